From an optimization exercise on the open Yosys and OpenROAD flow, aimed at small area; shortcuts taken in it are not production practice. At most, simulation tests tie the RTL to the original design; equivalence was not proved. Runs are listed by start time; runs that overlapped did not see each other's results, and the first one shown may already differ from the original design. The series may have gaps, and a smaller design here may also do less where the tests do not look. Only the layout flow was run in run 3; the RTL was not checked for function there. In runs 7 to 10 the design's own scripts or RTL, not TritonCTS, make the clock network. The clock port is modelled as an ideal driver, which makes a skipped or thinned clock tree look cheaper than it is; a real chip needs a root buffer or a tree.

$ cat design.v
module LedScan (
	input clk12MHz, 
	input rst,
	input [7:0] leds1,		
	input [7:0] leds2,
	input [7:0] leds3,
	input [7:0] leds4,
	output reg [7:0] leds, 
	output reg [3:0] lcol
	);
    reg [11:0] timer;
    always @ (posedge clk12MHz) begin
		if (rst) begin
			leds[7:0] <= 8'b0;
			lcol[3:0] <= 4'b0;
		end else
		case (timer[11:10])
			2'b00: begin
    			leds[7:0] <= leds1[7:0];
				lcol[3:0] <= 4'b1110;
			end	    
			2'b01: begin
    			leds[7:0] <= leds2[7:0];
				lcol[3:0] <= 4'b1101;
			end	    
			2'b10: begin
    			leds[7:0] <= leds3[7:0];
				lcol[3:0] <= 4'b1011;
			end	    
			2'b11: begin
    			leds[7:0] <= leds4[7:0];
				lcol[3:0] <= 4'b0111;
			end	    
    	endcase
    end
    always @ (posedge clk12MHz) begin
        if (rst) timer <= 12'b0;
        else timer <= timer + 1;
    end
endmodule
module ClkDiv (
	input clk12MHz, 
	input rst,
	output reg clk1MHz,
	output clk1MHz_rise,
	output clk1MHz_fall
	);
	reg clk;
	parameter frequency = 1000000;
	parameter DIVISOR = 12000000 / frequency;
    reg [31:0] counter;
	assign clk1MHz_rise = clk & ~clk1MHz;
	assign clk1MHz_fall = ~clk & clk1MHz;
	always @(posedge clk12MHz) begin
		if (rst) begin
			counter <= 32'b0;
			clk1MHz <= 1'b0;
			clk <= 1'b0;
		end else begin
			counter <= counter + 1;
			clk1MHz <= clk;
			if (((counter*2) % (DIVISOR)) == 0) clk <= ~clk;
		end
	end
endmodule
module ShiftReg (
	input clk12MHz, 
	input rst,
	input clk1MHz, 
	input clk1MHz_rise,
	input clk1MHz_fall,
	input shift_en, 
	input SPI_MISO_IN,
	output reg SPI_MOSI_OUT,
	output SPI_CLK,
	output reg [3:0] shift_count,
	output reg [7:0] shift_out_reg,
	output reg [7:0] shift_in_reg
	);
	reg [7:0] shift_out;
	reg [7:0] shift_in;
	assign SPI_CLK = ~clk1MHz & ~shift_en;
	always @(posedge clk12MHz) begin
		if (rst) begin
			shift_out_reg <= 8'b0;
			shift_in_reg <= 8'b0;
			SPI_MOSI_OUT <= 1'b0;
		end else if (clk1MHz_fall) begin
		shift_out_reg <= shift_out;
		shift_in_reg <= shift_in;
		SPI_MOSI_OUT <= shift_out[7];
		end
	end
	always @(posedge clk12MHz) begin
		if (rst) begin
			shift_count <= 4'b0;
			shift_out <= 8'b0;
			shift_in <= 8'b0;
		end else if (!clk1MHz_rise) begin
			shift_count <= shift_count;
			shift_out <= shift_out;
			shift_in <= shift_in;
		end else if (~shift_en) begin
			shift_count <= shift_count + 1;
			shift_out <= {shift_out[6:0], 1'b1};
			shift_in <= {shift_in[6:0], SPI_MISO_IN};
		end else begin
			shift_count <= shift_count;
			shift_out <= 8'b11011001;
			shift_in <= shift_in;
		end
	end
endmodule
module top (
	input clk12MHz, 
	input rst,
	input SPI_MISO_IN,
	output SPI_CLK_OUT,
	output SPI_MOSI_OUT,
	output SPI_CS_OUT,
	output led1, 
	output led2, 
	output led3, 
	output led4, 
	output led5, 
	output led6, 
	output led7, 
	output led8, 
	output lcol1, 
	output lcol2, 
	output lcol3, 
	output lcol4
	);
	wire SPI_CLK;
	wire clk1MHz;
	wire clk1MHz_rise;
	wire clk1MHz_fall;
	reg [7:0] leds1;
	reg [7:0] leds2;
	reg [7:0] leds3;
	reg [7:0] leds4;
	wire [7:0] leds;
	wire [3:0] lcol;
	assign { led8, led7, led6, led5, led4, led3, led2, led1 } = leds[7:0];
	assign { lcol4, lcol3, lcol2, lcol1 } = lcol[3:0];
	reg count_en;
	reg delay_en;
	reg [31:0] time_count;
	wire [7:0] shift_out_reg;
	wire [7:0] shift_in_reg;
	wire [3:0] shift_count;
	reg state;
	reg next;
	parameter IDLE=2'b00, SENDING=2'b01, DELAY=2'b10;
 	LedScan scan (
		.clk12MHz(clk12MHz), 
		.rst(rst),
		.leds1(leds1),		
		.leds2(leds2),
		.leds3(leds3),
		.leds4(leds4),
		.leds(leds), 
		.lcol(lcol)
	);
	ClkDiv clkDiv (
		.clk12MHz(clk12MHz),
		.rst(rst),
		.clk1MHz(clk1MHz),
		.clk1MHz_rise(clk1MHz_rise),
		.clk1MHz_fall(clk1MHz_fall)
	);
	ShiftReg shiftReg (
		.clk12MHz(clk12MHz),
		.rst(rst),
		.clk1MHz(clk1MHz),
		.clk1MHz_rise(clk1MHz_rise),
		.clk1MHz_fall(clk1MHz_fall),
		.SPI_CLK(SPI_CLK),
		.shift_en(count_en),
		.SPI_MISO_IN(SPI_MISO_IN),
		.SPI_MOSI_OUT(SPI_MOSI_OUT),
		.shift_count(shift_count),
		.shift_out_reg(shift_out_reg),
		.shift_in_reg(shift_in_reg)
	);
	assign SPI_CLK_OUT = SPI_CLK;
	assign SPI_CS_OUT = count_en;
    always @ (*) begin
		leds1[7:0] = {~count_en, ~delay_en, 2'b11, ~shift_count};
		leds2[7:0] = shift_out_reg;
		leds3[7:0] = shift_in_reg;
		leds4[7:0] = {~time_count[7:0]};
    end
    always@(*) begin
		case (state)
			IDLE: next = (!rst) ? SENDING : IDLE;
			SENDING: next = (shift_count == 4'b0111) ? DELAY : SENDING;
			DELAY: next = DELAY;
			default: next = DELAY;
		endcase
	end
	always @(posedge clk12MHz) begin
		if (rst) begin
			state <= IDLE;
			time_count <= 32'h0;
		end else if (clk1MHz_rise) begin
			state <= next;
			time_count <= (delay_en) ? (time_count + 1) : 32'h0;
		end
	end
	always @(*) begin
		case (state)
			IDLE: begin		
				count_en = 1'b1;
				delay_en = 1'b0;
			end
			SENDING: begin
				count_en = 1'b0;
				delay_en = 1'b0;
			end
			DELAY: begin
				count_en = 1'b1;
				delay_en = 1'b1;
			end
			default: begin
				count_en = 1'b0;
				delay_en = 1'b1;
			end
		endcase
	end
endmodule
$ cat run.sh
#!/bin/bash
# synth_recipe.tcl (not shown) runs the flow's synth.tcl, then flattens the netlist and writes it again
# the make line also repeats each setting of config.mk as NAME=value (left out here)
make -C /OpenROAD-flow-scripts/flow DESIGN_CONFIG=/design/flow/config.mk WORK_HOME=/design/flow/orfs CLKGATE_MAP_FILE= SYNTH_SCRIPT=/design/flow/synth_recipe.tcl finish
$ cat config.mk
export PLATFORM = sky130hd
export DESIGN_NAME = top
export DESIGN_NICKNAME = top
export VERILOG_FILES = /design/flow/design.v
export SDC_FILE = /design/flow/constraint.sdc
export NUM_CORES = 4
export LEC_CHECK = 0
export CAP_MARGIN = 20
export CORE_MARGIN = 2
export CORE_UTILIZATION = 40
export SLEW_MARGIN = 20
$ cat constraint.sdc
create_clock -name core_clock -period 10.0 [get_ports {clk12MHz}]
set_input_delay 2.0000 -clock core_clock [delete_from_list [all_inputs] [get_ports {clk12MHz}]]
set_output_delay 2.0000 -clock core_clock [all_outputs]
set_load 0.01 [all_outputs]
==> impl_results.md, run 1 <==
* Final WL at 12500 um
* Num CTS Buffers at 9
* Diode count at 0
* WP data arrival at 6.78 ns
* # DRC at 0
* WP data required at about 10 ns
* Run status: complete, no violations
* Final Skew at just over 0.01 ns
* Grt total ovfl at 0
* DR iter-0 viols at 298
* Main flop type after synthesis: dfxtp_1
* Nets at 739
* Core ar. at 0.0140 mm2
* Hold_sp: scan.timer[0]
* Synth async-reset ratio at 0
* Die Footprint at 0.0154 mm2
* Fraction of layout instances using a drive strength above 1 at 0.0761
* Met2 wire len at 5850 um
* Clk latency of the worst-skew pair at 0.34 ns
* Mapped cell area at 0.00576 mm2
* Fin crit share at 0.655
* Vias in the first global route at about 4700
* Overall Global Routing Usage at 0.170
* Most common cell in the synthesized netlist: nand2_1
* Antenna violations before repair at 0
* Area delta synth->final at 8.49%
* Synthesis Warnings at 4
* Worst-Margin Slew at 0.955 ns
* Root Driver: clkbuf_16
* Synth cell types at 93
* # Max-Cap Violations at 0
* Worst setup path startpoint: clkDiv.counter[27]
* # rows at 43
* Post-CTS Hold Fix Bufs at 0
* Mapped Avg Cell Area at 7.65 um2
* RSZ-0062 raised after global routing: false
* Relative slew slack at 0.364
* Fmax at between 150 and 200 MHz
* Ranking of synthesized cells by area: dfxtp_1 33%, nand2_1 7.0%, nor2_1 6.5%, a21oi_1 5.0%, xnor2_1 4.4%
* Worst hold path type: flop to flop
* H-tree depth at 3
* Slew Limit Fails at 0
* WL/cell at 13.6 um
* Setup crit end kind: flop
* Pin count of the biggest net entering global routing at 95
* Vias per cell at between 5 and 6
* TritonCTS clock tree: built
* Initial core utilization at 0.412
* Final min period at 6.55 ns
* Die W at 124 um
* Clock buffer depth at 2
* Worst Setup Start Kind: flop
* Post-synthesis sequential area ratio at 0.327
* Number of flops mapped to enable cells by yosys at 0
* Clock slew at reported path FFs at 0.07 ns
* Post-DRT Antenna Nets at 0
* Sink Count at 94
* Synth top cells by count: 107 x nand2_1, 100 x nor2_1, 94 x dfxtp_1, 58 x a21oi_1, 43 x clkbuf_1
* Final Hold Viols at 0
* Number of flip-flops in the largest register at 31
* Pre-antenna DRT Iters at 5
* First-pass GRT wire length at about 22000 um
* Post-CTS sizing at 0
* Gpl congestion at 0.883
* Crit Path Max Fanout at 16
* Worst r2r src: clkDiv.counter[27]
* Yosys top cell area share at 0.327
* DR top layer: met4
* Yosys top cell by area: dfxtp_1
* Wl on met1 at 6110 um
* Setup_tns at 0 ns
* Final setup vio count at 0
* Postcts setup bufs at 0
* Top Ports at 18
* Die height at 124 um
* Placed wire-length estimate at 8790 um
* CP Class: flop to flop
* Syn nets at 761
* FILL cells at 1417
* IO Port Bufs at 17
* Met3 WL at around 350 um
* Vias at 5105
* Flops & latches, synth at 94
* Syn Inst Count at 753
## area by class of cell
type                       instances  area (um2)  share of cell area
multi-input combinational        596        3620               0.579
sequential                        94        1880               0.301
clock buffer                      11         253              0.0404
tap                              180         225              0.0360
timing repair buffer              18         173              0.0276
clock inverter                     5        57.6             0.00921
inverter                          12        45.0             0.00720
## final timing paths
check / slack [ns] / to / depth (start not counted)
setup / recovery: 3.45 / clkDiv.clk / 23
hold / removal: 0.45 / scan.timer[0] / 1
setup reg to reg: 3.45 / clkDiv.clk / 23
hold reg to reg: 0.45 / scan.timer[0] / 1
## placed cells by master (no fill, tap or decap), types with 11 or more instances in the layout
master,count
dfxtp_1,94
nor2b_1,14
nor3b_1,12
nand2_1,107
a21oi_1,58
xnor2_1,29
nand3_1,37
nand2b_1,12
nor3_1,19
o21ai_0,19
clkdlybuf4s50_1,16
xor2_1,20
inv_1,11
a211oi_1,11
nor2_1,100
## cells by family (layout without fill, tap and decap cells)
kind of cell,after synthesis,count (layout),synth area share
buf+inv,63,46,0.0462
flops,94,94,0.327
fa+ha+maj,5,5,0.0109
compound gates,169,169,0.216
simple gates,369,369,0.318
xor+xnor,49,49,0.0745
mux,4,4,0.00782
## worst max-delay path: stages (launching register included)
cell,delay [ns]
dfxtp_1,0.65
xnor2_1,0.21
a211oi_1,0.33
a2bb2oi_2,0.27
and2_4,0.22
o311ai_0,0.15
a2bb2oi_1,0.32
nand2_1,0.18
or3_1,0.39
a21oi_2,0.22
nor3_4,0.09
or4_1,0.48
o21ai_1,0.11
or2_1,0.37
o31ai_1,0.19
a221o_1,0.37
or2_4,0.28
o21ai_0,0.08
o2111ai_1,0.16
a2bb2oi_1,0.37
nor3_1,0.08
o31a_1,0.31
o311ai_2,0.29
mux2_4,0.32
## metrics by stage
| step | util | setup slack, ns | std cells | cell area (um2) | hold WS (ns) |
|---|---|---|---|---|---|
| 4_1_cts | 0.447 | 3.50 | 916 | 6250 | 0.455 |
| 2_1_floorplan | - | 4.32 | 753 | 5760 | 0.418 |
| 3_5_place_dp | 0.425 | 3.51 | 900 | 5940 | 0.439 |
| 6_report | 0.447 | 3.45 | 916 | 6250 | 0.451 |
| 5_1_grt | 0.447 | 2.85 | 916 | 6250 | 0.476 |
| 3_3_place_gp | 0.425 | 3.70 | 900 | 5940 | 0.429 |
## layer usage
layer  GRT usage  up-vias
li1            -     2603
met1       0.227     2412
met2       0.283       75
met3      0.0348       15
met4      0.0393        0
met5           0        -
Power of run 1 is not shown: the default activity estimate is doubtful for this run.
==> inputs of run 2 (changes only) <==
==> design.v (replaced) <==
module top (
	input clk12MHz,
	input rst,
	input SPI_MISO_IN,
	output SPI_CLK_OUT,
	output SPI_MOSI_OUT,
	output SPI_CS_OUT,
	output led1,
	output led2,
	output led3,
	output led4,
	output led5,
	output led6,
	output led7,
	output led8,
	output lcol1,
	output lcol2,
	output lcol3,
	output lcol4
	);
	reg [1:0] ph;         
	reg [11:0] tmr;       
	reg state;            
	reg [3:0] sc;         
	reg first_done;       
	reg [8:0] sin;        
	reg [3:0] p;
	always @(*) begin
		case ({ph, tmr[1:0]})
			4'b00_00: p = 4'd0;
			4'b01_01: p = 4'd1;
			4'b10_10: p = 4'd2;
			4'b00_11: p = 4'd3;
			4'b01_00: p = 4'd4;
			4'b10_01: p = 4'd5;
			4'b00_10: p = 4'd6;
			4'b01_11: p = 4'd7;
			4'b10_00: p = 4'd8;
			4'b00_01: p = 4'd9;
			4'b01_10: p = 4'd10;
			4'b10_11: p = 4'd11;
			default:  p = 4'bxxxx;
		endcase
	end
	wire rise = (p == 4'd0);                        
	wire spi_hi = (p >= 4'd1) && (p <= 4'd6);       
	wire win = (p >= 4'd1) && (p <= 4'd7);          
	wire rst_d = ~state & ~sc[3] & tmr[0];
	always @(posedge clk12MHz) begin
		if (rst) begin
			ph <= 2'd2;
			tmr <= 12'hfff;
		end else begin
			ph <= (ph == 2'd2) ? 2'd0 : ph + 2'd1;
			tmr <= tmr + 12'd1;
		end
	end
	always @(posedge clk12MHz) begin
		if (rst) begin
			state <= 1'b0;
			sc <= 4'd0;
			first_done <= 1'b0;
		end else if (rise) begin
			if (state) begin
				sc <= sc + 4'd1;
				if (sc == 4'd7) state <= 1'b0;
			end else
				state <= 1'b1;
			if (sc[3]) first_done <= 1'b1;
		end
	end
	always @(posedge clk12MHz)
		if (rise && state) sin <= {sin[7:0], SPI_MISO_IN};
	function [7:0] pat(input [2:0] k);
		pat = (16'hd9ff << k) >> 8;
	endfunction
	wire [7:0] so_cur = state ? ((first_done & ~sc[3]) ? 8'hff : pat(sc[2:0]))
	                          : (sc[3] ? 8'hff : 8'h00);
	wire was_load = state & ((sc == 4'd8) | ((sc == 4'd0) & ~first_done));
	wire [3:0] sc_m1 = sc - 4'd1;
	wire state_prev = ~was_load;
	wire [3:0] sc_prev = was_load ? sc : sc_m1;
	wire [7:0] so_prev = ~state ? 8'hff :
	                     was_load ? (sc[3] ? 8'hff : 8'h00) :
	                     ((first_done & ~sc_m1[3]) ? 8'hff : pat(sc_m1[2:0]));
	wire [7:0] col1 = (p == 4'd1) ? {state_prev, 3'b111, ~sc_prev} : {state, 3'b111, ~sc};
	wire [7:0] col2 = win ? so_prev : so_cur;
	wire [7:0] col3 = (win & ~was_load) ? sin[8:1] : sin[7:0];
	reg [7:0] leds;
	reg [3:0] lcol;
	always @(*) begin
		if (rst_d) begin
			leds = 8'h00;
			lcol = 4'b0000;
		end else case (tmr[11:10])
			2'b00: begin leds = col1;  lcol = 4'b1110; end
			2'b01: begin leds = col2;  lcol = 4'b1101; end
			2'b10: begin leds = col3;  lcol = 4'b1011; end
			default: begin leds = 8'hff; lcol = 4'b0111; end
		endcase
	end
	assign { led8, led7, led6, led5, led4, led3, led2, led1 } = leds;
	assign { lcol4, lcol3, lcol2, lcol1 } = lcol;
	assign SPI_CS_OUT = ~state;
	assign SPI_CLK_OUT = state & ~spi_hi;
	assign SPI_MOSI_OUT = spi_hi ? so_prev[7] : so_cur[7];
endmodule
==> run 2 against run 1 <==
Net effect:
- still clean on timing, DRC and antenna
- critical path depth fell by 15
- fmax rose by 21%
- sequential share of layout area fell by 2.3 points
- global-route usage rose by 2.0 points
- setup slack improved by 1.1 ns
- cell count fell by 64%
==> impl_results.md, run 2 <==
* Vias at 1908 (was 5105)
* Die Footprint at 0.00597 mm2 (was 0.0154 mm2)
* # rows at 26 (was 43)
* Core ar. at 0.00514 mm2 (was 0.0140 mm2)
* Diode count at 0 (unchanged)
* Worst r2r src: tmr[1] (was clkDiv.counter[27])
* Mapped cell area at 0.00215 mm2 (was 0.00576 mm2)
* Post-CTS sizing at 0 (unchanged)
* Met3 WL at 239 um (was 353 um)
* H-tree depth at 2 (was 3)
* Gpl congestion at 0.940 (was 0.883)
* Root Driver: clkbuf_8 (was clkbuf_16)
* TritonCTS clock tree: built (unchanged)
* Die W at 77.2 um (was 124 um)
* Initial core utilization at 0.417 (was 0.412)
* RSZ-0062 raised after global routing: false (unchanged)
* IO Port Bufs at 17 (unchanged)
* Yosys top cell area share at 0.187 (was 0.327)
* Post-DRT Antenna Nets at 0 (unchanged)
* CP Class: flop to output port (was flop to flop)
* Post-synthesis sequential area ratio at 0.313 (was 0.327)
* Worst Setup Start Kind: flop (unchanged)
* Synth top cells by count: 20 x dfxtp_1, 14 x a31oi_1, 14 x nand2_1, 14 x nor2_1, 13 x ha_1 (was 107 x nand2_1, 100 x nor2_1, 94 x dfxtp_1, 58 x a21oi_1, 43 x clkbuf_1)
* Hold_ws at 0.483 ns (was 0.451 ns)
* # Max-Cap Violations at 0 (unchanged)
* Vias per cell at 5.82 (was 5.57)
* Overall Global Routing Usage at 0.190 (was 0.170)
* Area delta synth->final at 12.4% (was 8.49%)
* Sink Count at 29 (was 94)
* Hold depth at 0 (was 1)
* Antenna violations before repair at 0 (unchanged)
* Clock buffer depth at 2 (unchanged)
* WP data arrival at 3.40 ns (was 6.78 ns)
* Postcts setup bufs at 0 (unchanged)
* WP data required at 8.00 ns (was 10.23 ns)
* Relative slew slack at 0.382 (was 0.364)
* Top flop regs: tmr (12), sin (9), sc (4)
* Met2 wire len at 2440 um (was 5850 um)
* DP Cell Count at 320 (was 900)
* Top reg by flops: tmr
* Setup crit end kind: output port (was flop)
* Nets at 273 (was 739)
* Run status: complete, no violations (unchanged)
* Final worst-path setup slack at 4.60 ns (was 3.45 ns)
* Critical R2R Capture: sin[7] (was clkDiv.clk)
* Hold_sp: sin[0] (was scan.timer[0])
* R2r worst-path depth at 6 (was 23)
* Final setup vio count at 0 (unchanged)
* Wl on met1 at 2530 um (was 6110 um)
* Placed wire-length estimate at 3850 um (was 8790 um)
* Grt total ovfl at 0 (unchanged)
* First-pass GRT wire length at 9220 um (was 21600 um)
* Crit Path Max Fanout at 8 (was 16)
* Worst-Margin Slew at 0.923 ns (was 0.955 ns)
* Fraction of layout instances using a drive strength above 1 at 0.0736 (was 0.0761)
* Dpl ws at 4.91 ns (was 3.51 ns)
* Final WL at 5280 um (was 12500 um)
* Flops & latches, synth at 29 (was 94)
* Vias in the first global route at 1850 (was 4748)
* Main flop type after synthesis: dfxtp_1 (unchanged)
* Ranking of synthesized cells by area: dfxtp_1 19%, edfxtp_1 13%, ha_1 7.6%, a31oi_1 4.1%, mux2i_1 3.7% (was dfxtp_1 33%, nand2_1 7.0%, nor2_1 6.5%, a21oi_1 5.0%, xnor2_1 4.4%)
* Pre-antenna DRT Iters at 4 (was 5)
* Synthesis Warnings at 1 (was 4)
* Layout Cells excl Fill at 328 (was 916)
* Setup_tns at 0 ns (unchanged)
* Worst hold path type: flop to flop (unchanged)
* Slew Limit Fails at 0 (unchanged)
* Num CTS Buffers at 5 (was 9)
* Synth async-reset ratio at 0 (unchanged)
* # DRC at 0 (unchanged)
* Fmax at 185 MHz (was 153 MHz)
* Hold endpoint: sin[1] (was scan.timer[0])
* Flop-to-flop setup slack at 7.54 ns (was 3.45 ns)
* Pin count of the biggest net entering global routing at 21 (was 95)
* Final Hold Viols at 0 (unchanged)
* Final Skew at 0.00417 ns (was 0.0101 ns)
* Most common cell in the synthesized netlist: dfxtp_1 (was nand2_1)
* Yosys top cell by area: dfxtp_1 (unchanged)
* Syn nets at 265 (was 761)
* DR iter-0 viols at 167 (was 298)
* Syn Inst Count at 249 (was 753)
* DR top layer: met4 (unchanged)
* Die height at 77.2 um (was 124 um)
* Fin crit share at 0.540 (was 0.655)
* Clk latency of the worst-skew pair at 0.27 ns (was 0.34 ns)
* Final min period at 5.40 ns (was 6.55 ns)
* Most frequent cells in the layout: 20 x dfxtp_1, 17 x clkdlybuf4s50_1, 14 x nand2_1, 14 x nor2_1, 14 x a31oi_1 (was 107 x nand2_1, 100 x nor2_1, 94 x dfxtp_1, 58 x a21oi_1, 37 x nand3_1)
* Top Ports at 18 (unchanged)
* Post-CTS Hold Fix Bufs at 0 (unchanged)
* Mapped Avg Cell Area at 8.62 um2 (was 7.65 um2)
* Synth cell types at 53 (was 93)
* WL/cell at 16.1 um (was 13.6 um)
* Number of flops mapped to enable cells by yosys at 9 (was 0)
* Clock slew at reported path FFs at 0.06 ns (was 0.07 ns)
* Commonest non-fill, non-tap cell in the layout: dfxtp_1 (was nand2_1)
* Number of flip-flops in the largest register at 12 (was 31)
[run 2: routing by layer]
layer	track usage	up-vias
li1	-	945
met1	0.260	893
met2	0.294	62
met3	0.0329	8
met4	0.0804	0
met5	0	-
[run 2: cell families (layout without fill, tap and decap cells)]
kind of cell / count (synthesis) / in the layout / share of synthesized area
buf+inv: 28 / 37 / 0.0571
simple gates: 85 / 85 / 0.226
xor+xnor: 10 / 10 / 0.0408
fa+ha+maj: 13 / 13 / 0.0758
compound gates: 72 / 72 / 0.229
flops: 29 / 29 / 0.313
mux: 12 / 12 / 0.0583
[run 2: critical path: stages (launching register included)]
cell and delay, ns:
dfxtp_1 0.44, inv_1 0.15, ha_1 0.28, mux2_2 0.29, o21ai_1 0.55, nand2_1 0.24
mux2_2 0.34, a221oi_1 0.24, clkdlybuf4s50_1 0.58
[run 2: worst max path at each step]
stage | startpoint | endpoint | slack [ns] | depth (start not counted)
global route | tmr[0] | led7 | 4.37 | 8
CTS | tmr[0] | led7 | 4.57 | 8
floorplan | tmr[0] | led6 | 5.70 | 8
finish | tmr[0] | led7 | 4.60 | 8
global placement | tmr[0] | led7 | 4.98 | 8
detailed placement | tmr[0] | led7 | 4.91 | 8
[run 2: cell type report]
class / count / area (um2)
inverters: 11 / 41.3
repair buffers: 18 / 178
clock inverters: 2 / 10.0
fillers: 550 / 2730
flip-flops and latches: 29 / 671
multi-input cells: 192 / 1350
well taps: 70 / 87.6
clock buffers: 6 / 72.6
[run 2: through the flow]
step | util | cell area (um2)
6_report | 0.469 | 2410
5_1_grt | 0.469 | 2410
4_1_cts | 0.469 | 2410
3_5_place_dp | 0.453 | 2330
3_3_place_gp | 0.453 | 2330
2_1_floorplan | - | 2150
Power of run 2 is not shown: the default activity estimate is doubtful for this run.
==> inputs of run 3 (changes only) <==
--- a/design.v
+++ b/design.v
@@ -72,19 +72,19 @@
 	always @(posedge clk12MHz)
 		if (rise && state) sin <= {sin[7:0], SPI_MISO_IN};
-	function [7:0] pat(input [2:0] k);
-		pat = (16'hd9ff << k) >> 8;
-	endfunction
-	wire [7:0] so_cur = state ? ((first_done & ~sc[3]) ? 8'hff : pat(sc[2:0]))
-	                          : (sc[3] ? 8'hff : 8'h00);
+	wire [2:0] k = sc[2:0];
+	wire [8:0] w = ({1'b1, 16'hd9ff} << k) >> 8;
 	wire was_load = state & ((sc == 4'd8) | ((sc == 4'd0) & ~first_done));
-	wire [3:0] sc_m1 = sc - 4'd1;
-	wire state_prev = ~was_load;
-	wire [3:0] sc_prev = was_load ? sc : sc_m1;
-	wire [7:0] so_prev = ~state ? 8'hff :
-	                     was_load ? (sc[3] ? 8'hff : 8'h00) :
-	                     ((first_done & ~sc_m1[3]) ? 8'hff : pat(sc_m1[2:0]));
-	wire [7:0] col1 = (p == 4'd1) ? {state_prev, 3'b111, ~sc_prev} : {state, 3'b111, ~sc};
-	wire [7:0] col2 = win ? so_prev : so_cur;
-	wire [7:0] col3 = (win & ~was_load) ? sin[8:1] : sin[7:0];
+	wire ff_c = ~state | (first_done & ~sc[3]);
+	wire zero_c = ~first_done & (sc == 4'd0);
+	wire ff2 = ff_c | (win & (k == 3'd0));
+	wire zz2 = zero_c & (win | ~state);
+	wire ffm = ff_c | (spi_hi & (k == 3'd0));
+	wire zzm = zero_c & (spi_hi | ~state);
+	wire [8:0] x9 = tmr[11] ? sin : w;
+	wire sh = win & ~(tmr[11] & was_load);
+	wire [7:0] y = sh ? x9[8:1] : x9[7:0];
+	wire [7:0] col23 = tmr[11] ? y : (zz2 ? 8'h00 : (ff2 ? 8'hff : y));
+	wire [3:0] sc_prev = was_load ? sc : sc - 4'd1;
+	wire [7:0] col1 = (p == 4'd1) ? {~was_load, 3'b111, ~sc_prev} : {state, 3'b111, ~sc};
 	reg [7:0] leds;
 	reg [3:0] lcol;
@@ -95,6 +95,6 @@
 		end else case (tmr[11:10])
 			2'b00: begin leds = col1;  lcol = 4'b1110; end
-			2'b01: begin leds = col2;  lcol = 4'b1101; end
-			2'b10: begin leds = col3;  lcol = 4'b1011; end
+			2'b01: begin leds = col23; lcol = 4'b1101; end
+			2'b10: begin leds = col23; lcol = 4'b1011; end
 			default: begin leds = 8'hff; lcol = 4'b0111; end
 		endcase
@@ -104,4 +104,4 @@
 	assign SPI_CS_OUT = ~state;
 	assign SPI_CLK_OUT = state & ~spi_hi;
-	assign SPI_MOSI_OUT = spi_hi ? so_prev[7] : so_cur[7];
+	assign SPI_MOSI_OUT = ~zzm & (ffm | (spi_hi ? w[8] : w[7]));
 endmodule
==> flow/run.sh (new file) <==
#!/bin/bash
# Own layout flow: the standard synthesis, then its combinational logic
# re-mapped for area (flip-flops untouched), then the standard layout steps
# with 1x port buffers.
set -euo pipefail
W=$PWD
F=$W/flow
R=$W/orfs/results/$FLOW_PLATFORM/top/base
export LIB=$FLOW_HOME/platforms/$FLOW_PLATFORM/lib/sky130_fd_sc_hd__tt_025C_1v80.lib
export WORKDIR=$W

bash standard.sh synth > $W/run_synth.log 2>&1
cp $R/1_2_yosys.v $W/1_2_yosys_standard.v

export NETLIST_IN=$W/1_2_yosys_standard.v
export NETLIST_OUT=$W/1_2_yosys_reopt.v
export ABC_SCRIPT=$F/area.abc
yosys -c $F/reopt.ys > $W/run_reopt.log 2>&1

cp $NETLIST_OUT $R/1_2_yosys.v
rm -f $R/1_synth.odb $R/1_synth.sdc
bash standard.sh BUFFER_PORTS_ARGS="-buffer_cell sky130_fd_sc_hd__buf_1" finish > $W/run_finish.log 2>&1
==> flow/area.abc (new file) <==
strash
balance; rewrite; refactor; balance; rewrite; rewrite -z; balance; refactor -z; rewrite -z; balance
balance; rewrite; refactor; balance; rewrite; rewrite -z; balance; refactor -z; rewrite -z; balance
dch -f
amap
topo
==> flow/reopt.ys (new file) <==
# Re-map the combinational logic of the standard synthesis for area. The
# flip-flops stay as they are (same instances, names and cells): their cells
# are black boxes here, so only the logic between them is re-mapped.
yosys read_liberty -ignore_miss_func $::env(LIB)
yosys read_verilog $::env(NETLIST_IN)
yosys hierarchy -top $::env(FLOW_TOP)
yosys blackbox =*__df* =*__edf* =*__sdf* =*__sedf* =*__dl*
yosys flatten
yosys rename -hide w:*.*
yosys opt_clean -purge
yosys abc -liberty $::env(LIB) -dont_use *probe* -dont_use *lpflow* -script $::env(ABC_SCRIPT)
yosys opt_clean -purge
yosys hilomap -singleton -hicell sky130_fd_sc_hd__conb_1 HI -locell sky130_fd_sc_hd__conb_1 LO
yosys tee -o $::env(WORKDIR)/reopt_stat.txt stat -liberty $::env(LIB) $::env(FLOW_TOP)
yosys select $::env(FLOW_TOP)
yosys write_verilog -noattr -noexpr -nohex -nodec -selected $::env(NETLIST_OUT)
==> standard.sh (new file) <==
#!/bin/bash
# synth_recipe.tcl (not shown) runs the flow's synth.tcl, then flattens the netlist and writes it again
# the make line also repeats each setting of config.mk as NAME=value (left out here)
make -C /OpenROAD-flow-scripts/flow DESIGN_CONFIG=/design/flow/config.mk WORK_HOME=/design/flow/orfs CLKGATE_MAP_FILE= SYNTH_SCRIPT=/design/flow/synth_recipe.tcl "${@:-finish}"
removed: run.sh
==> run 3 against run 2 <==
Net effect:
- count of clock-buffer cells in the layout grew 2
- cell count decreased by 18%
- clock skew rose by 0.0023 ns
- critical path depth increased by 2
- fmax up 9.3%
- non-clock buffer count down 1
- setup slack improved by 0.46 ns
- synthesized cell count shrank 21%
- register-to-register slack gained 0.26 ns
- routed wire length decreased by 34%
==> impl_results.md, run 3 <==
* Final min period at 4.94 ns (was 5.40 ns)
* Synthesis Warnings at 1 (unchanged)
* Fmax at 203 MHz (was 185 MHz)
* Top Ports at 18 (unchanged)
* Gpl congestion at 0.881 (was 0.940)
* Initial core utilization at 0.412 (was 0.417)
* Final Hold Viols at 0 (unchanged)
* Hold endpoint: tmr[0] (was sin[1])
* Vias per cell at 5.30 (was 5.82)
* Worst r2r src: tmr[1] (unchanged)
* Setup crit end kind: output port (unchanged)
* Placed wire-length estimate at 2680 um (was 3850 um)
* Hold depth at 1 (was 0)
* Final setup vio count at 0 (unchanged)
* # rows at 22 (was 26)
* DR top layer: met4 (unchanged)
* Fin crit share at 0.494 (was 0.540)
* Clock slew at reported path FFs at 0.06 ns (about the same)
* CP Class: flop to output port (unchanged)
* TritonCTS clock tree: built (unchanged)
* Flop-to-flop setup slack at 7.80 ns (was 7.54 ns)
* Antenna violations before repair at 0 (unchanged)
* Final Skew at 0.00651 ns (was 0.00417 ns)
* Vias at 1425 (was 1908)
* Clock buffer depth at 2 (unchanged)
* Worst hold path type: flop to flop (unchanged)
* Pin count of the biggest net entering global routing at 19 (was 21)
* WP data arrival at 2.94 ns (was 3.40 ns)
* Top flop regs: tmr (12), sin (9), sc (4) (unchanged)
* Root Driver: clkbuf_8 (unchanged)
* Postcts setup bufs at 0 (unchanged)
* Number of flip-flops in the largest register at 12 (unchanged)
* Die height at 64.9 um (was 77.2 um)
* Mapped cell area at 0.00149 mm2 (was 0.00215 mm2)
* Post-DRT Antenna Nets at 0 (unchanged)
* Diode count at 0 (unchanged)
* Clk latency of the worst-skew pair at 0.28 ns (was 0.27 ns)
* Top reg by flops: tmr (unchanged)
* Syn nets at 199 (was 265)
* Die Footprint at 0.00422 mm2 (was 0.00597 mm2)
* # DRC at 0 (unchanged)
* Mapped Avg Cell Area at 7.58 um2 (was 8.62 um2)
* Crit Path Max Fanout at 9 (was 8)
* Post-CTS Hold Fix Bufs at 0 (unchanged)
* Met3 WL at 192 um (was 239 um)
* Grt total ovfl at 0 (unchanged)
* Area delta synth->final at 13.7% (was 12.4%)
* Met2 wire len at 1500 um (was 2440 um)
* Syn Inst Count at 196 (was 249)
* Post-CTS sizing at 0 (unchanged)
* Worst-Margin Slew at 0.909 ns (was 0.923 ns)
* Nets at 223 (was 273)
* Sink Count at 29 (unchanged)
* Core ar. at 0.00361 mm2 (was 0.00514 mm2)
* DR iter-0 viols at 43 (was 167)
* FILL cells at 403 (was 550)
* Relative slew slack at 0.392 (was 0.382)
* Run status: complete, no violations (unchanged)
* Overall Global Routing Usage at 0.189 (was 0.190)
* Vias in the first global route at 1312 (was 1850)
* Wl on met1 at 1720 um (was 2530 um)
* Critical R2R Capture: sc[3] (was sin[7])
* Fraction of layout instances using a drive strength above 1 at 0.0226 (was 0.0736)
* First-pass GRT wire length at 5990 um (was 9220 um)
* Setup_tns at 0 ns (unchanged)
* Die W at 64.9 um (was 77.2 um)
* Hold_sp: tmr[0] (was sin[0])
* H-tree depth at 2 (unchanged)
* WL/cell at 13.0 um (was 16.1 um)
* Most frequent cells in the layout: 46 x nor2_1, 23 x o21ai_0, 22 x clkinv_1, 20 x dfxtp_1 (was 20 x dfxtp_1, 17 x clkdlybuf4s50_1, 14 x nand2_1, 14 x nor2_1, 14 x a31oi_1)
* RSZ-0062 raised after global routing: false (unchanged)
* Num CTS Buffers at 5 (unchanged)
* Pre-antenna DRT Iters at 4 (unchanged)
* Worst Setup Start Kind: flop (unchanged)
* Final WL at 3490 um (was 5280 um)
* IO Port Bufs at 17 (unchanged)
* # Max-Cap Violations at 0 (unchanged)
* Slew Limit Fails at 0 (unchanged)
* Commonest non-fill, non-tap cell in the layout: nor2_1 (was dfxtp_1)
* WP data required at 8.00 ns (about the same)
* R2r worst-path depth at 8 (was 6)
## run 3: metrics by stage
stage | hold slack [ns] | utilization | worst slack [ns] | cells | area (um2)
6_report | 0.448 | 0.468 | 5.06 | 269 | 1690
5_1_grt | 0.482 | 0.468 | 4.83 | 269 | 1690
4_1_cts | 0.446 | 0.468 | 5.10 | 269 | 1690
3_5_place_dp | 0.430 | 0.446 | 5.42 | 261 | 1610
3_3_place_gp | 0.425 | 0.446 | 5.41 | 261 | 1610
2_1_floorplan | 0.405 | - | 5.99 | 196 | 1490
## run 3: worst max path at each step
stage / from / to / cells past startpoint / slack (ns)
detailed placement: tmr[0] / led7 / 10 / 5.42
global placement: tmr[0] / led7 / 10 / 5.41
CTS: tmr[0] / led7 / 10 / 5.10
finish: tmr[0] / led7 / 10 / 5.06
floorplan: tmr[0] / led3 / 9 / 5.99
global route: tmr[0] / led7 / 10 / 4.83
## run 3: cell type report
class	count	area, um2	share of cell area
Inverter	22	82.6	0.0489
Clock buffer	8	80.1	0.0474
Timing Repair Buffer	17	63.8	0.0378
Sequential cell	29	671	0.397
Tap cell	48	60.1	0.0356
Multi-Input combinational cell	145	732	0.433
## run 3: worst max-delay path, cell delays in order, from the launching register on
cell and delay, ns:
dfxtp_1 0.40, clkinv_1 0.17, o22ai_1 0.18, o21ai_0 0.28, nor2_1 0.37, clkinv_1 0.31, o21ai_0 0.26, clkinv_1 0.20
o22ai_1 0.21, o21a_1 0.13, buf_1 0.15
## run 3: per-layer routing
layer  vias up  global-route usage
met5         -                   0
met2        36               0.274
met4         0              0.0904
met1       627               0.257
met3         7              0.0521
li1        755                   -
Power of run 3 is not shown: the default activity estimate is doubtful for this run.
==> inputs of run 4 (changes only) <==
==> design.v (replaced) <==
module top (
	input clk12MHz,
	input rst,
	input SPI_MISO_IN,
	output SPI_CLK_OUT,
	output SPI_MOSI_OUT,
	output SPI_CS_OUT,
	output led1,
	output led2,
	output led3,
	output led4,
	output led5,
	output led6,
	output led7,
	output led8,
	output lcol1,
	output lcol2,
	output lcol3,
	output lcol4
	);
	reg [1:0] ph;         
	reg [11:0] tmr;       
	reg state;            
	reg [3:0] sc;         
	reg first_done;       
	reg miso_bit;         
	reg [7:0] din;        
	reg [3:0] p;
	always @(*) begin
		case ({ph, tmr[1:0]})
			4'b00_00: p = 4'd0;
			4'b01_01: p = 4'd1;
			4'b10_10: p = 4'd2;
			4'b00_11: p = 4'd3;
			4'b01_00: p = 4'd4;
			4'b10_01: p = 4'd5;
			4'b00_10: p = 4'd6;
			4'b01_11: p = 4'd7;
			4'b10_00: p = 4'd8;
			4'b00_01: p = 4'd9;
			4'b01_10: p = 4'd10;
			4'b10_11: p = 4'd11;
			default:  p = 4'bxxxx;
		endcase
	end
	wire c1 = (p == 4'd0);                          
	wire c2 = (p == 4'd1);                          
	wire c8 = (p == 4'd7);                          
	wire spi_hi = (p >= 4'd1) && (p <= 4'd6);       
	wire win_m = (p >= 4'd2) && (p <= 4'd6);        
	wire win_2 = (p >= 4'd2) && (p <= 4'd7);        
	wire was_load = state & ((sc == 4'd8) | ((sc == 4'd0) & ~first_done));
	wire rst_d = ~state & ~sc[3] & tmr[1];
	always @(posedge clk12MHz) begin
		if (rst) begin
			ph <= 2'd2;
			tmr <= 12'hfff;
		end else begin
			ph <= (ph == 2'd2) ? 2'd0 : ph + 2'd1;
			tmr <= tmr + 12'd1;
		end
	end
	always @(posedge clk12MHz) begin
		if (rst) begin
			state <= 1'b0;
			sc <= 4'd0;
			first_done <= 1'b0;
		end else if (c2) begin
			if (state) begin
				sc <= sc + 4'd1;
				if (sc == 4'd7) state <= 1'b0;
			end else
				state <= 1'b1;
			if (sc[3]) first_done <= 1'b1;
		end
	end
	always @(posedge clk12MHz)
		if (c1 && state) miso_bit <= SPI_MISO_IN;
	always @(posedge clk12MHz)
		if (c8 && !was_load) din <= {din[6:0], miso_bit};
	function [7:0] pat(input [2:0] j);
		pat = (16'hd9ff << j) >> 8;
	endfunction
	wire ff_c = ~state | (first_done & ~sc[3]);
	wire zero_c = ~first_done & (sc == 4'd0);
	function [7:0] view(input prev, input zero, input ff, input st, input [2:0] k);
		if (zero & (prev | ~st)) view = 8'h00;
		else if (ff) view = 8'hff;
		else view = pat(k - {2'b00, prev});
	endfunction
	wire [7:0] col1 = {state, 3'b111, ~sc};
	wire [7:0] col2 = view(win_2, zero_c, ff_c, state, sc[2:0]);
	wire [7:0] col3 = din;
	wire [7:0] mosi_v = view(win_m, zero_c, ff_c, state, sc[2:0]);
	reg [7:0] leds;
	reg [3:0] lcol;
	always @(*) begin
		if (rst_d) begin
			leds = 8'h00;
			lcol = 4'b0000;
		end else case (tmr[11:10])
			2'b00: begin leds = col1;  lcol = 4'b1110; end
			2'b01: begin leds = col2;  lcol = 4'b1101; end
			2'b10: begin leds = col3;  lcol = 4'b1011; end
			default: begin leds = 8'hff; lcol = 4'b0111; end
		endcase
	end
	assign { led8, led7, led6, led5, led4, led3, led2, led1 } = leds;
	assign { lcol4, lcol3, lcol2, lcol1 } = lcol;
	assign SPI_CS_OUT = c2 ? (state & (sc == 4'd7)) : ~state;
	assign SPI_CLK_OUT = state & ~spi_hi;
	assign SPI_MOSI_OUT = mosi_v[7];
endmodule
--- a/flow/run.sh
+++ b/flow/run.sh
@@ -20,3 +20,5 @@
 cp $NETLIST_OUT $R/1_2_yosys.v
 rm -f $R/1_synth.odb $R/1_synth.sdc
-bash standard.sh BUFFER_PORTS_ARGS="-buffer_cell sky130_fd_sc_hd__buf_1" finish > $W/run_finish.log 2>&1
+bash standard.sh BUFFER_PORTS_ARGS="-buffer_cell sky130_fd_sc_hd__buf_1" \
+  CTS_ARGS="-sink_clustering_enable -repair_clock_nets -buf_list sky130_fd_sc_hd__clkbuf_4 -root_buf sky130_fd_sc_hd__clkbuf_4 -sink_clustering_size 30 -dont_use_dummy_load" \
+  finish > $W/run_finish.log 2>&1
==> run 4 against run 3 <==
Net effect:
- count of clock-buffer cells in the layout is 3 lower
- utilization increased by 0.25 points
- routed wire length fell by 10%
- via count fell by 5.5%
- non-clock buffer count grew 1
- register-to-register slack better by 0.24 ns
- setup slack better by 0.058 ns
- first-iteration DRC count rose to 2.6 times the previous value
- die area shrank 5.4%
- highest routed layer unchanged
- largest cell class is now registers
- hold slack about the same
- critical path type unchanged
- global-route usage decreased by 1.2 points
- synthesized area decreased by 5.7%
==> impl_results.md, run 4 <==
* Run status: complete, no violations (unchanged)
* Design area at 0.00157 mm2 (was 0.00169 mm2)
* DP Cell Count at 249 (was 261)
* Met3 Usage GRT at 0.0518 (was 0.0521)
* Most Used Layer, Global Route: met2 (unchanged)
* Final Hold Viols at 0 (unchanged)
* H-tree depth at 2 (unchanged)
* Core Util, Final at 0.471 (was 0.468)
* IO Port Bufs at 17 (unchanged)
* Clk latency of the worst-skew pair at 0.34 ns (was 0.28 ns)
* Flop-to-flop setup slack at 8.04 ns (was 7.80 ns)
* CP Class: flop to output port (unchanged)
* Worst Setup Start Kind: flop (unchanged)
* Gpl congestion at 0.940 (was 0.881)
* Worst r2r src: state (was tmr[1])
* Critical R2R Capture: state (was sc[3])
* Vias in the first global route at 1266 (was 1312)
* Root Driver: clkbuf_4 (was clkbuf_8)
* Vias per cell at 5.30 (about the same)
* # DRC at 0 (unchanged)
* WP data arrival at 2.88 ns (was 2.94 ns)
* RSZ-0062 raised after global routing: false (unchanged)
* Layout Cells excl Fill at 254 (was 269)
* Die W at 63.2 um (was 64.9 um)
* Crit Path Max Fanout at 7 (was 9)
* Commonest non-fill, non-tap cell in the layout: nor2_1 (unchanged)
* Die Footprint at 0.00399 mm2 (was 0.00422 mm2)
* Die height at 63.2 um (was 64.9 um)
* Setup crit end kind: output port (unchanged)
* Placed wire-length estimate at 2390 um (was 2680 um)
* Fraction of layout instances using a drive strength above 1 at 0.0337 (was 0.0226)
* Final Skew at 0.0214 ns (was 0.00651 ns)
* Hold_sp: miso_bit (was tmr[0])
* Clock slew at reported path FFs at 0.07 ns (was 0.06 ns)
* WP data required at 8.00 ns (about the same)
* Relative slew slack at 0.550 (was 0.392)
* Diode count at 0 (unchanged)
* Pre-antenna DRT Iters at 4 (unchanged)
* Mapped Avg Cell Area at 7.57 um2 (was 7.58 um2)
* Nets at 213 (was 223)
* # rows at 21 (was 22)
* Post-CTS Hold Fix Bufs at 0 (unchanged)
* Initial core utilization at 0.420 (was 0.412)
* Number of flip-flops in the largest register at 12 (unchanged)
* Vias at 1346 (was 1425)
* R2r worst-path depth at 7 (was 8)
* Sequential standard cell area at 671 um2 (unchanged)
* Multi-input logic area at 659 um2 (was 732 um2)
* Grt total ovfl at 0 (unchanged)
* Clock buffer depth at 2 (unchanged)
* Sink Count at 29 (unchanged)
* Post-DRT Antenna Nets at 0 (unchanged)
* Postcts setup bufs at 0 (unchanged)
* Overall Global Routing Usage at 0.176 (was 0.189)
* Syn Inst Count at 185 (was 196)
* GR Util met2 at 0.283 (was 0.274)
* Post-CTS sizing at 0 (unchanged)
* Setup_tns at 0 ns (unchanged)
* Syn nets at 188 (was 199)
* Most frequent cells in the layout: 49 x nor2_1, 20 x clkinv_1, 20 x dfxtp_1, 18 x o21ai_0, 17 x buf_1 (was 46 x nor2_1, 23 x o21ai_0, 22 x clkinv_1, 20 x dfxtp_1)
* DR iter-0 viols at 112 (was 43)
* Pin count of the biggest net entering global routing at 16 (was 19)
* Final min period at 4.88 ns (was 4.94 ns)
* Placed cell area at 0.00153 mm2 (was 0.00161 mm2)
* Top reg by flops: tmr (unchanged)
* Fmax at 205 MHz (was 203 MHz)
* TritonCTS clock tree: built (unchanged)
* Mapped cell area at 0.00140 mm2 (was 0.00149 mm2)
* Top Ports at 18 (unchanged)
* Slew Limit Fails at 0 (unchanged)
* Top flop regs: tmr (12), din (8), sc (4) (was tmr (12), sin (9), sc (4))
* Hold depth at 0 (was 1)
* Hold endpoint: din[0] (was tmr[0])
* FILL cells at 344 (was 403)
* Worst hold path type: flop to flop (unchanged)
* # Max-Cap Violations at 0 (unchanged)
* Fin crit share at 0.488 (was 0.494)
* Num CTS Buffers at 5 (unchanged)
* Worst-Margin Slew at 0.671 ns (was 0.909 ns)
* M1 GR Usage at 0.214 (was 0.257)
* Area delta synth->final at 12.2% (was 13.7%)
* WL/cell at 12.3 um (was 13.0 um)
* Final WL at 3130 um (was 3490 um)
* First-pass GRT wire length at 5460 um (was 5990 um)
* Synthesis Warnings at 1 (unchanged)
* Core ar. at 0.00334 mm2 (was 0.00361 mm2)
* Final setup vio count at 0 (unchanged)
* Antenna violations before repair at 0 (unchanged)
==> run 4: metrics by stage <==
step	setup slack (ns)	hold WS [ns]
finish	5.12	0.449
global placement	5.66	0.422
detailed placement	5.53	0.428
global route	4.81	0.459
floorplan	5.72	0.400
CTS	5.14	0.446
==> run 4: layer usage <==
layer,wire length [um],up-vias
met4,57,0
met3,147,8
met5,0,-
met1,1460,608
met2,1470,35
li1,-,695
==> run 4: final cells by class <==
cell class              count  share of cell area
multi-input cells         136               0.420
well taps                  46              0.0366
inverters                  20              0.0478
clock buffers               5              0.0239
flip-flops and latches     29               0.427
repair buffers             18              0.0454
==> run 4: worst max path at each step <==
| stage | cells after the start | end | startpoint |
|---|---|---|---|
| 5_1_grt | 11 | led7 | tmr[1] |
| 6_report | 11 | led6 | tmr[1] |
| 3_5_place_dp | 11 | led6 | tmr[1] |
| 3_3_place_gp | 11 | led6 | tmr[1] |
| 4_1_cts | 11 | led6 | tmr[1] |
| 2_1_floorplan | 10 | led6 | tmr[1] |
==> run 4: critical path: stages, from the launching register on <==
cell and delay [ns]:
dfxtp_1 0.42, clkinv_1 0.16, nor2_1 0.19, clkinv_1 0.13
o21ai_0 0.19, nor2_1 0.07, a21oi_1 0.28, nor2_1 0.09
a21oi_1 0.22, o21ai_0 0.20, a2111oi_0 0.42, buf_1 0.19
Power of run 4 is not shown: the default activity estimate is doubtful for this run.
==> inputs of run 5 (changes only) <==
--- a/flow/run.sh
+++ b/flow/run.sh
@@ -21,4 +21,4 @@
 rm -f $R/1_synth.odb $R/1_synth.sdc
 bash standard.sh BUFFER_PORTS_ARGS="-buffer_cell sky130_fd_sc_hd__buf_1" \
-  CTS_ARGS="-sink_clustering_enable -repair_clock_nets -buf_list sky130_fd_sc_hd__clkbuf_4 -root_buf sky130_fd_sc_hd__clkbuf_4 -sink_clustering_size 30 -dont_use_dummy_load" \
+  CTS_ARGS="-sink_clustering_enable -repair_clock_nets -buf_list sky130_fd_sc_hd__clkbuf_8 -root_buf sky130_fd_sc_hd__clkbuf_8 -sink_clustering_size 40 -sink_clustering_max_diameter 200 -dont_use_dummy_load" \
   finish > $W/run_finish.log 2>&1
==> run 5 against run 4 <==
Net effect:
- sequential cell count unchanged
- synthesized cell count did not move
- fmax up 1.1%
- setup slack better by 0.052 ns
- first-iteration DRC count is 21% higher
- still clean
- routed wire length grew 0.13%
- final area increased by 2.0%
- clock skew down 0.0095 ns
==> impl_results.md, run 5 <==
* Layout Cells excl Fill at 254 (unchanged)
* Crit path largest cell delay at 0.42 ns (about the same)
* IO Port Bufs at 17 (unchanged)
* Fin crit share at 0.483 (was 0.488)
* Synthesis Warnings at 1 (unchanged)
* H-tree depth at 2 (unchanged)
* Worst-Margin Slew at 0.675 ns (was 0.671 ns)
* Clock slew at reported path FFs at 0.05 ns (was 0.07 ns)
* Core Util, Final at 0.480 (was 0.471)
* Final worst-path setup slack at 5.17 ns (was 5.12 ns)
* Diode count at 0 (unchanged)
* Hold_sp: miso_bit (unchanged)
* Slew Limit Fails at 0 (unchanged)
* First-pass GRT wire length at 5440 um (was 5460 um)
* # rows at 21 (unchanged)
* Initial core utilization at 0.420 (unchanged)
* WP data required at 8.00 ns (about the same)
* FILL cells at 340 (was 344)
* Post-CTS sizing at 0 (unchanged)
* WP data arrival at 2.83 ns (was 2.88 ns)
* Antenna violations before repair at 0 (unchanged)
* Setup crit end kind: output port (unchanged)
* CP max stage cell: dfxtp_1 (unchanged)
* Pre-antenna DRT Iters at 4 (unchanged)
* Final Hold Viols at 0 (unchanged)
* Worst Setup Start Kind: flop (unchanged)
* Postcts setup bufs at 0 (unchanged)
* Placed wire-length estimate at 2390 um (unchanged)
* Vias per cell at 5.33 (was 5.30)
* Num CTS Buffers at 5 (unchanged)
* Worst Path Buf+Inv at 3 (unchanged)
* Cell mode on critical path: nor2_1 (unchanged)
* # DRC at 0 (unchanged)
* CP Class: flop to output port (unchanged)
* R2r worst-path depth at 7 (unchanged)
* Most frequent cells in the layout: 49 x nor2_1, 20 x clkinv_1, 20 x dfxtp_1, 18 x o21ai_0, 17 x buf_1 (unchanged)
* Syn Inst Count at 185 (unchanged)
* Critical R2R Capture: state (unchanged)
* Post-CTS Hold Fix Bufs at 0 (unchanged)
* Top reg by flops: tmr (unchanged)
* Die height at 63.2 um (unchanged)
* Hold depth at 0 (unchanged)
* Mapped cell area at 0.00140 mm2 (unchanged)
* Hold endpoint: din[0] (unchanged)
* Commonest non-fill, non-tap cell in the layout: nor2_1 (unchanged)
* TritonCTS clock tree: built (unchanged)
* Mapped Avg Cell Area at 7.57 um2 (unchanged)
* Run status: complete, no violations (unchanged)
* Pin count of the biggest net entering global routing at 16 (unchanged)
* Worst setup path startpoint: tmr[1] (unchanged)
* Root Driver: clkbuf_8 (was clkbuf_4)
* Final Skew at 0.0119 ns (was 0.0214 ns)
* Dpl ws at 5.53 ns (unchanged)
* Vias at 1353 (was 1346)
* Worst hold path type: flop to flop (unchanged)
* Area delta synth->final at 14.5% (was 12.2%)
* Gpl congestion at 0.940 (unchanged)
* Die W at 63.2 um (unchanged)
* Clock buffer depth at 2 (unchanged)
* Top Ports at 18 (unchanged)
* WL/cell at 12.4 um (was 12.3 um)
* Crit Path Max Fanout at 7 (unchanged)
* Fmax at 207 MHz (was 205 MHz)
* Vias in the first global route at 1262 (was 1266)
* Final WL at 3140 um (was 3130 um)
* Cell family with the largest share of critical-path delay: compound AO/OA/AOI/OAI gates (unchanged)
* Relative slew slack at 0.548 (was 0.550)
* Sink Count at 29 (unchanged)
* Syn nets at 188 (unchanged)
* RSZ-0062 raised after global routing: false (unchanged)
* Top flop regs: tmr (12), din (8), sc (4) (unchanged)
* Die Footprint at 0.00399 mm2 (unchanged)
* Flop-to-flop setup slack at 8.02 ns (was 8.04 ns)
* Cells along the critical path: clkinv_1, nor2_1, clkinv_1, o21ai_0, nor2_1, a21oi_1, nor2_1, a21oi_1, o21ai_0, a2111oi_0, buf_1 (unchanged)
* Setup_tns at 0 ns (unchanged)
* Nets at 213 (unchanged)
* Post-DRT Antenna Nets at 0 (unchanged)
* Number of flip-flops in the largest register at 12 (unchanged)
* DP Cell Count at 249 (unchanged)
* DR iter-0 viols at 135 (was 112)
* Clk latency of the worst-skew pair at 0.28 ns (was 0.34 ns)
* Grt total ovfl at 0 (unchanged)
* Overall Global Routing Usage at 0.174 (was 0.176)
* Core ar. at 0.00334 mm2 (unchanged)
* Fraction of layout instances using a drive strength above 1 at 0.0337 (unchanged)
* # Max-Cap Violations at 0 (unchanged)
* Final setup vio count at 0 (unchanged)
* Final min period at 4.83 ns (was 4.88 ns)
* Worst r2r src: state (unchanged)
[run 5: cell types whose count changed in the layout (fill, tap and decap cells not counted)]
cell,previous run,this run
clkbuf_8,0,5
clkbuf_4,5,0
[run 5: area by class of cell]
class,count,area (um2),share of cell area
Inverter,20,75.1,0.0468
Sequential cell,29,671,0.418
Tap cell,46,57.6,0.0359
Clock buffer,5,68.8,0.0429
Multi-Input combinational cell,136,659,0.411
Timing Repair Buffer,18,71.3,0.0445
[run 5: how the worst max path moves through the flow]
stage               cells past startpoint  slack (ns)    to
detailed placement                     11        5.53  led6
global route                           11        4.88  led7
floorplan                              10        5.72  led6
global placement                       11        5.66  led6
finish                                 11        5.17  led6
CTS                                    11        5.21  led6
[run 5: worst reg2reg max path, delay by kind of cell, from the launching register on]
family,cells,cell delay (ns)
DFF,1,0.51
AOI/OAI and AO/OA,1,0.22
buffers and inverters,1,0.18
and+or+nand+nor,5,0.97
[run 5: stage by stage]
step / hold WS (ns) / instance area, um2
finish: 0.443 / 1600
global route: 0.452 / 1600
CTS: 0.440 / 1600
detailed placement: 0.428 / 1530
global placement: 0.422 / 1530
floorplan: 0.400 / 1400
[run 5: routing by layer]
metal	part of all wire	GRT usage	up-vias
met5	0	0	-
met4	0.020	0.0722	0
met3	0.047	0.0518	7
met2	0.46	0.282	39
met1	0.47	0.215	611
li1	-	-	696
Power of run 5 is not shown: the default activity estimate is doubtful for this run.
==> inputs of run 6 (changes only) <==
==> flow/run.sh (replaced) <==
#!/bin/bash
# Own layout flow: the standard synthesis, then its combinational logic
# re-mapped for area (flip-flops untouched; the smallest of a few ABC
# scripts is kept), then the standard layout steps with 1x port buffers and
# a small clock tree.
set -euo pipefail
W=$PWD
F=$W/flow
R=$W/orfs/results/$FLOW_PLATFORM/top/base
export LIB=$FLOW_HOME/platforms/$FLOW_PLATFORM/lib/sky130_fd_sc_hd__tt_025C_1v80.lib

bash standard.sh synth > $W/run_synth.log 2>&1
cp $R/1_2_yosys.v $W/1_2_yosys_standard.v

export NETLIST_IN=$W/1_2_yosys_standard.v
for s in abc1 abc2 abc3; do
  ( NETLIST_OUT=$W/reopt_$s.v ABC_SCRIPT=$F/$s.abc \
    yosys -c $F/reopt.ys > $W/run_reopt_$s.log 2>&1 || true ) &
done
wait
best=""; best_area=""
for s in abc1 abc2 abc3; do
  [[ -f $W/reopt_$s.v.stat ]] || continue
  a=$(awk '/Chip area/ {print $NF}' $W/reopt_$s.v.stat)
  echo "$s $a" >> $W/reopt_areas.txt
  if [[ -z "$best" ]] || awk -v a="$a" -v b="$best_area" 'BEGIN{exit !(a<b)}'; then
    best=$s; best_area=$a
  fi
done
echo "best $best $best_area" >> $W/reopt_areas.txt

cp $W/reopt_$best.v $R/1_2_yosys.v
rm -f $R/1_synth.odb $R/1_synth.sdc
bash standard.sh BUFFER_PORTS_ARGS="-buffer_cell sky130_fd_sc_hd__buf_1" \
  CTS_ARGS="-sink_clustering_enable -repair_clock_nets -buf_list sky130_fd_sc_hd__clkbuf_4 -root_buf sky130_fd_sc_hd__clkbuf_4 -sink_clustering_size 30 -dont_use_dummy_load" \
  finish > $W/run_finish.log 2>&1
==> flow/abc1.abc (new file) <==
strash
balance; rewrite; refactor; balance; rewrite; rewrite -z; balance; refactor -z; rewrite -z; balance
balance; rewrite; refactor; balance; rewrite; rewrite -z; balance; refactor -z; rewrite -z; balance
dch -f
amap
topo
==> flow/abc2.abc (new file) <==
strash
&get -n
&deepsyn -T 60
&put
dch -f
amap
topo
==> flow/abc3.abc (new file) <==
strash
&get -n
&deepsyn -T 60 -S 7
&put
strash
dch -f
amap
strash
dch -f
amap
topo
--- a/flow/reopt.ys
+++ b/flow/reopt.ys
@@ -12,5 +12,5 @@
 yosys opt_clean -purge
 yosys hilomap -singleton -hicell sky130_fd_sc_hd__conb_1 HI -locell sky130_fd_sc_hd__conb_1 LO
-yosys tee -o $::env(WORKDIR)/reopt_stat.txt stat -liberty $::env(LIB) $::env(FLOW_TOP)
+yosys tee -o $::env(NETLIST_OUT).stat stat -liberty $::env(LIB) $::env(FLOW_TOP)
 yosys select $::env(FLOW_TOP)
 yosys write_verilog -noattr -noexpr -nohex -nodec -selected $::env(NETLIST_OUT)
removed: flow/area.abc
==> run 6 against run 5 <==
Net effect:
- synthesized area decreased by 8.4%
- hold slack got worse by 0.025 ns
- first-iteration DRC count shrank 58%
- count of clock-buffer cells in the layout unchanged
- sequential share of layout area grew 4.8 points
- register-to-register slack worse by 0.27 ns
- via count decreased by 14%
- critical endpoint is now led7
==> impl_results.md, run 6 <==
* Mapped Avg Cell Area at 8.22 um2 (was 7.57 um2)
* RSZ-0062 raised after global routing: false (unchanged)
* Root Driver: clkbuf_4 (was clkbuf_8)
* CP max stage cell: dfxtp_1 (unchanged)
* Vias at 1166 (was 1353)
* Number of flip-flops in the largest register at 12 (unchanged)
* WP data arrival at 3.00 ns (was 2.83 ns)
* Overall Global Routing Usage at 0.174 (about the same)
* Post-CTS sizing at 0 (unchanged)
* Hold_ws at 0.418 ns (was 0.443 ns)
* Fin crit share at 0.500 (was 0.483)
* Syn nets at 159 (was 188)
* Most frequent cells in the layout: 39 x nor2_1, 20 x clkinv_1, 20 x dfxtp_1, 17 x buf_1 (was 49 x nor2_1, 20 x clkinv_1, 20 x dfxtp_1, 18 x o21ai_0, 17 x buf_1)
* Mapped cell area at 0.00128 mm2 (was 0.00140 mm2)
* IO Port Bufs at 17 (unchanged)
* Clock buffer depth at 2 (unchanged)
* Final WL at 2820 um (was 3140 um)
* Setup_tns at 0 ns (unchanged)
* Vias per cell at 5.25 (was 5.33)
* Fraction of layout instances using a drive strength above 1 at 0.0281 (was 0.0337)
* Run status: complete, no violations (unchanged)
* Commonest non-fill, non-tap cell in the layout: nor2_1 (unchanged)
* Sink Count at 29 (unchanged)
* Synthesis Warnings at 1 (unchanged)
* Worst Setup Start Kind: flop (unchanged)
* Setup crit end kind: output port (unchanged)
* WL/cell at 12.7 um (was 12.4 um)
* Die W at 60.6 um (was 63.2 um)
* DR iter-0 viols at 57 (was 135)
* Worst hold path type: flop to flop (unchanged)
* Num CTS Buffers at 5 (unchanged)
* Fmax at 200 MHz (was 207 MHz)
* Die Footprint at 0.00368 mm2 (was 0.00399 mm2)
* Initial core utilization at 0.420 (about the same)
* Relative slew slack at 0.558 (was 0.548)
* Clk latency of the worst-skew pair at 0.33 ns (was 0.28 ns)
* Post-DRT Antenna Nets at 0 (unchanged)
* Top reg by flops: tmr (unchanged)
* Gpl congestion at 0.947 (was 0.940)
* Post-CTS Hold Fix Bufs at 0 (unchanged)
* Syn Inst Count at 156 (was 185)
* Pre-antenna DRT Iters at 5 (was 4)
* Pin count of the biggest net entering global routing at 16 (unchanged)
* Crit path largest cell delay at 0.44 ns (was 0.42 ns)
* Die height at 60.6 um (was 63.2 um)
* Antenna violations before repair at 0 (unchanged)
* WP data required at 8.00 ns (about the same)
* Top Ports at 18 (unchanged)
* Postcts setup bufs at 0 (unchanged)
* Worst-Margin Slew at 0.660 ns (was 0.675 ns)
* Nets at 183 (was 213)
* Placed wire-length estimate at 2120 um (was 2390 um)
* Diode count at 0 (unchanged)
* Final setup vio count at 0 (unchanged)
* Grt total ovfl at 0 (unchanged)
* Crit Path Max Fanout at 7 (unchanged)
* Vias in the first global route at 1054 (was 1262)
* First-pass GRT wire length at 4640 um (was 5440 um)
* Final min period at 5.00 ns (was 4.83 ns)
* Top flop regs: tmr (12), din (8), sc (4) (unchanged)
* Clock slew at reported path FFs at 0.09 ns (was 0.05 ns)
* H-tree depth at 2 (unchanged)
* Final Hold Viols at 0 (unchanged)
* Area delta synth->final at 12.2% (was 14.5%)
* Cells along the critical path: clkinv_1, o22ai_1, nand2_1, o21ai_0, clkinv_1, a21oi_1, nor3_1, nor4_1, nor2_1, nor2_1, a21oi_1, a21boi_0, o32a_1, buf_1 (was clkinv_1, nor2_1, clkinv_1, o21ai_0, nor2_1, a21oi_1, nor2_1, a21oi_1, o21ai_0, a2111oi_0, buf_1)
* Slew Limit Fails at 0 (unchanged)
* TritonCTS clock tree: built (unchanged)
* # DRC at 0 (unchanged)
* Final Skew at 0.0175 ns (was 0.0119 ns)
* CP Class: flop to output port (unchanged)
* Core ar. at 0.00305 mm2 (was 0.00334 mm2)
* # Max-Cap Violations at 0 (unchanged)
* # rows at 20 (was 21)
[run 6: final cells by class]
cell class | instances | area (um2)
Tap cell | 44 | 55.1
Sequential cell | 29 | 671
Multi-Input combinational cell | 107 | 537
Clock buffer | 5 | 37.5
Timing Repair Buffer | 17 | 63.8
Inverter | 20 | 75.1
Fill cell | 326 | 1610
[run 6: final timing paths]
check                             from        to  slack (ns)  cells past startpoint
worst max-delay path            tmr[0]      led7        5.00                     14
worst min-delay path             ph[1]     ph[0]        0.42                      1
worst max register to register  tmr[0]  miso_bit        7.75                      8
worst min register to register   ph[1]     ph[0]        0.42                      1
[run 6: layer usage]
metal	global-route usage	up-vias	share of wire
met2	0.266	35	0.44
met1	0.225	531	0.48
met4	0.0652	0	0.016
met3	0.0661	6	0.066
li1	-	594	-
met5	0	-	0
[run 6: per-stage QoR]
stage	setup slack (ns)	cell area, um2	std cells	utilization
after floorplan	5.76	1280	156	-
after global placement	5.47	1400	217	0.459
after detailed placement	5.40	1400	217	0.459
after global routing	4.71	1440	222	0.471
final	5.00	1440	222	0.471
after CTS	5.05	1440	222	0.471
[run 6: critical path, delay by kind of cell, from the launching register on]
family	cells	cell delay [ns]
AND/OR/NAND/NOR	5	0.74
flip-flops	1	0.44
buffers and inverters	3	0.40
AO/OA/AOI/OAI	6	1.11
Power of run 6 is not shown: the default activity estimate is doubtful for this run.
==> inputs of run 7 (changes only) <==
--- a/flow/run.sh
+++ b/flow/run.sh
@@ -3,5 +3,5 @@
 # re-mapped for area (flip-flops untouched; the smallest of a few ABC
 # scripts is kept), then the standard layout steps with 1x port buffers and
-# a small clock tree.
+# a clock tree of one buffer.
 set -euo pipefail
 W=$PWD
@@ -33,4 +33,4 @@
 rm -f $R/1_synth.odb $R/1_synth.sdc
 bash standard.sh BUFFER_PORTS_ARGS="-buffer_cell sky130_fd_sc_hd__buf_1" \
-  CTS_ARGS="-sink_clustering_enable -repair_clock_nets -buf_list sky130_fd_sc_hd__clkbuf_4 -root_buf sky130_fd_sc_hd__clkbuf_4 -sink_clustering_size 30 -dont_use_dummy_load" \
+  PRE_CTS_TCL=$F/cts_one_buffer.tcl ONE_CLOCK_BUFFER=sky130_fd_sc_hd__clkbuf_16 CLOCK_PORT=clk12MHz \
   finish > $W/run_finish.log 2>&1
==> flow/cts_one_buffer.tcl (new file) <==
# Clock tree of one buffer: the clock port drives a single clock buffer,
# placed at the centre of the registers, which drives every register's clock
# pin (no skew between registers). Replaces the clock_tree_synthesis call of
# ORFS's cts.tcl; the rest of that step (legalisation, timing repair) runs
# as usual.
rename clock_tree_synthesis my_tritoncts
proc clock_tree_synthesis { args } {
  set buf_cell $::env(ONE_CLOCK_BUFFER)
  set block [ord::get_db_block]
  set clk_net [$block findNet $::env(CLOCK_PORT)]
  set sx 0
  set sy 0
  set n 0
  foreach iterm [$clk_net getITerms] {
    set box [[$iterm getInst] getBBox]
    set sx [expr { $sx + ([$box xMin] + [$box xMax]) / 2.0 }]
    set sy [expr { $sy + ([$box yMin] + [$box yMax]) / 2.0 }]
    incr n
  }
  set dbu [$block getDbUnitsPerMicron]
  set x [expr { $sx / $n / $dbu }]
  set y [expr { $sy / $n / $dbu }]
  puts "one clock buffer $buf_cell for $n clock pins at ($x, $y) um"
  insert_buffer -buffer_cell $buf_cell -net [get_nets $::env(CLOCK_PORT)] \
    -location [list $x $y] -buffer_name clkbuf_root -net_name clk_root
  set_propagated_clock [all_clocks]
}
==> run 7 against run 6 <==
Net effect:
- setup slack gained 0.14 ns
- die area is the same
- largest cell class unchanged
- highest routed layer unchanged
- still clean
- sequential cell count is the same
- first-iteration DRC count grew 21%
==> impl_results.md, run 7 <==
* Critical Path Stages at 14 (unchanged)
* Mapped cell area at 0.00128 mm2 (unchanged)
* Antenna violations before repair at 0 (unchanged)
* Vias in the first global route at 1013 (was 1054)
* Die height at 60.6 um (unchanged)
* Syn nets at 159 (unchanged)
* DR iter-0 viols at 69 (was 57)
* Worst Setup Start Kind: flop (unchanged)
* CP Class: flop to output port (unchanged)
* Fin crit share at 0.486 (was 0.500)
* Post-CTS Hold Fix Bufs at 0 (unchanged)
* Pre-antenna DRT Iters at 4 (was 5)
* Slew Limit Fails at 0 (unchanged)
* Syn Inst Count at 156 (unchanged)
* Final Hold Viols at 0 (unchanged)
* Hold_sp: miso_bit (was ph[1])
* IO Port Bufs at 17 (unchanged)
* Grt total ovfl at 0 (unchanged)
* Fmax at 206 MHz (was 200 MHz)
* Nets at 179 (was 183)
* R2r worst-path depth at 8 (unchanged)
* Postcts setup bufs at 0 (unchanged)
* Dpl ws at 5.40 ns (unchanged)
* Worst r2r src: ph[1] (was tmr[0])
* Overall Global Routing Usage at 0.152 (was 0.174)
* Placed cell area at 0.00140 mm2 (unchanged)
* Worst setup path startpoint: ph[1] (was tmr[0])
* Gpl congestion at 0.947 (unchanged)
* Mapped Avg Cell Area at 8.22 um2 (unchanged)
* Initial core utilization at 0.420 (unchanged)
* Cells along the critical path: clkinv_1, nand2_1, o22ai_1, o21ai_0, clkinv_1, a21oi_1, nor3_1, nor4_1, nor2_1, nor2_1, a21oi_1, a21boi_0, o32a_1, buf_1 (was clkinv_1, o22ai_1, nand2_1, o21ai_0, clkinv_1, a21oi_1, nor3_1, nor4_1, nor2_1, nor2_1, a21oi_1, a21boi_0, o32a_1, buf_1)
* Post-DRT Antenna Nets at 0 (unchanged)
* Setup crit end kind: output port (unchanged)
* Final min period at 4.86 ns (was 5.00 ns)
* Setup_tns at 0 ns (unchanged)
* Worst-Margin Slew at 0.691 ns (was 0.660 ns)
* Hold_ws at 0.431 ns (was 0.418 ns)
* Vias per cell at 5.26 (was 5.25)
* Run status: complete, no violations (unchanged)
* First-pass GRT wire length at 4450 um (was 4640 um)
* Top Ports at 18 (unchanged)
* Vias at 1147 (was 1166)
* WP data arrival at 2.86 ns (was 3.00 ns)
* Synthesis Warnings at 1 (unchanged)
* Die W at 60.6 um (unchanged)
* # rows at 20 (unchanged)
* RSZ-0062 raised after global routing: false (unchanged)
* Final WL at 2730 um (was 2820 um)
* Worst hold path type: flop to flop (unchanged)
* Final Skew at 0.00174 ns (was 0.0175 ns)
* Design area at 0.00143 mm2 (was 0.00144 mm2)
* FILL cells at 321 (was 326)
* Top reg by flops: tmr (unchanged)
* Commonest non-fill, non-tap cell in the layout: nor2_1 (unchanged)
* Sequential standard cell area at 671 um2 (unchanged)
* Die Footprint at 0.00368 mm2 (unchanged)
* Hold depth at 0 (was 1)
* Worst Path Buf+Inv at 3 (unchanged)
* Clk latency of the worst-skew pair at 0.16 ns (was 0.33 ns)
* Placed wire-length estimate at 2120 um (unchanged)
* Pin count of the biggest net entering global routing at 30 (was 16)
* WP data required at 8.00 ns (about the same)
* Area delta synth->final at 11.2% (was 12.2%)
* Final worst-path setup slack at 5.14 ns (was 5.00 ns)
* Crit path largest cell delay at 0.36 ns (was 0.44 ns)
* Top flop regs: tmr (12), din (8), sc (4) (unchanged)
* Most frequent cells in the layout: 39 x nor2_1, 20 x clkinv_1, 20 x dfxtp_1, 17 x buf_1 (unchanged)
* Cell family with the largest share of critical-path delay: compound AO/OA/AOI/OAI gates (unchanged)
* Number of flip-flops in the largest register at 12 (unchanged)
* Multi-input logic area at 537 um2 (unchanged)
* Final setup vio count at 0 (unchanged)
* Relative slew slack at 0.538 (was 0.558)
* Crit Path Max Fanout at 5 (was 7)
* # Max-Cap Violations at 0 (unchanged)
* Clock slew at reported path FFs at 0.11 ns (was 0.09 ns)
* Post-CTS sizing at 0 (unchanged)
* CP max stage cell: dfxtp_1 (unchanged)
* Core ar. at 0.00305 mm2 (unchanged)
* Diode count at 0 (unchanged)
* WL/cell at 12.5 um (was 12.7 um)
* Fraction of layout instances using a drive strength above 1 at 0.00575 (was 0.0281)
* # DRC at 0 (unchanged)
==> run 7: cell types whose count changed in the layout (fill, tap and decap cells not counted), sizes merged <==
cell | before | now
clkbuf | 5 | 1
==> run 7: path summary, 6_finish.rpt <==
kind / slack, ns / endpoint
worst min-delay path: 0.43 / din[0]
worst max register to register: 7.72 / miso_bit
worst max-delay path: 5.14 / led7
worst min register to register: 0.43 / din[0]
==> run 7: metal layers <==
metal	vias to the layer above	wire length, um	part of all wire	GRT usage
met5	-	0	0	0
met4	0	18	0.0066	0.00932
met3	2	120	0.044	0.00853
met2	22	1230	0.45	0.260
met1	538	1350	0.50	0.225
li1	585	-	-	-
==> run 7: final cells by class, clock buffers not listed <==
| cell class | instances | area share |
|---|---|---|
| flip-flops and latches | 29 | 0.470 |
| repair buffers | 17 | 0.0447 |
| well taps | 44 | 0.0386 |
| multi-input cells | 107 | 0.376 |
| inverters | 20 | 0.0526 |
==> run 7: through the flow <==
| step | cells | utilization |
|---|---|---|
| CTS | 218 | 0.467 |
| global route | 218 | 0.467 |
| detailed placement | 217 | 0.459 |
| floorplan | 156 | - |
| global placement | 217 | 0.459 |
| finish | 218 | 0.467 |
==> run 7: worst reg2reg max path: stages, from the launching register on <==
cell and delay [ns]:
dfxtp_1 0.36, clkinv_1 0.11, nand2_1 0.14, o22ai_1 0.10
o21ai_0 0.23, clkinv_1 0.15, a211oi_1 0.44, clkinv_1 0.20
nor4_1 0.25
Power of run 7 is not shown: the default activity estimate is doubtful for this run.
==> inputs of run 8 (changes only) <==
--- a/design.v
+++ b/design.v
@@ -50,5 +50,5 @@
 	wire win_m = (p >= 4'd2) && (p <= 4'd6);        
 	wire win_2 = (p >= 4'd2) && (p <= 4'd7);        
-	wire was_load = state & ((sc == 4'd8) | ((sc == 4'd0) & ~first_done));
+	wire was_load = state & (sc == 4'd8);
 	wire rst_d = ~state & ~sc[3] & tmr[1];
 	always @(posedge clk12MHz) begin
@@ -76,5 +76,5 @@
 	end
 	always @(posedge clk12MHz)
-		if (c1 && state) miso_bit <= SPI_MISO_IN;
+		if (c1) miso_bit <= SPI_MISO_IN;
 	always @(posedge clk12MHz)
 		if (c8 && !was_load) din <= {din[6:0], miso_bit};
@@ -82,15 +82,12 @@
 		pat = (16'hd9ff << j) >> 8;
 	endfunction
-	wire ff_c = ~state | (first_done & ~sc[3]);
-	wire zero_c = ~first_done & (sc == 4'd0);
-	function [7:0] view(input prev, input zero, input ff, input st, input [2:0] k);
-		if (zero & (prev | ~st)) view = 8'h00;
-		else if (ff) view = 8'hff;
-		else view = pat(k - {2'b00, prev});
-	endfunction
+	wire [2:0] j2 = sc[2:0] - {2'b00, win_2};
+	wire [7:0] col2 = (~state | ~sc[3]) ? 8'hff : pat(j2);
+	wire [2:0] jm = sc[2:0] - {2'b00, win_m};
+	wire [7:0] pm = pat(jm);
+	wire mosi_zero = ~first_done & (sc == 4'd0) & (win_m | ~state);
+	wire mosi_one = ~state | (first_done & ~sc[3]);
 	wire [7:0] col1 = {state, 3'b111, ~sc};
-	wire [7:0] col2 = view(win_2, zero_c, ff_c, state, sc[2:0]);
 	wire [7:0] col3 = din;
-	wire [7:0] mosi_v = view(win_m, zero_c, ff_c, state, sc[2:0]);
 	reg [7:0] leds;
 	reg [3:0] lcol;
@@ -110,4 +107,4 @@
 	assign SPI_CS_OUT = c2 ? (state & (sc == 4'd7)) : ~state;
 	assign SPI_CLK_OUT = state & ~spi_hi;
-	assign SPI_MOSI_OUT = mosi_v[7];
+	assign SPI_MOSI_OUT = ~mosi_zero & (mosi_one | pm[7]);
 endmodule
==> run 8 against run 7 <==
Net effect:
- still clean on timing, DRC and antenna
- synthesized cell count down 6.4%
- utilization fell by 0.72 points
- first-iteration DRC count is 26% higher
- synthesized area decreased by 2.4%
- sequential cell count unchanged
- sequential share of layout area up 1.5 points
- final area down 3.2%
- critical path depth unchanged
- critical endpoint unchanged
==> impl_results.md, run 8 <==
* Commonest non-fill, non-tap cell in the layout: nor2_1 (unchanged)
* Postcts setup bufs at 0 (unchanged)
* Diode count at 0 (unchanged)
* Hold depth at 0 (unchanged)
* Top Ports at 18 (unchanged)
* Setup crit end kind: output port (unchanged)
* Nets at 169 (was 179)
* Most frequent cells in the layout: 37 x nor2_1, 20 x dfxtp_1, 17 x clkinv_1, 17 x buf_1, 15 x o21ai_0 (was 39 x nor2_1, 20 x clkinv_1, 20 x dfxtp_1, 17 x buf_1)
* Die Footprint at 0.00359 mm2 (was 0.00368 mm2)
* Hold endpoint: din[0] (unchanged)
* Gpl congestion at 0.885 (was 0.947)
* Antenna violations before repair at 0 (unchanged)
* Top reg by flops: tmr (unchanged)
* Overall Global Routing Usage at 0.150 (was 0.152)
* Fin crit share at 0.493 (was 0.486)
* Final worst-path setup slack at 5.07 ns (was 5.14 ns)
* Fmax at 203 MHz (was 206 MHz)
* Final min period at 4.93 ns (was 4.86 ns)
* Fraction of layout instances using a drive strength above 1 at 0.00610 (was 0.00575)
* Post-CTS sizing at 0 (unchanged)
* Relative slew slack at 0.390 (was 0.538)
* Grt total ovfl at 0 (unchanged)
* IO Port Bufs at 17 (unchanged)
* Final WL at 2700 um (was 2730 um)
* Mapped cell area at 0.00125 mm2 (was 0.00128 mm2)
* WP data arrival at 2.93 ns (was 2.86 ns)
* # Max-Cap Violations at 0 (unchanged)
* Synthesis Warnings at 1 (unchanged)
* Final setup vio count at 0 (unchanged)
* Setup_tns at 0 ns (unchanged)
* R2r worst-path depth at 8 (unchanged)
* Vias per cell at 5.43 (was 5.26)
* WL/cell at 13.7 um (was 12.5 um)
* Post-DRT Antenna Nets at 0 (unchanged)
* Pre-antenna DRT Iters at 4 (unchanged)
* Worst r2r src: ph[0] (was ph[1])
* Top flop regs: tmr (12), din (8), sc (4) (unchanged)
* Final Hold Viols at 0 (unchanged)
* Placed wire-length estimate at 2010 um (was 2120 um)
* DR iter-0 viols at 87 (was 69)
* Vias in the first global route at 912 (was 1013)
* Die height at 59.9 um (was 60.6 um)
* RSZ-0062 raised after global routing: false (unchanged)
* Slew Limit Fails at 0 (unchanged)
* Worst-Margin Slew at 0.908 ns (was 0.691 ns)
* Final Skew at 0.00323 ns (was 0.00174 ns)
* CP Class: flop to output port (unchanged)
* Syn nets at 149 (was 159)
* Number of flip-flops in the largest register at 12 (unchanged)
* Run status: complete, no violations (unchanged)
* Post-CTS Hold Fix Bufs at 0 (unchanged)
* # DRC at 0 (unchanged)
* Die W at 59.9 um (was 60.6 um)
* Dpl ws at 5.33 ns (was 5.40 ns)
* First-pass GRT wire length at 4260 um (was 4450 um)
* Core ar. at 0.00300 mm2 (was 0.00305 mm2)
* Worst hold path type: flop to flop (unchanged)
* Core Util, Final at 0.460 (was 0.467)
* Area delta synth->final at 10.4% (was 11.2%)
* Pin count of the biggest net entering global routing at 30 (unchanged)
* Syn Inst Count at 146 (was 156)
* Hold_sp: miso_bit (unchanged)
* Crit Path Max Fanout at 6 (was 5)
* Vias at 1070 (was 1147)
* # rows at 20 (unchanged)
* Clock slew at reported path FFs at 0.10 ns (was 0.11 ns)
* Initial core utilization at 0.417 (was 0.420)
* Flop-to-flop setup slack at 7.87 ns (was 7.72 ns)
* Critical R2R Capture: state (was miso_bit)
* WP data required at 8.00 ns (about the same)
* Clk latency of the worst-skew pair at 0.16 ns (about the same)
* Mapped Avg Cell Area at 8.57 um2 (was 8.22 um2)
* Worst Setup Start Kind: flop (unchanged)
==> run 8: metrics by stage <==
stage / cell area, um2 / instances / hold WS (ns)
after floorplan: 1250 / 146 / 0.400
after CTS: 1380 / 197 / 0.445
final: 1380 / 197 / 0.440
after global routing: 1380 / 197 / 0.465
after detailed placement: 1360 / 196 / 0.418
after global placement: 1360 / 196 / 0.403
==> run 8: how the worst max path moves through the flow <==
stage / endpoint / cells past startpoint / slack, ns / startpoint
detailed placement: led7 / 14 / 5.33 / tmr[1]
finish: led7 / 14 / 5.07 / tmr[1]
floorplan: led2 / 10 / 5.74 / tmr[1]
global route: led7 / 14 / 4.68 / tmr[1]
global placement: led7 / 14 / 5.58 / tmr[1]
CTS: led7 / 14 / 5.12 / tmr[1]
==> run 8: layer usage <==
layer,share of wire,vias to the layer above,GRT usage
met5,0,-,0
li1,-,558,-
met1,0.49,492,0.218
met3,0.030,2,0.00866
met4,0.011,0,0.0159
met2,0.47,18,0.253
==> run 8: layout make-up, clock buffers not listed <==
type,instances,area [um2]
tap,33,41.3
multi-input combinational,100,517
timing repair buffer,17,63.8
fill,332,1620
inverter,17,63.8
sequential,29,671
==> run 8: worst max-delay path: stages, from the launching register on <==
cell	delay [ns]
dfxtp_1	0.43
clkinv_1	0.14
nor2_1	0.32
nor2_1	0.09
o22ai_1	0.15
o21ai_0	0.13
a21oi_1	0.28
nor2_1	0.07
o32ai_1	0.22
clkinv_1	0.18
nor2_1	0.16
clkinv_1	0.09
nor2_1	0.16
o221a_1	0.20
buf_1	0.15
Power of run 8 is not shown: the default activity estimate is doubtful for this run.
==> inputs of run 9 (changes only) <==
--- a/flow/run.sh
+++ b/flow/run.sh
@@ -3,5 +3,5 @@
 # re-mapped for area (flip-flops untouched; the smallest of a few ABC
 # scripts is kept), then the standard layout steps with 1x port buffers and
-# a clock tree of one buffer.
+# a clock tree of a few buffers driven by the clock port.
 set -euo pipefail
 W=$PWD
@@ -33,4 +33,4 @@
 rm -f $R/1_synth.odb $R/1_synth.sdc
 bash standard.sh BUFFER_PORTS_ARGS="-buffer_cell sky130_fd_sc_hd__buf_1" \
-  PRE_CTS_TCL=$F/cts_one_buffer.tcl ONE_CLOCK_BUFFER=sky130_fd_sc_hd__clkbuf_16 CLOCK_PORT=clk12MHz \
+  PRE_CTS_TCL=$F/cts_groups.tcl CLOCK_GROUPS=3 CLOCK_BUFFER=sky130_fd_sc_hd__clkbuf_4 CLOCK_PORT=clk12MHz \
   finish > $W/run_finish.log 2>&1
==> flow/cts_groups.tcl (new file) <==
# Small clock tree: the clock port drives CLOCK_GROUPS clock buffers of cell
# CLOCK_BUFFER directly; each drives the clock pins of one group of nearby
# registers. All registers see the same buffer type and similar loads, so
# there is no intended skew. Replaces the clock_tree_synthesis call of
# ORFS's cts.tcl; the rest of that step (legalisation, timing repair) runs
# as usual.
rename clock_tree_synthesis my_tritoncts
proc clock_tree_synthesis { args } {
  set buf_cell $::env(CLOCK_BUFFER)
  set k $::env(CLOCK_GROUPS)
  set block [ord::get_db_block]
  set dbu [$block getDbUnitsPerMicron]
  set clk_net [$block findNet $::env(CLOCK_PORT)]
  set pins {}
  foreach iterm [$clk_net getITerms] {
    set box [[$iterm getInst] getBBox]
    set x [expr { ([$box xMin] + [$box xMax]) / 2.0 / $dbu }]
    set y [expr { ([$box yMin] + [$box yMax]) / 2.0 / $dbu }]
    lappend pins [list [$iterm getName] $x $y]
  }
  set n [llength $pins]
  # k-means on the pin locations, started from pins spread along x
  set sorted [lsort -real -index 1 $pins]
  set cx {}
  set cy {}
  for { set g 0 } { $g < $k } { incr g } {
    set p [lindex $sorted [expr { int(($g + 0.5) * $n / $k) }]]
    lappend cx [lindex $p 1]
    lappend cy [lindex $p 2]
  }
  for { set it 0 } { $it < 50 } { incr it } {
    set assign {}
    foreach p $pins {
      set best 0
      set bd 1e30
      for { set g 0 } { $g < $k } { incr g } {
        set dx [expr { [lindex $p 1] - [lindex $cx $g] }]
        set dy [expr { [lindex $p 2] - [lindex $cy $g] }]
        set d [expr { $dx * $dx + $dy * $dy }]
        if { $d < $bd } {
          set bd $d
          set best $g
        }
      }
      lappend assign $best
    }
    for { set g 0 } { $g < $k } { incr g } {
      set sx 0.0
      set sy 0.0
      set m 0
      foreach p $pins a $assign {
        if { $a == $g } {
          set sx [expr { $sx + [lindex $p 1] }]
          set sy [expr { $sy + [lindex $p 2] }]
          incr m
        }
      }
      if { $m > 0 } {
        lset cx $g [expr { $sx / $m }]
        lset cy $g [expr { $sy / $m }]
      }
    }
  }
  for { set g 0 } { $g < $k } { incr g } {
    set loads {}
    foreach p $pins a $assign {
      if { $a == $g } {
        lappend loads [get_pins [lindex $p 0]]
      }
    }
    if { [llength $loads] == 0 } {
      continue
    }
    puts "clock buffer $g: $buf_cell for [llength $loads] clock pins at ([lindex $cx $g], [lindex $cy $g]) um"
    insert_buffer -buffer_cell $buf_cell -net [get_nets $::env(CLOCK_PORT)] \
      -load_pins $loads -location [list [lindex $cx $g] [lindex $cy $g]] \
      -buffer_name clkbuf_g$g -net_name clk_g$g
  }
  set_propagated_clock [all_clocks]
}
removed: flow/cts_one_buffer.tcl
==> run 9 against run 8 <==
Net effect:
- sequential share of layout area up 0.088 points
- clock skew up 0.020 ns
- fmax up 0.15%
- register-to-register slack about the same
- global-route usage up 0.32 points
- first-iteration DRC count down 8.0%
- critical path type unchanged
==> impl_results.md, run 9 <==
* Setup crit end kind: output port (unchanged)
* Relative slew slack at 0.385 (was 0.390)
* Final min period at 4.92 ns (was 4.93 ns)
* Placed cell area at 0.00136 mm2 (unchanged)
* Final worst-path setup slack at 5.08 ns (was 5.07 ns)
* Fraction of layout instances using a drive strength above 1 at 0.0181 (was 0.00610)
* Top flop regs: tmr (12), din (8), sc (4) (unchanged)
* Final WL at 2750 um (was 2700 um)
* CP Class: flop to output port (unchanged)
* Pre-antenna DRT Iters at 4 (unchanged)
* Antenna violations before repair at 0 (unchanged)
* Design area at 0.00138 mm2 (about the same)
* Die height at 59.9 um (unchanged)
* Run status: complete, no violations (unchanged)
* Worst Setup Start Kind: flop (unchanged)
* Diode count at 0 (unchanged)
* Overall Global Routing Usage at 0.153 (was 0.150)
* Final Skew at 0.0233 ns (was 0.00323 ns)
* Final Hold Viols at 0 (unchanged)
* R2r worst-path depth at 8 (unchanged)
* WP data required at 8.00 ns (about the same)
* DR iter-0 viols at 80 (was 87)
* Commonest non-fill, non-tap cell in the layout: nor2_1 (unchanged)
* # rows at 20 (unchanged)
* Critical R2R Capture: state (unchanged)
* RSZ-0062 raised after global routing: false (unchanged)
* Fin crit share at 0.492 (was 0.493)
* Syn Inst Count at 146 (unchanged)
* # DRC at 0 (unchanged)
* Hold depth at 0 (unchanged)
* Synthesis Warnings at 1 (unchanged)
* Worst r2r src: ph[0] (unchanged)
* Gpl congestion at 0.885 (unchanged)
* Post-DRT Antenna Nets at 0 (unchanged)
* Grt total ovfl at 0 (unchanged)
* Dpl ws at 5.33 ns (unchanged)
* Initial core utilization at 0.417 (unchanged)
* Vias in the first global route at 934 (was 912)
* Setup_tns at 0 ns (unchanged)
* Fmax at 203 MHz (about the same)
* Mapped cell area at 0.00125 mm2 (unchanged)
* Placed wire-length estimate at 2010 um (unchanged)
* Pin count of the biggest net entering global routing at 14 (was 30)
* Worst-Margin Slew at 0.916 ns (was 0.908 ns)
* Worst hold path type: flop to flop (unchanged)
* Core Util, Final at 0.459 (was 0.460)
* Post-CTS sizing at 0 (unchanged)
* First-pass GRT wire length at 4350 um (was 4260 um)
* Clk latency of the worst-skew pair at 0.17 ns (was 0.16 ns)
* Mapped Avg Cell Area at 8.57 um2 (unchanged)
* Hold_sp: miso_bit (unchanged)
* Vias per cell at 5.48 (was 5.43)
* Core ar. at 0.00300 mm2 (unchanged)
* Slew Limit Fails at 0 (unchanged)
* Final setup vio count at 0 (unchanged)
* Clock slew at reported path FFs at 0.11 ns (was 0.10 ns)
* Syn nets at 149 (unchanged)
* Vias at 1091 (was 1070)
* Die Footprint at 0.00359 mm2 (unchanged)
* Top reg by flops: tmr (unchanged)
* Area delta synth->final at 10.2% (was 10.4%)
* WP data arrival at 2.92 ns (was 2.93 ns)
* Postcts setup bufs at 0 (unchanged)
* Post-CTS Hold Fix Bufs at 0 (unchanged)
* Most frequent cells in the layout: 37 x nor2_1, 20 x dfxtp_1, 17 x clkinv_1, 17 x buf_1, 15 x o21ai_0 (unchanged)
* # Max-Cap Violations at 0 (unchanged)
* IO Port Bufs at 17 (unchanged)
* WL/cell at 13.8 um (was 13.7 um)
* Nets at 171 (was 169)
* Top Ports at 18 (unchanged)
* Hold endpoint: din[0] (unchanged)
* Flop-to-flop setup slack at 7.87 ns (about the same)
* Die W at 59.9 um (unchanged)
* Crit Path Max Fanout at 6 (unchanged)
* Number of flip-flops in the largest register at 12 (unchanged)
## run 9: cell types whose count changed in the layout (fill, tap and decap cells not counted), sizes merged
cell	change
clkbuf	+2
## run 9: final cells by class, clock buffers not listed
cell class	instances	area (um2)
Inverter	17	63.8
Sequential cell	29	671
Timing Repair Buffer	17	63.8
Multi-Input combinational cell	100	517
Tap cell	33	41.3
Fill cell	332	1620
## run 9: through the flow
| stage | std cells | hold slack (ns) |
|---|---|---|
| global route | 199 | 0.441 |
| floorplan | 146 | 0.400 |
| finish | 199 | 0.406 |
| global placement | 196 | 0.403 |
| detailed placement | 196 | 0.418 |
| CTS | 199 | 0.416 |
## run 9: worst max path at each step
stage	from	endpoint	slack, ns	cells after the start
2_1_floorplan	tmr[1]	led2	5.74	10
3_3_place_gp	tmr[1]	led7	5.58	14
3_5_place_dp	tmr[1]	led7	5.33	14
4_1_cts	tmr[1]	led7	5.11	14
5_1_grt	tmr[1]	led7	4.67	14
6_report	tmr[1]	led7	5.08	14
## run 9: layer usage
| metal | wire length (um) | up-vias | track usage |
|---|---|---|---|
| met5 | 0 | - | 0 |
| met4 | 38 | 0 | 0.0190 |
| met3 | 108 | 3 | 0.0173 |
| met2 | 1310 | 25 | 0.252 |
| met1 | 1290 | 501 | 0.222 |
| li1 | - | 562 | - |
## run 9: worst max-delay path: stages, from the launching register on
cell	delay, ns
dfxtp_1	0.44
clkinv_1	0.14
nor2_1	0.32
nor2_1	0.09
o22ai_1	0.15
o21ai_0	0.13
a21oi_1	0.28
nor2_1	0.07
o32ai_1	0.20
clkinv_1	0.17
nor2_1	0.16
clkinv_1	0.09
nor2_1	0.16
o221a_1	0.20
buf_1	0.15
Power of run 9 is not shown: the default activity estimate is doubtful for this run.
==> inputs of run 10 (changes only) <==
--- a/flow/run.sh
+++ b/flow/run.sh
@@ -14,14 +14,22 @@
 
 export NETLIST_IN=$W/1_2_yosys_standard.v
-for s in abc1 abc2 abc3; do
-  ( NETLIST_OUT=$W/reopt_$s.v ABC_SCRIPT=$F/$s.abc \
-    yosys -c $F/reopt.ys > $W/run_reopt_$s.log 2>&1 || true ) &
+SCRIPTS="abc1 abc2 abc3 abc4 abc5 abc6 abc7"
+# each ABC run checks its result against its input (cec)
+for s in $SCRIPTS; do
+  printf 'strash\nwrite_blif %s\nsource %s\ncec -n %s\n' \
+    $W/abc_in_$s.blif $F/$s.abc $W/abc_in_$s.blif > $W/abc_$s.abc
 done
-wait
+printf '%s\n' $SCRIPTS | xargs -P ${NUM_CORES:-4} -I{} bash -c \
+  'NETLIST_OUT=$0/reopt_{}.v ABC_SCRIPT=$0/abc_{}.abc yosys -c $1/reopt.ys > $0/run_reopt_{}.log 2>&1 || true' $W $F
+# keep the smallest result that ABC proved equivalent and whose logic is
+# not implausibly small next to the standard synthesis's
+std_area=$(awk '/Chip area/ {print $NF}' $W/orfs/reports/$FLOW_PLATFORM/top/base/synth_stat.txt)
 best=""; best_area=""
-for s in abc1 abc2 abc3; do
+for s in $SCRIPTS; do
   [[ -f $W/reopt_$s.v.stat ]] || continue
+  grep -q "Networks are equivalent" $W/run_reopt_$s.log || continue
   a=$(awk '/Chip area/ {print $NF}' $W/reopt_$s.v.stat)
   echo "$s $a" >> $W/reopt_areas.txt
+  awk -v a="$a" -v b="$std_area" 'BEGIN{exit !(a > 0.5 * b)}' || continue
   if [[ -z "$best" ]] || awk -v a="$a" -v b="$best_area" 'BEGIN{exit !(a<b)}'; then
     best=$s; best_area=$a
@@ -30,5 +38,7 @@
 echo "best $best $best_area" >> $W/reopt_areas.txt
 
-cp $W/reopt_$best.v $R/1_2_yosys.v
+if [[ -n "$best" ]]; then
+  cp $W/reopt_$best.v $R/1_2_yosys.v
+fi
 rm -f $R/1_synth.odb $R/1_synth.sdc
 bash standard.sh BUFFER_PORTS_ARGS="-buffer_cell sky130_fd_sc_hd__buf_1" \
==> flow/abc3.abc (replaced) <==
strash; &get -n; &deepsyn -T 60 -S 1; &put; dch -f; amap; topo
==> flow/abc4.abc (new file) <==
strash; &get -n; &deepsyn -T 60 -S 2; &put; dch -f; amap; topo
==> flow/abc5.abc (new file) <==
strash; &get -n; &deepsyn -T 60; &put; dc2; dch -f; amap; topo
==> flow/abc6.abc (new file) <==
strash; &get -n; &deepsyn -T 60; &put; dch -f; amap -F 100 -A 100 -C 20000; topo
==> flow/abc7.abc (new file) <==
strash; &get -n; &deepsyn -T 60 -t; &put; dch -f; amap; topo
==> run 10 against run 9 <==
Net effect:
- final area unchanged
- register-to-register slack about the same
- utilization unchanged
- critical path depth unchanged
- hold slack unchanged
- routed wire length unchanged
- via count unchanged
- clock skew unchanged
- synthesized area unchanged
- sequential cell count unchanged
- sequential share of layout area unchanged
- cell count unchanged
==> impl_results.md, run 10 <==
* Run status: complete, no violations (unchanged)
* Cell mode on critical path: nor2_1 (unchanged)
* Top flop regs: tmr (12), din (8), sc (4) (unchanged)
* Setup crit end kind: output port (unchanged)
* Clk latency of the worst-skew pair at 0.17 ns (about the same)
* Final Hold Viols at 0 (unchanged)
* Syn nets at 149 (unchanged)
* Mapped Avg Cell Area at 8.57 um2 (unchanged)
* # DRC at 0 (unchanged)
* WL/cell at 13.8 um (unchanged)
* Die W at 59.9 um (unchanged)
* Synthesis Warnings at 1 (unchanged)
* Crit Path Max Fanout at 6 (unchanged)
* Overall Global Routing Usage at 0.153 (unchanged)
* Die height at 59.9 um (unchanged)
* Final WL at 2750 um (unchanged)
* Pre-antenna DRT Iters at 4 (unchanged)
* Final Skew at 0.0233 ns (unchanged)
* Post-DRT Antenna Nets at 0 (unchanged)
* Grt total ovfl at 0 (unchanged)
* Placed wire-length estimate at 2010 um (unchanged)
* FILL cells at 332 (unchanged)
* Worst-Margin Slew at 0.916 ns (unchanged)
* Vias at 1091 (unchanged)
* Fmax at 203 MHz (unchanged)
* Final setup vio count at 0 (unchanged)
* DR iter-0 viols at 80 (unchanged)
* Worst Path Buf+Inv at 4 (unchanged)
* RSZ-0062 raised after global routing: false (unchanged)
* Cells along the critical path: clkinv_1, nor2_1, nor2_1, o22ai_1, o21ai_0, a21oi_1, nor2_1, o32ai_1, clkinv_1, nor2_1, clkinv_1, nor2_1, o221a_1, buf_1 (unchanged)
* Crit path largest cell delay at 0.44 ns (about the same)
* Pin count of the biggest net entering global routing at 14 (unchanged)
* First-pass GRT wire length at 4350 um (unchanged)
* Mapped cell area at 0.00125 mm2 (unchanged)
* Most frequent cells in the layout: 37 x nor2_1, 20 x dfxtp_1, 17 x clkinv_1, 17 x buf_1, 15 x o21ai_0 (unchanged)
* Setup_tns at 0 ns (unchanged)
* Final min period at 4.92 ns (unchanged)
* IO Port Bufs at 17 (unchanged)
* Fin crit share at 0.492 (unchanged)
* Worst hold path type: flop to flop (unchanged)
* Top Ports at 18 (unchanged)
* Hold_ws at 0.406 ns (unchanged)
* Post-CTS sizing at 0 (unchanged)
* Diode count at 0 (unchanged)
* Commonest non-fill, non-tap cell in the layout: nor2_1 (unchanged)
* # Max-Cap Violations at 0 (unchanged)
* Syn Inst Count at 146 (unchanged)
* Relative slew slack at 0.385 (unchanged)
* Vias in the first global route at 934 (unchanged)
* Gpl congestion at 0.885 (unchanged)
* CP max stage cell: dfxtp_1 (unchanged)
* Postcts setup bufs at 0 (unchanged)
* Fraction of layout instances using a drive strength above 1 at 0.0181 (unchanged)
* # rows at 20 (unchanged)
* Number of flip-flops in the largest register at 12 (unchanged)
* Initial core utilization at 0.417 (unchanged)
* Worst Setup Start Kind: flop (unchanged)
* WP data arrival at 2.92 ns (about the same)
* Slew Limit Fails at 0 (unchanged)
* Core ar. at 0.00300 mm2 (unchanged)
* Antenna violations before repair at 0 (unchanged)
* Nets at 171 (unchanged)
* Clock slew at reported path FFs at 0.11 ns (about the same)
* Cell family with the largest share of critical-path delay: compound AO/OA/AOI/OAI gates (unchanged)
* Die Footprint at 0.00359 mm2 (unchanged)
* Post-CTS Hold Fix Bufs at 0 (unchanged)
* Area delta synth->final at 10.2% (unchanged)
* WP data required at 8.00 ns (about the same)
* CP Class: flop to output port (unchanged)
* Vias per cell at 5.48 (unchanged)
* Top reg by flops: tmr (unchanged)
[run 10: path summary, 6_finish.rpt]
check                end  slack, ns      from  cells past startpoint
setup reg to reg   state       7.87     ph[0]                      8
hold / removal    din[0]       0.41  miso_bit                      0
hold reg to reg   din[0]       0.41  miso_bit                      0
setup / recovery    led7       5.08    tmr[1]                     14
[run 10: cell type report, clock buffers not listed]
type                       instances  area (um2)  share of cell area
multi-input combinational        100         517               0.375
timing repair buffer              17        63.8              0.0463
tap                               33        41.3              0.0299
sequential                        29         671               0.486
inverter                          17        63.8              0.0463
[run 10: stage by stage]
step / area (um2) / instances / setup WS [ns] / util
detailed placement: 1360 / 196 / 5.33 / 0.452
global route: 1380 / 199 / 4.67 / 0.459
floorplan: 1250 / 146 / 5.74 / -
global placement: 1360 / 196 / 5.58 / 0.452
CTS: 1380 / 199 / 5.11 / 0.459
finish: 1380 / 199 / 5.08 / 0.459
[run 10: layer usage]
layer | up-vias | GRT usage | share of wire
met3 | 3 | 0.0173 | 0.039
met5 | - | 0 | 0
li1 | 562 | - | -
met2 | 25 | 0.252 | 0.48
met1 | 501 | 0.222 | 0.47
met4 | 0 | 0.0190 | 0.014
Power of run 10 is not shown: the default activity estimate is doubtful for this run.

-- afterwards: timing with drivers on the ports --
The flow's constraints put no driver on any port. The routed layouts listed below were extracted and timed again, unchanged, in two steps. Step 1 sets driving cells, clkbuf_16 on the clock port and buf_2 on the other inputs (assumed; they add their load-dependent delay and slew). Step 2 also shifts input and output timing later by t, the mid clock arrival at the registers, as if the neighbouring blocks saw the same clock. Slacks: ideal / step 1 / step 2; pairs: ideal / step 1.
run | shift t [ns] | slack for setup (ns) | worst slew at a driven data input, ns
run 1 | 0.368 | 3.454 / 3.454 / 3.454 | 0.03
run 2 | 0.299 | 4.603 / 4.576 / 4.875 | 0.03
run 3 | 0.304 | 5.062 / 5.037 / 5.341 | 0.03
run 4 | 0.351 | 5.120 / 5.096 / 5.447 | 0.03
run 5 | 0.297 | 5.172 / 5.146 / 5.443 | 0.03
run 6 | 0.340 | 4.999 / 4.977 / 5.317 | 0.03
run 7 | 0.193 | 5.138 / 5.109 / 5.302 | 0.03
run 8 | 0.193 | 5.073 / 5.043 / 5.236 | 0.03
run 9 | 0.201 | 5.081 / 5.039 / 5.240 | 0.03
run 10 | 0.201 | 5.081 / 5.039 / 5.240 | 0.03
After both steps setup and hold are still met in every run listed.
